Background: an optimization exercise with open tools, aiming at small area, a short achievable clock period and few clock cycles. Do not read the settings as production practice.
The RTL was checked by simulation tests, not by an equivalence proof against the original design.
Order is by start time. A run may have started before the one above it ended, and the first run may already hold edits.
Not every run is shown, and edits may drop behaviour that the tests do not exercise.
Power and IR drop assume default switching activity.

[config.mk]
export PLATFORM = sky130hd
export DESIGN_NAME = FBCPU
export DESIGN_NICKNAME = FBCPU
export VERILOG_FILES = /design/flow/design.v
export SDC_FILE = /design/flow/constraint.sdc
export NUM_CORES = 4
export LEC_CHECK = 0
export CAP_MARGIN = 20
export CORE_MARGIN = 2
export CORE_UTILIZATION = 40
export SLEW_MARGIN = 20
[constraint.sdc]
create_clock -name core_clock -period 20.0 [get_ports {clk}]
set_input_delay 4.0000 -clock core_clock [delete_from_list [all_inputs] [get_ports {clk}]]
set_output_delay 4.0000 -clock core_clock [all_outputs]
set_load 0.01 [all_outputs]
[design.v]
`timescale 1ns / 1ps
module FBCPU #(
    parameter ADDRESS_WIDTH = 6,
    parameter DATA_WIDTH = 10
)(
    input clk, 
    input rst, 
    output reg [DATA_WIDTH-1:0] MDRIn, 
    output reg RAMWr, 
    output reg [ADDRESS_WIDTH-1:0] MAR, 
    input [DATA_WIDTH-1:0] MDROut, 
    output reg [5:0] PC,
    output HLT
);
reg [DATA_WIDTH - 1:0] IR, IRNext;
reg [5:0] PCNext;
reg [9:0] ACC, ACCNext;
reg [2:0] durum, durumNext;
assign HLT = (durum == 4);
always@(posedge clk) begin
    durum       <= durumNext;
    PC          <= PCNext;
    IR          <= IRNext;
    ACC         <= ACCNext;
end
always@(*) begin
    durumNext   = durum;
    PCNext      = PC;
    IRNext      = IR;
    ACCNext     = ACC;
    MAR         = 0;
    RAMWr       = 0;
    MDRIn       = 0;
    if(rst) begin
        durumNext   = 0;
        PCNext      = 0;
        MAR         = 0;
        RAMWr       = 0;
        IRNext      = 0;
        ACCNext     = 0;
        MDRIn       = 0;
    end else begin
        case(durum)
            0: begin
                MAR = PC;
                RAMWr = 0;
                durumNext = durum + 1;
            end
            1: begin
                IRNext = MDROut;
                PCNext = PC + 1;
                durumNext = durum + 1;
            end
            2: begin
				if(IR[9:6] < 6) begin
                    MAR = IR[5:0];
                    durumNext = 3;
                end else if(IR[9:6] ==  6) begin
                    PCNext = IR[5:0];
                    durumNext = 0;
                end else if(IR[9:6] == 7) begin
                    if(ACC == 0) begin
                        PCNext = IR[5:0];
                    end
                    durumNext = 0;
                end else if(IR[9:6] == 8) begin
                    durumNext = 0;
                end else begin
                    durumNext = 4;
                end
            end
            3: begin
				durumNext = 0;
                RAMWr = 0;
                MAR = 0;
                if(IR[9:6]==0) begin
                    ACCNext = MDROut;
                end else if(IR[9:6] ==  1) begin
                    MAR = IR[5:0];
                    RAMWr = 1;
                    MDRIn = ACC;
                end else if(IR[9:6] ==  2) begin
                    ACCNext = ACC + MDROut;
                end else if(IR[9:6] ==  3) begin
                    ACCNext = ACC - MDROut;
                end else if(IR[9:6] ==  4) begin
                    ACCNext = ACC * MDROut;
                end else if(IR[9:6] ==  5) begin
                    ACCNext = (MDROut == 0) ? 10'h3FF : ACC / MDROut;
                end
            end
            4: begin
                durumNext = durum;
				PCNext = PC;
				IRNext = IR;
				ACCNext = ACC;
				MAR = 0;
				MDRIn = 0;
				RAMWr = 0;
            end
        endcase
    end
end
endmodule
[run.sh]
#!/bin/bash
# synth_recipe.tcl (not shown) runs the flow's synth.tcl, then flattens the netlist and writes it again
# the make line also repeats each setting of config.mk as NAME=value (left out here)
make -C /OpenROAD-flow-scripts/flow DESIGN_CONFIG=/design/flow/config.mk WORK_HOME=/design/flow/orfs CLKGATE_MAP_FILE= SYNTH_SCRIPT=/design/flow/synth_recipe.tcl finish
==> Flow_metrics.wiki, run 1 <==
{| class="wikitable"
! Metric !! Value
|-
| Fraction of final layout cells sized beyond drive strength 1 || 7.75%
|-
| Placed Instances || between 1000 and 1500
|-
| Port bufs || 35
|-
| Net switching component of the power || 253 µW
|-
| Combinational share of power || roughly two thirds
|-
| Antenna viol nets, final || 0
|-
| Post-place instance area || 7140 µm²
|-
| Max clock buf depth || 2
|-
| Initial core utilization || 41.0%
|-
| Critical path required time || 20170 ps
|-
| Post-synthesis instance total || 867
|-
| Sequential-to-total area share from yosys stat || 8.89%
|-
| Most Frequent Cell on Critical Path || sky130_fd_sc_hd__ha_1
|-
| Clock network fraction of design power || 17.1%
|-
| Internal Dissipation || ~270 µW
|-
| Setup Skew || 7.46 ps
|-
| Number of antenna violations at the first check in global routing || 0
|-
| Post-layout utilization of the core || 45.9%
|-
| Worst path buffer plus inverter count || 7
|-
| Layer with the highest usage after global routing || met2
|-
| # DRC || 0
|-
| Core region area || 15900 µm²
|-
| Finished Cell Area || 7320 µm²
|-
| Number of global-route vias before repair || approximately 6000
|-
| P per Cell Area || 71.8 nW/µm²
|-
| Start-to-end type of the worst setup path || input port to register
|-
| Met3 usage || 3.11%
|-
| Total wire length after detailed routing || 20300 µm
|-
| Total grt overflow || 0
|-
| Switching share of power || roughly 48%
|-
| Clock buffer count from CTS || 5
|-
| CTS tree || built
|-
| Fin Hold WS || between 400 and 500 ps
|-
| Nature of the critical path endpoint || register
|-
| Number of max-slew violations in the final report || 0
|-
| Data arrival, critical path || 19060 ps
|-
| Routed WL per cell || 18.4 µm
|-
| Die area || 17400 µm²
|-
| Mean instance size in the synthesized netlist || 7.53 µm²
|-
| Net count after synthesis || 1009
|-
| Layout-stage area growth over the synthesis result || 12.1%
|-
| Number of register bits inferred by synthesis || 29
|-
| Commonest cells after routing, fill and taps aside || sky130_fd_sc_hd__ha_1 (106), sky130_fd_sc_hd__nand2_1 (89), sky130_fd_sc_hd__nor2_1 (82)
|-
| Clock slew at the register clock pins of the worst setup and hold paths || 50 ps
|-
| Most instantiated flip-flop cell in the synthesis netlist || sky130_fd_sc_hd__dfxtp_1
|-
| Total setup violations reported at the end of the flow || 0
|-
| Final Cycle Share || between 90 and 100%
|-
| Final Non-Filler Cells || 1106
|-
| Initial drt markers || between 400 and 500
|-
| Final hold violations || 0
|-
| HPWL after DPL || 15700 µm
|-
| Slowest-stage cell, CP || sky130_fd_sc_hd__or4_1
|-
| Result of the run || finished clean
|-
| Width of the die || 132 µm
|-
| Number of top-level pins || 36
|-
| Pleak || 0.00337 µW
|-
| Height of the die || 132 µm
|-
| Headroom to the max-slew limit || 46.5%
|-
| Timing-limited maximum frequency || 0.0529 GHz
|-
| Depth of the CTS H-tree || 2
|-
| Fin nets || between 1000 and 1500
|-
| Std-Cell Rows || 46
|-
| GR Util All Layers || 23.4%
|-
| Slew at the pin with the worst max-slew slack || 800 ps
|-
| Clock root cell || sky130_fd_sc_hd__clkbuf_16
|-
| Sort of element at the start of the critical path || input port
|-
| Setup total negative slack || 0 ps
|-
| VDD IR max || between 0.03 and 0.04 mV
|-
| Final critical delay including setup and external delays || roughly 19000 ps
|-
| Max FO, Critical Path || 13
|-
| Top Family by Delay on Critical Path || compound AO/OA/AOI/OAI gates
|-
| CTS Sinks || 29
|-
| Count of unique library cells instantiated by Yosys || just under 80
|-
| Post-CTS setup buffers || 0
|-
| Path type of the worst min-delay path || register to register
|-
| Part of the power in registers || 16.8%
|-
| Total standard cell area after synthesis || 6530 µm²
|-
| Final RePlAce weighted congestion || 0.908
|-
| Yosys warns || 1
|-
| Largest stage delay, worst path || 470 ps
|-
| Wire length of the first global-routing pass || 32700 µm
|-
| Number of search-and-repair iterations in the first detailed-routing pass || 5
|-
| Number of enable flip-flop cells after synthesis || 0
|-
| Antenna diode count || 0
|-
| Met2 global-route usage || 36.7%
|-
| Later-pin clock latency in the skew report || 280 ps
|-
| Grt met1 use || 33.7%
|-
| Fraction of registers with async set or reset after synthesis || 0%
|-
| Pin count of the biggest net entering global routing || 35
|-
| Vias/cell || 5.78
|-
| Most common cell after layout, fill and taps aside || sky130_fd_sc_hd__ha_1
|-
| Setup repair after global routing missed its margin || false
|-
| Max-cap check violation count || 0
|-
| Via count || roughly 6400
|}
-- worst paths after layout --
kind                                          start                  end  slack [ps]  cells after the start
worst min-delay path             IR[5]$_SDFFE_PP0P_   IR[5]$_SDFFE_PP0P_         490                      2
worst max register to register  ACC[9]$_SDFFE_PP0P_  ACC[0]$_SDFFE_PP0P_        5300                     62
worst max-delay path                      MDROut[7]  ACC[0]$_SDFFE_PP0P_        1110                     65
worst min register to register   IR[5]$_SDFFE_PP0P_   IR[5]$_SDFFE_PP0P_         490                      2
-- tightest hold or removal path, cell delays in order, from the launching register on --
cell                      delay, ps
sky130_fd_sc_hd__dfxtp_1        330
sky130_fd_sc_hd__nand2_1         60
sky130_fd_sc_hd__a21oi_1         50
-- sequential cells by signal, indices dropped and copies added (netlist names) --
register  cells
durum         3
PC            6
ACC          10
IR           10
-- metal layers --
| metal | part of all wire (%) | vias up |
|---|---|---|
| met5 | 0 | - |
| met4 | 2.9 | 0 |
| met3 | 6.8 | 41 |
| met2 | 43 | 226 |
| met1 | 47 | 3005 |
| li1 | - | 3118 |
-- stage by stage --
stage / total power [µW] / worst slack [ps]
detailed placement: 430 / 882
global route: 572 / 0.473
global placement: 431 / 1250
finish: 526 / 1110
CTS: 522 / 1130
floorplan: 338 / 2510
-- logic make-up (layout without fill, tap and decap cells) --
family / Yosys count / count (layout) / synth area share, %
flip-flops: 29 / 29 / 8.89
AND/OR/NAND/NOR: 303 / 303 / 22.6
multiplexers: 27 / 27 / 4.68
AO/OA/AOI/OAI: 214 / 214 / 22.1
XOR/XNOR: 51 / 51 / 7.05
adder cells (fa/ha/maj): 130 / 130 / 27.7
buffers and inverters: 113 / 136 / 6.96
-- layout make-up --
cell class	count	area [µm²]
fill	1650	8620
multi-input combinational	725	5510
sequential	29	581
timing repair buffer	59	531
tap	216	270
inverter	69	259
clock buffer	7	143
clock inverter	1	30.0
-- synthesized netlist by cell type (6+ instances only) --
cell type / number / area share, %
sky130_fd_sc_hd__a211oi_1: 13 / 1.5
sky130_fd_sc_hd__a21o_1: 12 / 1.4
sky130_fd_sc_hd__a21oi_1: 54 / 4.1
sky130_fd_sc_hd__a221oi_1: 6 / 0.80
sky130_fd_sc_hd__a22oi_1: 12 / 1.4
sky130_fd_sc_hd__a31oi_1: 10 / 0.96
sky130_fd_sc_hd__and2_1: 22 / 2.1
sky130_fd_sc_hd__and3_1: 11 / 1.1
sky130_fd_sc_hd__buf_2: 6 / 0.46
sky130_fd_sc_hd__clkbuf_1: 32 / 1.8
sky130_fd_sc_hd__dfxtp_1: 29 / 8.9
sky130_fd_sc_hd__fa_1: 24 / 7.4
sky130_fd_sc_hd__ha_1: 106 / 20
sky130_fd_sc_hd__inv_1: 68 / 3.9
sky130_fd_sc_hd__mux2_2: 12 / 2.1
sky130_fd_sc_hd__mux2i_1: 11 / 1.7
sky130_fd_sc_hd__nand2_1: 89 / 5.1
sky130_fd_sc_hd__nand2b_1: 8 / 0.77
sky130_fd_sc_hd__nand3_1: 16 / 1.2
sky130_fd_sc_hd__nor2_1: 82 / 4.7
sky130_fd_sc_hd__nor2b_1: 11 / 1.1
sky130_fd_sc_hd__nor3_1: 23 / 1.8
sky130_fd_sc_hd__nor4_1: 7 / 0.67
sky130_fd_sc_hd__o211ai_1: 9 / 1.0
sky130_fd_sc_hd__o21a_1: 12 / 1.4
sky130_fd_sc_hd__o21ai_0: 35 / 2.7
sky130_fd_sc_hd__o31ai_1: 8 / 0.92
sky130_fd_sc_hd__or3_1: 9 / 0.86
sky130_fd_sc_hd__xnor2_1: 31 / 4.2
sky130_fd_sc_hd__xor2_1: 19 / 2.5
-- repair_timing --
action	in CTS	in global routing
hold buffers	0	0
setup endpoints to repair	0	1
gates resized for setup	0	1
-- power by group through the flow --
stage          Sequential [µW]  Combinational (µW)  Clock, µW
3_5_place_dp              89.1                 341          0
5_1_grt                   90.2                 389       92.6
6_report                  88.1                 348       89.9
2_1_floorplan             80.0                 258          0
3_3_place_gp              89.1                 342          0
4_1_cts                   87.9                 344       90.8
Testbench counts, summed over its fixed seeds: cycles 180,667.
==> inputs of run 2 (changes only) <==
==> design.v (replaced) <==
`timescale 1ns / 1ps
module FBCPU #(
    parameter ADDRESS_WIDTH = 6,
    parameter DATA_WIDTH = 10
)(
    input clk,
    input rst,
    output reg [DATA_WIDTH-1:0] MDRIn,
    output reg RAMWr,
    output reg [ADDRESS_WIDTH-1:0] MAR,
    input [DATA_WIDTH-1:0] MDROut,
    output reg [5:0] PC,
    output HLT
);
reg        dec;         
reg        hlt;         
reg        xv;          
reg  [2:0] xop;         
reg  [9:0] ACC;
reg        busy;
reg        mmul;        
reg        ph2;         
reg  [9:0] P;           
reg [10:0] A;           
reg  [3:0] k;           
assign HLT = hlt;
wire [3:0] op    = MDROut[9:6];
wire [5:0] a     = MDROut[5:0];
wire memop = ~op[3] & ~(op[2] & op[1]);
wire isSTO = (op == 4'd1);
wire isJMP = (op == 4'd6);
wire isJZ  = (op == 4'd7);
wire isHLT = op[3] & (op[2] | op[1] | op[0]);
wire accz  = (ACC == 10'd0);
wire md_last = busy & (mmul ? (ACC[9:1] == 9'd0) : (ph2 & (k == 4'd1)));
wire stall = (isSTO | isJZ) ? busy : (memop & busy & ~md_last);
wire taken = isJMP | (isJZ & accz);
wire go    = dec & ~stall;
always @(*) begin
    MDRIn = ACC;
    RAMWr = go & isSTO & ~rst;
    if (go & (memop | taken))
        MAR = a;
    else if (go)
        MAR = PC + 6'd1;
    else
        MAR = PC;
end
wire [10:0] ysel  = mmul ? (ACC[0] ? {1'b0, A[9:0]} : 11'd0)
                         : ~(ph2 ? {1'b0, A[10:1]} : A);
wire [11:0] msum  = {2'b0, P} + {1'b0, ysel} + {11'd0, ~mmul};
wire        ge    = msum[11];       
wire [10:0] adiff = {1'b0, ACC} - {1'b0, MDROut};
wire        mdz   = (MDROut == 10'd0);
always @(posedge clk) begin
    if (rst) begin
        dec  <= 1'b0;
        hlt  <= 1'b0;
        xv   <= 1'b0;
        busy <= 1'b0;
        PC   <= 6'd0;
        ACC  <= 10'd0;
    end else begin
        if (busy) begin
            if (mmul) begin
                if (ACC[9:1] == 9'd0) begin
                    ACC  <= msum[9:0];
                    busy <= 1'b0;
                end else begin
                    P   <= msum[9:0];
                    A   <= {A[9:0], 1'b0};
                    ACC <= {1'b0, ACC[9:1]};
                end
            end else if (!ph2) begin
                if (ge) begin
                    A <= {A[9:0], 1'b0};
                    k <= k + 4'd1;
                end else begin
                    ph2 <= 1'b1;
                end
            end else begin
                if (ge) P <= msum[9:0];
                ACC <= {ACC[8:0], ge};
                A   <= {1'b0, A[10:1]};
                k   <= k - 4'd1;
                if (k == 4'd1) busy <= 1'b0;
            end
        end
        if (hlt) begin
        end else if (!dec) begin
            dec <= 1'b1;
            if (xv) begin
                case (xop)
                    3'd0: ACC <= MDROut;
                    3'd2: ACC <= ACC + MDROut;
                    3'd3: ACC <= adiff[9:0];
                    3'd4: begin
                        if (ACC[9:1] == 9'd0) begin
                            ACC <= ACC[0] ? MDROut : 10'd0;
                        end else begin
                            P    <= ACC[0] ? MDROut : 10'd0;
                            A    <= {MDROut, 1'b0};
                            ACC  <= {1'b0, ACC[9:1]};
                            mmul <= 1'b1;
                            busy <= 1'b1;
                        end
                    end
                    3'd5: begin
                        if (mdz) begin
                            ACC <= 10'h3FF;
                        end else if (adiff[10]) begin
                            ACC <= 10'd0;           
                        end else begin
                            P    <= ACC;
                            A    <= {MDROut, 1'b0};
                            k    <= 4'd1;
                            ACC  <= 10'd0;
                            mmul <= 1'b0;
                            ph2  <= 1'b0;
                            busy <= 1'b1;
                        end
                    end
                    default: ;
                endcase
            end
        end else if (!stall) begin
            if (memop) begin
                PC  <= PC + 6'd1;
                dec <= 1'b0;
                xv  <= ~isSTO;
                xop <= op[2:0];
            end else if (taken) begin
                PC  <= a;
                xv  <= 1'b0;
            end else if (isHLT) begin
                PC  <= PC + 6'd1;
                hlt <= 1'b1;
                dec <= 1'b0;
            end else begin
                PC  <= PC + 6'd1;
                xv  <= 1'b0;
            end
        end
    end
end
endmodule
==> run 2 against run 1 <==
  * Synthesized cell count down 24%
  * Final area down 21%
  * Still clean on timing, DRC and antenna
  * Total power down 38%
  * Global-route usage up 0.59 points
  * Largest power group is now sequential cells
  * Via count down 16%
  * Maximum frequency up 78%
  * Critical endpoint is now MAR[3]
  * First-iteration DRC count up 59%
==> Flow_metrics.wiki, run 2 <==
{| class="wikitable"
! Metric !! Value
|-
| Result of the run || finished clean
|-
| Number of top-level pins || 36 (unchanged)
|-
| Wire length of the first global-routing pass || 27100 µm (-17%)
|-
| Post-synthesis instance total || 657 (-24%)
|-
| Pin count of the biggest net entering global routing || 31 (-11%)
|-
| Final hold violations || 0 (unchanged)
|-
| Post-synthesis share of cell area spent on full adders, half adders and majority gates || 9.25% (-18 points)
|-
| Sequential cell area || 1300 µm² (+120%)
|-
| Length of routed met2 wiring || 7790 µm (-12%)
|-
| Later-pin clock latency in the skew report || 300 ps (+20 ps)
|-
| Final RePlAce weighted congestion || 0.892 (-1.8%)
|-
| Part of the power in registers || 39.3% (+22 points)
|-
| Clock root cell || sky130_fd_sc_hd__clkbuf_16
|-
| Data arrival, critical path || 6640 ps (-12420 ps)
|-
| Fraction of registers with async set or reset after synthesis || 0% (unchanged)
|-
| Number of antenna violations at the first check in global routing || 1 (+1)
|-
| Port bufs || 35 (unchanged)
|-
| Largest registers || A (11), ACC (10), P (10)
|-
| Headroom to the max-slew limit || 31.6% (-15 points)
|-
| Height of the die || 118 µm (-10%)
|-
| Initial drt markers || 761 (+59%)
|-
| # DRC || 0 (unchanged)
|-
| Depth of the CTS H-tree || 2 (unchanged)
|-
| Most common cell after layout, fill and taps aside || sky130_fd_sc_hd__nor2_1
|-
| Clock buffer count from CTS || 5 (unchanged)
|-
| Combinational share of power || 31.3% (-35 points)
|-
| Yosys top cell by area || sky130_fd_sc_hd__edfxtp_1
|-
| Most instantiated flip-flop cell in the synthesis netlist || sky130_fd_sc_hd__edfxtp_1
|-
| Post-synthesis xor/xnor area fraction || 3.04% (-4.0 points)
|-
| Die area || 13900 µm² (-20%)
|-
| Internal Dissipation || 214 µW (-22%)
|-
| Fin nets || 704 (-32%)
|-
| P per Cell Area || 56.7 nW/µm² (-21%)
|-
| Finished Cell Area || 5780 µm² (-21%)
|-
| Net count after synthesis || 705 (-30%)
|-
| Std-Cell Rows || 41 (-11%)
|-
| Initial core utilization || 41.0% (about the same)
|-
| Count of unique library cells instantiated by Yosys || 69 (-12%)
|-
| Post-place instance area || 5600 µm² (-22%)
|-
| Critical path required time || 16000 ps (-4170 ps)
|-
| Path type of the worst min-delay path || register to register
|-
| Final-layout fill cell count || 1282 (-22%)
|-
| Total standard cell area after synthesis || 5190 µm² (-20%)
|-
| Vias/cell || 6.47 (+12%)
|-
| Slew at the pin with the worst max-slew slack || 1030 ps (+226 ps)
|-
| Number of global-route vias before repair || 5000 (-17%)
|-
| Sequential-to-total area share from yosys stat || 25.1% (+16 points)
|-
| Via count || 5374 (-16%)
|-
| Area of combinational cells with multiple inputs || 3560 µm² (-35%)
|-
| Layout-stage area growth over the synthesis result || 11.3%
|-
| Number of flip-flops under the largest register name || 11
|-
| Clock network fraction of design power || 29.4% (+12 points)
|-
| Register name with the most flops || A
|-
| Max FO, Critical Path || 14 (+1)
|-
| Fraction of final layout cells sized beyond drive strength 1 || 4.87% (-2.9 points)
|-
| CTS tree || built
|-
| Number of enable flip-flop cells after synthesis || 30 (+30)
|-
| Wire length on met3 || 1430 µm (+3.2%)
|-
| VDD IR max || 0.0311 mV (-9.3%)
|-
| Width of the die || 118 µm (-10%)
|-
| Setup repair after global routing missed its margin || false
|-
| Setup total negative slack || 0 ps (unchanged)
|-
| Max-cap check violation count || 0 (unchanged)
|-
| Core region area || 12700 µm² (-21%)
|-
| Total setup violations reported at the end of the flow || 0 (unchanged)
|-
| CTS Sinks || 50 (+72%)
|-
| Area contributors post-synth || sky130_fd_sc_hd__edfxtp_1 (17%), sky130_fd_sc_hd__dfxtp_1 (7.7%), sky130_fd_sc_hd__ha_1 (7.7%)
|-
| Total grt overflow || 0 (unchanged)
|-
| Synth top area share || 17.3% (-3.0 points)
|-
| Timing-limited maximum frequency || 0.0940 GHz (+78%)
|-
| Highest signal layer in the routed design || met4
|-
| Simple-gate share of the synthesized area || 18.6% (-4.1 points)
|-
| Start-to-end type of the worst setup path || input port to primary output
|-
| Hold buffer count at CTS || 0 (unchanged)
|-
| Area fraction in compound gates after synthesis || 31.4% (+9.3 points)
|-
| Routed WL per cell || 20.7 µm (+13%)
|-
| Clock slew at the register clock pins of the worst setup and hold paths || 70 ps (+20 ps)
|-
| Setup Skew || 2.77 ps (-4.69 ps)
|-
| Final Cycle Share || 53.2% (-41 points)
|-
| Number of register bits inferred by synthesis || 50 (+72%)
|-
| Max clock buf depth || 2 (unchanged)
|-
| Pleak || 0.00207 µW (-39%)
|-
| Yosys warns || 1 (unchanged)
|-
| Nature of the critical path endpoint || primary output
|-
| Most frequent cell after synthesis || sky130_fd_sc_hd__nor2_1
|-
| Mean instance size in the synthesized netlist || 7.91 µm² (+5.0%)
|-
| Post-CTS setup buffers || 0 (unchanged)
|-
| Total wire length after detailed routing || 17200 µm (-15%)
|-
| Share of synthesized area spent on multiplexers || 6.07% (+1.4 points)
|-
| Top cell types by occurrence after synthesis || sky130_fd_sc_hd__nor2_1 (58), sky130_fd_sc_hd__nand2_1 (53), sky130_fd_sc_hd__a21oi_1 (46)
|-
| Commonest cells after routing, fill and taps aside || sky130_fd_sc_hd__nor2_1 (58), sky130_fd_sc_hd__nand2_1 (53), sky130_fd_sc_hd__a21oi_1 (46)
|-
| Net switching component of the power || 114 µW (-55%)
|-
| Final critical delay including setup and external delays || 10640 ps (-8250 ps)
|-
| Switching share of power || 34.7% (-13 points)
|-
| Number of instances resized during post-cts repair || 0 (unchanged)
|-
| Number of max-slew violations in the final report || 0 (unchanged)
|-
| GR Util All Layers || 24.0% (+0.59 points)
|-
| Antenna viol nets, final || 0 (unchanged)
|-
| Dominant combinational cell family by area after synthesis || compound AO/OA/AOI/OAI gates
|-
| M1 WL || 7480 µm (-22%)
|-
| Sort of element at the start of the critical path || input port
|-
| HPWL after DPL || 12600 µm (-20%)
|-
| Number of search-and-repair iterations in the first detailed-routing pass || 6 (+1)
|}
-- run 2: cell count changes after synthesis, sizes merged, moves of 16 or more --
| cell | delta |
|---|---|
| ha | -74 |
| nand2 | -36 |
| o22ai | +22 |
| edfxtp | +30 |
| inv | -38 |
| and2 | -16 |
| xnor2 | -22 |
| fa | -20 |
| nor2 | -24 |
| mux2i | +16 |
-- run 2: metal layers --
| layer | global-route usage [%] | vias to the layer above |
|---|---|---|
| li1 | - | 2498 |
| met1 | 33.5 | 2545 |
| met2 | 38.5 | 290 |
| met3 | 3.00 | 41 |
| met4 | 7.61 | 0 |
| met5 | 0 | - |
-- run 2: through the flow --
stage / util, % / setup slack, ps / hold slack, ps / total power (µW) / cells
6_report: 45.6 / 9360 / 514 / 328 / 830
2_1_floorplan: - / 10600 / 452 / 199 / 657
5_1_grt: 45.6 / 9170 / 551 / 343 / 829
3_3_place_gp: 44.2 / 9520 / 489 / 230 / 820
3_5_place_dp: 44.2 / 9450 / 502 / 231 / 820
4_1_cts: 45.5 / 9440 / 512 / 328 / 828
-- run 2: power by group through the flow --
stage	registers [µW]	logic (µW)	clock network (µW)
final	129	103	96.3
after floorplan	124	75.3	0
after global placement	130	99.2	0
after global routing	130	113	100
after CTS	128	101	98.0
after detailed placement	131	100	0
-- run 2: worst paths after layout --
path / start / endpoint / slack [ps] / depth (start not counted)
min reg2reg: PC[5]$_SDFFE_PP0P_ / PC[5]$_SDFFE_PP0P_ / 510 / 2
max: MDROut[7] / MAR[3] / 9360 / 7
max reg2reg: mmul$_DFFE_PP_ / P[9]$_DFFE_PN_ / 15180 / 11
min: PC[5]$_SDFFE_PP0P_ / PC[5]$_SDFFE_PP0P_ / 510 / 2
-- run 2: worst max-delay path, cell delays in order --
cell,delay [ps]
sky130_fd_sc_hd__clkdlybuf4s50_1,760
sky130_fd_sc_hd__nand2_1,190
sky130_fd_sc_hd__o21ai_1,720
sky130_fd_sc_hd__nor2_1,90
sky130_fd_sc_hd__a31oi_1,180
sky130_fd_sc_hd__o22a_1,150
sky130_fd_sc_hd__clkdlybuf4s50_1,530
-- run 2: logic make-up after synthesis --
family          after synthesis
fa+ha+maj                    36
simple gates                203
buf+inv                      83
xor+xnor                     18
flops                        50
compound gates              236
mux                          31
-- run 2: area by class of cell --
cell class              count  area share, %
repair buffers             44           7.23
flip-flops and latches     50           22.5
inverters                  31           2.01
diodes                      1         0.0433
well taps                 172           3.72
clock inverters             2          0.303
multi-input cells         524           61.6
clock buffers               6           2.60
Testbench counts for the RTL of run 2, summed over its fixed seeds: cycles 108,927.
==> inputs of run 3 (changes only) <==
==> design.v (replaced) <==
`timescale 1ns / 1ps
module FBCPU #(
    parameter ADDRESS_WIDTH = 6,
    parameter DATA_WIDTH = 10
)(
    input clk,
    input rst,
    output reg [DATA_WIDTH-1:0] MDRIn,
    output reg RAMWr,
    output reg [ADDRESS_WIDTH-1:0] MAR,
    input [DATA_WIDTH-1:0] MDROut,
    output reg [5:0] PC,
    output HLT
);
reg        dec;         
reg        hlt;         
reg  [2:0] xop;         
reg  [9:0] ACC;
reg        busy;
reg        mmul;        
reg        ph2;         
reg  [9:0] P;           
reg [10:0] A;           
reg  [3:0] k;           
assign HLT = hlt;
wire [3:0] op    = MDROut[9:6];
wire [5:0] a     = MDROut[5:0];
wire memop = ~op[3] & ~(op[2] & op[1]);
wire isSTO = (op == 4'd1);
wire isJZ  = (op == 4'd7);
wire isHLT = op[3] & (op[2] | op[1] | op[0]);
wire accz  = (ACC == 10'd0);
wire md_last = mmul ? (P[9:1] == 9'd0) : (ph2 & (k == 4'd1));
wire wait_rd = busy & ~md_last;       
wire wait_ac = busy;                  
wire stall = ~op[3] & (op[2] & op[1] ? (op[0] & wait_ac)
                                     : (isSTO ? wait_ac : wait_rd));
wire use_a = ~op[3] & ~stall & ~(op[2] & op[1] & op[0] & ~accz);
always @(*) begin
    MDRIn = ACC;
    RAMWr = dec & isSTO & ~wait_ac & ~rst;
    if (dec & use_a)
        MAR = a;
    else if (dec & ~stall)
        MAR = PC + 6'd1;
    else
        MAR = PC;
end
wire [10:0] yb  = busy ? ((~mmul & ph2) ? {1'b0, A[10:1]} : A) : {1'b0, MDROut};
wire        inv = busy ? ~mmul : xop[0];
wire        ym  = ~busy | ~mmul | P[0];
wire [10:0] y   = inv ? ~yb : (ym ? yb : 11'd0);
reg  [11:0] c;
reg  [10:0] s;
integer i;
always @(*) begin
    c[0] = inv;
    for (i = 0; i < 11; i = i + 1) begin
        s[i]   = (i < 10 ? ACC[i] : 1'b0) ^ y[i] ^ c[i];
        c[i+1] = ((i < 10 ? ACC[i] : 1'b0) & y[i]) | (c[i] & ((i < 10 ? ACC[i] : 1'b0) ^ y[i]));
    end
end
wire ge  = c[11];                     
wire mdz = (MDROut == 10'd0);
always @(posedge clk) begin
    if (rst) begin
        dec  <= 1'b0;
        hlt  <= 1'b0;
        xop  <= 3'd1;
        busy <= 1'b0;
        PC   <= 6'd0;
        ACC  <= 10'd0;
    end else begin
        if (busy) begin
            if (mmul) begin
                ACC <= s[9:0];
                P   <= {1'b0, P[9:1]};
                A   <= {A[9:0], 1'b0};
                if (P[9:1] == 9'd0) busy <= 1'b0;
            end else if (!ph2) begin
                if (ge) begin
                    A <= {A[9:0], 1'b0};
                    k <= k + 4'd1;
                end else begin
                    ph2 <= 1'b1;
                end
            end else begin
                if (k == 4'd1) begin
                    ACC  <= {P[8:0], ge};
                    busy <= 1'b0;
                end else if (ge) begin
                    ACC <= s[9:0];
                end
                P <= {P[8:0], ge};
                A <= {1'b0, A[10:1]};
                k <= k - 4'd1;
            end
        end
        if (hlt) begin
        end else if (!dec) begin
            dec <= 1'b1;
            case (xop)
                3'd0: ACC <= MDROut;
                3'd2, 3'd3: ACC <= s[9:0];
                3'd4: begin
                    ACC <= ACC[0] ? MDROut : 10'd0;
                    if (ACC[9:1] != 9'd0) begin
                        P    <= {1'b0, ACC[9:1]};
                        A    <= {MDROut, 1'b0};
                        mmul <= 1'b1;
                        busy <= 1'b1;
                    end
                end
                3'd5: begin
                    if (mdz) begin
                        ACC <= 10'h3FF;
                    end else if (!ge) begin
                        ACC <= 10'd0;           
                    end else begin
                        P    <= 10'd0;
                        A    <= {MDROut, 1'b0};
                        k    <= 4'd1;
                        mmul <= 1'b0;
                        ph2  <= 1'b0;
                        busy <= 1'b1;
                    end
                end
                default: ;
            endcase
        end else if (!stall) begin
            if (memop) begin
                PC  <= PC + 6'd1;
                dec <= 1'b0;
                xop <= op[2:0];
            end else if (use_a) begin
                PC  <= a;
            end else if (isHLT) begin
                PC  <= PC + 6'd1;
                hlt <= 1'b1;
                dec <= 1'b0;
            end else begin
                PC  <= PC + 6'd1;
            end
        end
    end
end
endmodule
==> run 3 against run 2 <==
  * First-iteration DRC count is 28% lower
  * Critical path depth increased by 12
  * Final cell count is 14% lower
  * Total power decreased by 1.7%
  * Critical path type is now input port to register
  * Non-clock buffer count is 2 higher
  * Die area down 12%
  * Synthesized cell count shrank 14%
  * Clock skew increased by 6.4 ps
  * Largest power group unchanged
  * Utilization grew 1.2 points
==> Flow_metrics.wiki, run 3 <==
{| class="wikitable"
! Metric !! Value
|-
| Mean instance size in the synthesized netlist || 8.08 µm² (+2.2%)
|-
| Setup Skew || 9.12 ps (+6.35 ps)
|-
| Commonest cells after routing, fill and taps aside || sky130_fd_sc_hd__a21oi_1 (58), sky130_fd_sc_hd__nand2_1 (48), sky130_fd_sc_hd__nor2_1 (35), sky130_fd_sc_hd__clkdlybuf4s50_1 (35), sky130_fd_sc_hd__o21ai_0 (32)
|-
| Core region area || 11000 µm² (-13%)
|-
| Setup total negative slack || 0 ps (unchanged)
|-
| Pin count of the biggest net entering global routing || 54 (+74%)
|-
| Critical path required time || 20050 ps (+4050 ps)
|-
| Area contributors post-synth || sky130_fd_sc_hd__edfxtp_1 (18%), sky130_fd_sc_hd__dfxtp_1 (9.7%), sky130_fd_sc_hd__a21oi_1 (6.4%)
|-
| Antenna diode count || 0 (-1)
|-
| Number of cells on the worst reg-to-reg path || 19 (+8)
|-
| P per Cell Area || 62.7 nW/µm² (+11%)
|-
| Most common cell after layout, fill and taps aside || sky130_fd_sc_hd__a21oi_1
|-
| Max FO, Critical Path || 21 (+7)
|-
| Data arrival, critical path || 10960 ps (+4320 ps)
|-
| Final critical delay including setup and external delays || 10910 ps (+274 ps)
|-
| Timing-limited maximum frequency || 0.0916 GHz (-2.5%)
|-
| Largest registers || A (11), ACC (10), P (10)
|-
| Total wire length after detailed routing || 15900 µm (-7.4%)
|-
| Yosys warns || 1 (unchanged)
|-
| Sort of element at the start of the critical path || input port
|-
| Headroom to the max-slew limit || 24.4% (-7.2 points)
|-
| Depth of the CTS H-tree || 2 (unchanged)
|-
| Finished Cell Area || 5140 µm² (-11%)
|-
| Total grt overflow || 0 (unchanged)
|-
| Sequential-to-total area share from yosys stat || 27.5% (+2.4 points)
|-
| Count of unique library cells instantiated by Yosys || 72 (+4.3%)
|-
| Clock buffer count from CTS || 5 (unchanged)
|-
| Number of max-slew violations in the final report || 0 (unchanged)
|-
| Path type of the worst min-delay path || register to register
|-
| GR Util All Layers || 25.3% (+1.3 points)
|-
| Start-to-end type of the worst setup path || input port to register
|-
| Register name with the most flops || A
|-
| Fraction of final layout cells sized beyond drive strength 1 || 7.72% (+2.8 points)
|-
| VDD IR max || 0.0359 mV (+16%)
|-
| Capture point of the critical path || A[7]$_DFFE_PN_
|-
| Number of antenna violations at the first check in global routing || 0 (-1)
|-
| Height of the die || 111 µm (-6.1%)
|-
| Number of global-route vias before repair || 4382 (-12%)
|-
| Post-place instance area || 4970 µm² (-11%)
|-
| Total standard cell area after synthesis || 4560 µm² (-12%)
|-
| Initial drt markers || 550 (-28%)
|-
| Worst setup startpoint || MDROut[0]
|-
| Routed WL per cell || 22.4 µm (+8.3%)
|-
| Total setup violations reported at the end of the flow || 0 (unchanged)
|-
| Vias/cell || 6.73 (+3.9%)
|-
| Critical register-to-register path startpoint || busy$_SDFF_PP0_
|-
| Pleak || 0.00171 µW (-17%)
|-
| Number of register bits inferred by synthesis || 49 (-2.0%)
|-
| Clock slew at the register clock pins of the worst setup and hold paths || 70 ps (about the same)
|-
| Result of the run || finished clean
|-
| Final hold violations || 0 (unchanged)
|-
| Wire length of the first global-routing pass || 25100 µm (-7.4%)
|-
| Hold buffer count at CTS || 0 (unchanged)
|-
| Reg2Reg Setup Slack || 12200 ps (-2980 ps)
|-
| Top cell types by occurrence after synthesis || sky130_fd_sc_hd__a21oi_1 (58), sky130_fd_sc_hd__nand2_1 (48), sky130_fd_sc_hd__clkbuf_1 (41)
|-
| Number of enable flip-flop cells after synthesis || 27 (-10%)
|-
| Via count || 4775 (-11%)
|-
| Fraction of registers with async set or reset after synthesis || 0% (unchanged)
|-
| Number of search-and-repair iterations in the first detailed-routing pass || 5 (-1)
|-
| Nature of the critical path endpoint || register
|-
| Post-synthesis instance total || 564 (-14%)
|-
| Width of the die || 111 µm (-6.1%)
|-
| Slew at the pin with the worst max-slew slack || 1130 ps (+105 ps)
|-
| Std-Cell Rows || 38 (-7.3%)
|-
| Layout-stage area growth over the synthesis result || 12.7%
|-
| Yosys top cell by area || sky130_fd_sc_hd__edfxtp_1
|-
| Port bufs || 35 (unchanged)
|-
| Net count after synthesis || 590 (-16%)
|-
| Most frequent cell after synthesis || sky130_fd_sc_hd__a21oi_1
|-
| # DRC || 0 (unchanged)
|-
| Fin nets || 595 (-15%)
|-
| Antenna viol nets, final || 0 (unchanged)
|-
| Number of flip-flops under the largest register name || 11 (unchanged)
|-
| Setup repair after global routing missed its margin || false
|-
| Final Cycle Share || 54.6% (+1.4 points)
|-
| Number of top-level pins || 36 (unchanged)
|-
| Number of instances resized during post-cts repair || 0 (unchanged)
|-
| Later-pin clock latency in the skew report || 290 ps (about the same)
|-
| Worst flop-to-flop path endpoint || A[7]$_DFFE_PN_
|-
| Initial core utilization || 41.5% (+0.50 points)
|-
| Max clock buf depth || 2 (unchanged)
|-
| Max-cap check violation count || 0 (unchanged)
|-
| Post-CTS setup buffers || 0 (unchanged)
|-
| Synth top area share || 17.8% (+0.45 points)
|-
| Most instantiated flip-flop cell in the synthesis netlist || sky130_fd_sc_hd__edfxtp_1
|-
| Clock root cell || sky130_fd_sc_hd__clkbuf_16
|-
| CTS tree || built
|-
| Die area || 12300 µm² (-12%)
|-
| Number of stages on the worst hold path || 2 (unchanged)
|-
| Final RePlAce weighted congestion || 0.930 (+4.3%)
|-
| HPWL after DPL || 10800 µm (-14%)
|-
| CTS Sinks || 49 (-2.0%)
|}
run 3: final cells by class:
type | count | area, µm²
timing repair buffer | 46 | 430
fill | 1108 | 5850
tap | 140 | 175
clock inverter | 1 | 3.75
clock buffer | 7 | 154
sequential | 49 | 1250
inverter | 18 | 67.6
multi-input combinational | 449 | 3050
run 3: worst min-delay path by stage:
stage                       startpoint            endpoint
floorplan             dec$_SDFFE_PP0N_    dec$_SDFFE_PP0N_
global placement    PC[4]$_SDFFE_PP0P_  PC[4]$_SDFFE_PP0P_
detailed placement  PC[4]$_SDFFE_PP0P_  PC[4]$_SDFFE_PP0P_
CTS                 PC[4]$_SDFFE_PP0P_  PC[4]$_SDFFE_PP0P_
global route        PC[4]$_SDFFE_PP0P_  PC[4]$_SDFFE_PP0P_
finish              PC[4]$_SDFFE_PP0P_  PC[4]$_SDFFE_PP0P_
run 3: stage by stage:
step                hold WS (ps)  utilization [%]  total power [µW]  cells  worst slack [ps]
floorplan                    523                -               192    564             10320
global placement             521             45.2               227    700              8830
detailed placement           527             45.3               228    701              8820
CTS                          540             46.7               321    709              9110
global route                 565             46.8               337    710              8720
finish                       540             46.8               322    710              9090
run 3: power breakdown:
group | leakage, µW | switching, µW | internal [µW] | total (µW)
logic | 0.00120 | 58.0 | 43.2 | 101
clock network | 0.0000767 | 39.6 | 53.8 | 93.4
registers | 0.000441 | 13.3 | 114 | 127
total | 0.00171 | 111 | 211 | 322
run 3: routing by layer:
metal / share of wire [%] / GRT usage [%]
met3: 7.1 / 3.44
met4: 2.8 / 8.25
met2: 47 / 40.9
met5: 0 / 0
met1: 43 / 35.0
run 3: critical path: stages:
cell	delay [ps]
sky130_fd_sc_hd__clkdlybuf4s50_1	550
sky130_fd_sc_hd__xor2_1	200
sky130_fd_sc_hd__nand2_1	90
sky130_fd_sc_hd__o21ai_0	120
sky130_fd_sc_hd__fa_1	450
sky130_fd_sc_hd__fa_1	430
sky130_fd_sc_hd__fa_1	440
sky130_fd_sc_hd__fa_1	440
sky130_fd_sc_hd__fa_1	440
sky130_fd_sc_hd__fa_1	430
sky130_fd_sc_hd__fa_1	430
sky130_fd_sc_hd__fa_1	430
sky130_fd_sc_hd__fa_1	390
sky130_fd_sc_hd__inv_1	80
sky130_fd_sc_hd__fa_1	250
sky130_fd_sc_hd__o21ba_2	230
sky130_fd_sc_hd__o211a_1	430
sky130_fd_sc_hd__a31oi_2	690
sky130_fd_sc_hd__mux2_2	410
run 3: cell families (layout without fill, tap and decap cells):
logic type                 after synthesis  after routing  share of synthesized area [%]
and+or+nand+nor                        163            163                           18.4
DFF                                     49             49                           27.5
muxes                                    7              7                           1.73
AOI/OAI and AO/OA                      251            251                           38.7
xor gates and xnor gates                14             14                           2.69
adders and majority gates               14             14                           5.49
buffers and inverters                   66             72                           5.55
Testbench counts for the RTL of run 3, summed over its fixed seeds: cycles 108,927.
==> inputs of run 4 (changes only) <==
--- a/config.mk
+++ b/config.mk
@@ -7,2 +7,3 @@
 export LEC_CHECK = 0
+export ABC_AREA = 1
 export CAP_MARGIN = 20
==> run 4 against run 3 <==
  * Non-clock buffer count down 8
  * Clock skew up 4.0 ps
  * Flip-flop and latch count unchanged
  * Sequential share of layout area up 1.2 points
  * Register-to-register slack better by 70 ps
  * Still clean on timing, DRC and antenna
  * Largest cell class unchanged
  * Routed wire length down 8.2%
  * Area after synthesis down 4.7%
  * Via count down 2.3%
  * Clock-buffer cell count up 1
  * Final cell count up 15%
  * First-iteration DRC count down 13%
==> Flow_metrics.wiki, run 4 <==
{| class="wikitable"
! Metric !! Value
|-
| VDD IR max || 0.0391 mV (+8.8%)
|-
| Yosys warns || 1 (unchanged)
|-
| Synth top area share || 18.7% (+0.88 points)
|-
| # DRC || 0 (unchanged)
|-
| Clock slew at the register clock pins of the worst setup and hold paths || 100 ps (+30 ps)
|-
| CTS Sinks || 49 (unchanged)
|-
| CTS tree || built
|-
| Overall power after layout || 331 µW (+2.7%)
|-
| Layout-stage area growth over the synthesis result || 12.7% (about the same)
|-
| Antenna diode count || 0 (unchanged)
|-
| Hold buffer count at CTS || 0 (unchanged)
|-
| Max clock buf depth || 2 (unchanged)
|-
| Final Non-Filler Cells || 815 (+15%)
|-
| Clock root cell || sky130_fd_sc_hd__clkbuf_8
|-
| Setup total negative slack || 0 ps (unchanged)
|-
| Pleak || 0.00220 µW (+28%)
|-
| Sequential-to-total area share from yosys stat || 28.8% (+1.4 points)
|-
| Result of the run || finished clean
|-
| Post-synthesis instance total || 653 (+16%)
|-
| Net switching component of the power || 129 µW (+17%)
|-
| Most common cell after layout, fill and taps aside || sky130_fd_sc_hd__nand2_1
|-
| Worst hold start || xop[2]$_SDFFE_PP0P_
|-
| Number of global-route vias before repair || 4237 (-3.3%)
|-
| Data arrival, critical path || 6730 ps (-4230 ps)
|-
| Mean instance size in the synthesized netlist || 6.65 µm² (-18%)
|-
| Max FO, Critical Path || 12 (-43%)
|-
| Final RePlAce weighted congestion || 0.993 (+6.7%)
|-
| Path type of the worst min-delay path || register to register
|-
| Number of instances resized during post-cts repair || 0 (unchanged)
|-
| Headroom to the max-slew limit || 51.2% (+27 points)
|-
| Register name with the most flops || A
|-
| Largest registers || A (11), ACC (10), P (10)
|-
| Area contributors post-synth || sky130_fd_sc_hd__edfxtp_1 (19%), sky130_fd_sc_hd__nand2_1 (15%), sky130_fd_sc_hd__dfxtp_1 (10%)
|-
| Number of search-and-repair iterations in the first detailed-routing pass || 5 (unchanged)
|-
| Critical register-to-register path startpoint || mmul$_DFFE_PP_
|-
| Top cell types by occurrence after synthesis || sky130_fd_sc_hd__nand2_1 (169), sky130_fd_sc_hd__inv_1 (98), sky130_fd_sc_hd__o21ai_0 (55)
|-
| Net count after synthesis || 679 (+15%)
|-
| Die area || 11700 µm² (-4.6%)
|-
| Slew at the pin with the worst max-slew slack || 727 ps (-404 ps)
|-
| P per Cell Area || 67.6 nW/µm² (+7.8%)
|-
| Number of stages on the worst hold path || 2 (unchanged)
|-
| Total standard cell area after synthesis || 4340 µm² (-4.7%)
|-
| Core region area || 10700 µm² (-2.6%)
|-
| Total setup violations reported at the end of the flow || 0 (unchanged)
|-
| Initial core utilization || 40.6% (-0.91 points)
|-
| Clock network fraction of design power || 21.9% (-7.1 points)
|-
| Placed Instances || 807 (+15%)
|-
| Total wire length after detailed routing || 14600 µm (-8.2%)
|-
| Number of flip-flops under the largest register name || 11 (unchanged)
|-
| HPWL after DPL || 10900 µm (+1.3%)
|-
| Height of the die || 108 µm (-2.3%)
|-
| Sort of element at the start of the critical path || input port
|-
| Later-pin clock latency in the skew report || 320 ps (+30 ps)
|-
| Routed WL per cell || 17.9 µm (-20%)
|-
| Part of the power in registers || 39.2% (-0.3 points)
|-
| Number of top-level pins || 36 (unchanged)
|-
| Timing-limited maximum frequency || 0.0932 GHz (+1.7%)
|-
| Port bufs || 35 (unchanged)
|-
| Post-CTS setup buffers || 0 (unchanged)
|-
| Final critical delay including setup and external delays || 10730 ps (-186 ps)
|-
| Fin Hold WS || 504 ps (-36.2 ps)
|-
| Via count || 4667 (-2.3%)
|-
| Endpoint with the worst hold slack || xop[2]$_SDFFE_PP0P_
|-
| Setup Skew || 13.1 ps (+4.01 ps)
|-
| Yosys top cell by area || sky130_fd_sc_hd__edfxtp_1
|-
| Final hold violations || 0 (unchanged)
|-
| Fraction of registers with async set or reset after synthesis || 0% (unchanged)
|-
| Internal Dissipation || 201 µW (-4.6%)
|-
| Initial drt markers || 477 (-13%)
|-
| Setup repair after global routing missed its margin || false
|-
| Post-layout utilization of the core || 45.7% (-1.0 points)
|-
| Worst flop-to-flop path endpoint || A[9]$_DFFE_PN_
|-
| Reg2Reg Setup Slack || 12270 ps (+70 ps)
|-
| Vias/cell || 5.73 (-15%)
|-
| Number of max-slew violations in the final report || 0 (unchanged)
|-
| Total grt overflow || 0 (unchanged)
|-
| Fraction of final layout cells sized beyond drive strength 1 || 5.04% (-2.7 points)
|-
| Number of cells on the worst reg-to-reg path || 26 (+7)
|-
| Commonest cells after routing, fill and taps aside || sky130_fd_sc_hd__nand2_1 (169), sky130_fd_sc_hd__inv_1 (98), sky130_fd_sc_hd__o21ai_0 (55)
|-
| Most frequent cell after synthesis || sky130_fd_sc_hd__nand2_1
|-
| Most instantiated flip-flop cell in the synthesis netlist || sky130_fd_sc_hd__edfxtp_1
|-
| Std-Cell Rows || 38 (unchanged)
|-
| Switching share of power || 39.2% (+4.7 points)
|-
| GR Util All Layers || 25.5% (+0.19 points)
|-
| Pin count of the biggest net entering global routing || 39 (-28%)
|-
| Max-cap check violation count || 0 (unchanged)
|-
| Number of antenna violations at the first check in global routing || 0 (unchanged)
|-
| Start-to-end type of the worst setup path || input port to primary output
|-
| Nature of the critical path endpoint || primary output
|-
| Critical path required time || 16000 ps (-4050 ps)
|-
| Antenna viol nets, final || 0 (unchanged)
|-
| Combinational share of power || 38.9% (+7.5 points)
|-
| Count of unique library cells instantiated by Yosys || 37 (-49%)
|-
| Width of the die || 108 µm (-2.3%)
|-
| Wire length of the first global-routing pass || 23200 µm (-7.7%)
|-
| Clock buffer count from CTS || 5 (unchanged)
|-
| Depth of the CTS H-tree || 2 (unchanged)
|-
| Number of enable flip-flop cells after synthesis || 27 (unchanged)
|-
| Fin nets || 700 (+18%)
|-
| Number of register bits inferred by synthesis || 49 (unchanged)
|-
| Final Cycle Share || 53.6% (-0.93 points)
|-
| Final-layout fill cell count || 1132 (+2.2%)
|}
run 4: cell types whose count changed after synthesis, sizes merged, moves of 10 or more:
cell    before  now
o311ai      10    0
o221ai       1   15
inv         17  107
a21oi       58   43
o22ai       10   27
nor2        35   46
o21ai       34   58
a211oi      19    3
a31oi       11    0
nand3        9   50
clkbuf      42   16
a22oi       17    2
nand2       48  175
run 4: worst max-delay path by stage:
stage	slack, ps	cells past startpoint	from	endpoint
floorplan	10540	27	MDROut[0]	A[10]$_DFFE_PN_
global placement	9260	25	MDROut[0]	A[9]$_DFFE_PN_
detailed placement	9080	25	MDROut[0]	A[9]$_DFFE_PN_
CTS	9330	10	MDROut[8]	MAR[0]
global route	8970	25	MDROut[0]	A[9]$_DFFE_PN_
finish	9270	10	MDROut[8]	MAR[0]
run 4: stage by stage:
| step | instance area, µm² | setup slack, ps |
|---|---|---|
| final | 4890 | 9270 |
| after global routing | 4890 | 8970 |
| after CTS | 4890 | 9330 |
| after detailed placement | 4780 | 9080 |
| after global placement | 4780 | 9260 |
| after floorplan | 4340 | 10540 |
run 4: worst max-delay path, cell delays in order:
cell and delay, ps:
sky130_fd_sc_hd__clkdlybuf4s50_1 680, sky130_fd_sc_hd__nor2_1 110, sky130_fd_sc_hd__inv_1 90, sky130_fd_sc_hd__nor3_1 60, sky130_fd_sc_hd__o21ai_0 150, sky130_fd_sc_hd__nand2_1 90, sky130_fd_sc_hd__nor2_1 360, sky130_fd_sc_hd__nand2_1 340
sky130_fd_sc_hd__o22ai_1 270, sky130_fd_sc_hd__clkdlybuf4s50_1 570
run 4: cell type report:
cell class              instances  area, µm²  share of cell area [%]
well taps                     140        175                    3.58
multi-input cells             472       2570                    52.6
clock buffers                   8        111                    2.28
repair buffers                 38        373                    7.62
flip-flops and latches         49       1250                    25.6
inverters                     108        405                    8.29
run 4: power groups by stage:
stage,clock [µW],sequential (µW),combinational (µW)
after CTS,72.8,129,126
after floorplan,0,129,81.6
final,72.5,129,129
after detailed placement,0,132,126
after global routing,77.3,131,142
after global placement,0,131,126
run 4: kinds of logic after synthesis:
kind of cell	after synthesis	synth area share, %
xor+xnor	6	1.21
fa+ha+maj	14	5.76
flops	49	28.8
compound gates	170	24.7
buf+inv	132	11.9
simple gates	282	27.6
run 4: layer usage:
metal / vias up / wire (µm) / GRT usage (%)
met5: - / 0 / 0
met4: 0 / 157 / 5.13
met3: 17 / 1110 / 5.06
met2: 223 / 6440 / 38.4
met1: 2173 / 6900 / 37.8
li1: 2254 / - / -
==> inputs of run 5 (changes only) <==
==> design.v (replaced) <==
`timescale 1ns / 1ps
module FBCPU #(
    parameter ADDRESS_WIDTH = 6,
    parameter DATA_WIDTH = 10
)(
    input clk,
    input rst,
    output reg [DATA_WIDTH-1:0] MDRIn,
    output reg RAMWr,
    output reg [ADDRESS_WIDTH-1:0] MAR,
    input [DATA_WIDTH-1:0] MDROut,
    output reg [5:0] PC,
    output HLT
);
reg        dec;         
reg        hlt;         
reg  [2:0] xop;         
reg  [9:0] ACC;
reg        busy;
reg        mmul;        
reg        ph2;         
reg  [9:0] P;           
reg [10:0] A;           
reg  [3:0] k;           
assign HLT = hlt;
wire [3:0] op   = MDROut[9:6];
wire [5:0] a    = MDROut[5:0];
wire       accz = (ACC == 10'd0);
always @(*) begin
    MDRIn = ACC;
    RAMWr = dec & (op == 4'd1) & ~rst;
    MAR   = dec ? a : PC;
end
wire [10:0] yb  = busy ? ((~mmul & ph2) ? {1'b0, A[10:1]} : A) : {1'b0, MDROut};
wire        inv = busy ? ~mmul : xop[0];
wire        ym  = ~busy | ~mmul | P[0];
wire [10:0] y   = inv ? ~yb : (ym ? yb : 11'd0);
wire [10:0] x = {1'b0, ACC};
reg  [10:0] s0, s1;        
reg  [11:0] c0, c1;        
reg         k4r, k8r0, k8r1;
integer i;
always @(*) begin
    k4r = 1'b0; k8r0 = 1'b0; k8r1 = 1'b0;
    c0 = 12'd0;
    c1 = 12'd0;
    c0[0] = inv;
    c1[0] = inv;
    for (i = 0; i < 11; i = i + 1) begin
        if (i == 4) k4r = c0[4];
        if (i == 8) begin k8r0 = c0[8]; k8r1 = c1[8]; end
        if (i == 4 || i == 8) begin
            c0[i] = 1'b0;
            c1[i] = 1'b1;
        end
        s0[i]   = x[i] ^ y[i] ^ c0[i];
        c0[i+1] = (x[i] & y[i]) | (c0[i] & (x[i] ^ y[i]));
        s1[i]   = x[i] ^ y[i] ^ c1[i];
        c1[i+1] = (x[i] & y[i]) | (c1[i] & (x[i] ^ y[i]));
    end
end
wire        k4 = k4r;
wire        k8 = k4 ? k8r1 : k8r0;
wire [10:0] s  = {k8 ? s1[10:8] : s0[10:8], k4 ? s1[7:4] : s0[7:4], s0[3:0]};
wire        c11 = k8 ? c1[11] : c0[11];
wire ge  = c11;                     
wire md_last = mmul ? (P[9:1] == 9'd0) : (ph2 & (k == 4'd1));
always @(posedge clk) begin
    if (rst) begin
        dec  <= 1'b0;
        hlt  <= 1'b0;
        xop  <= 3'd1;
        busy <= 1'b0;
        PC   <= 6'd0;
        ACC  <= 10'd0;
    end else begin
        if (busy) begin
            if (mmul) begin
                ACC <= s[9:0];
                P   <= {1'b0, P[9:1]};
                A   <= {A[9:0], 1'b0};
                if (P[9:1] == 9'd0) begin
                    busy <= 1'b0;
                    dec  <= 1'b1;
                end
            end else if (!ph2) begin
                if (A == 11'd0) begin
                    ACC  <= 10'h3FF;            
                    busy <= 1'b0;
                    dec  <= 1'b1;
                end else if (k == 4'd0) begin
                    ACC  <= 10'd0;              
                    busy <= 1'b0;
                    dec  <= 1'b1;
                end else if (ge) begin
                    A <= {A[9:0], 1'b0};
                    k <= k + 4'd1;
                end else begin
                    ph2 <= 1'b1;
                end
            end else begin
                if (k == 4'd1) begin
                    ACC  <= {P[8:0], ge};
                    busy <= 1'b0;
                    dec  <= 1'b1;
                end else if (ge) begin
                    ACC <= s[9:0];
                end
                P <= {P[8:0], ge};
                A <= {1'b0, A[10:1]};
                k <= k - 4'd1;
            end
        end
        if (hlt) begin
        end else if (!dec) begin
            xop <= 3'd1;
            if (!busy) dec <= 1'b1;
            case (xop)
                3'd0: ACC <= MDROut;
                3'd2, 3'd3: ACC <= s[9:0];
                3'd4: begin
                    ACC <= ACC[0] ? MDROut : 10'd0;
                    if (ACC[9:1] != 9'd0) begin
                        P    <= {1'b0, ACC[9:1]};
                        A    <= {MDROut, 1'b0};
                        mmul <= 1'b1;
                        busy <= 1'b1;
                        dec  <= 1'b0;
                    end
                end
                3'd5: begin
                    P    <= 10'd0;
                    A    <= {MDROut, 1'b0};
                    k    <= {3'd0, ge};
                    mmul <= 1'b0;
                    ph2  <= 1'b0;
                    busy <= 1'b1;
                    dec  <= 1'b0;
                end
                default: ;
            endcase
        end else begin
            if (op[3]) begin
                PC  <= PC + 6'd1;
                dec <= 1'b0;
                hlt <= op[2] | op[1] | op[0];
            end else if (op[2] & op[1] & (~op[0] | accz)) begin
                PC  <= a;                       
            end else begin
                PC  <= PC + 6'd1;
                dec <= 1'b0;
                xop <= op[2:0];                 
            end
        end
    end
end
endmodule
==> flow/run.sh (new file) <==
#!/bin/bash
# Standard ORFS layout (standard.sh, unchanged synthesis) with two
# changes to how the layout is optimised, not to the constraints:
#  - port buffers are buf_2 instead of the resizer's default pick
#  - repair_timing aims for a larger setup margin, so it shortens the
#    critical paths although the 20 ns clock is met with room to spare
set -euo pipefail
bash standard.sh \
  "BUFFER_PORTS_ARGS=-buffer_cell sky130_fd_sc_hd__buf_2" \
  "SETUP_SLACK_MARGIN=${MARGIN:-11}" \
  finish > layout.log 2>&1
==> standard.sh (new file) <==
#!/bin/bash
# synth_recipe.tcl (not shown) runs the flow's synth.tcl, then flattens the netlist and writes it again
# the make line also repeats each setting of config.mk as NAME=value (left out here)
make -C /OpenROAD-flow-scripts/flow DESIGN_CONFIG=/design/flow/config.mk WORK_HOME=/design/flow/orfs CLKGATE_MAP_FILE= SYNTH_SCRIPT=/design/flow/synth_recipe.tcl "${@:-finish}"
removed: run.sh
==> run 5 against run 4 <==
  * Still clean on timing, DRC and antenna
  * Largest power group is now combinational cells
  * Total power up 35%
  * Largest cell class unchanged
  * Register-to-register slack gained 1100 ps
  * Highest routed layer unchanged
  * Non-clock buffer count grew 8
  * Die area down 0.40%
==> Flow_metrics.wiki, run 5 <==
{| class="wikitable"
! Metric !! Value
|-
| Total grt overflow || 0 (unchanged)
|-
| Clock slew at the register clock pins of the worst setup and hold paths || 100 ps (about the same)
|-
| Clock buffer count from CTS || 5 (unchanged)
|-
| Initial drt markers || 330 (-31%)
|-
| Sort of element at the start of the critical path || input port
|-
| Timing-limited maximum frequency || 0.115 GHz (+23%)
|-
| Synth top area share || 18.8% (+0.076 points)
|-
| Number of global-route vias before repair || 4237 (unchanged)
|-
| Std-Cell Rows || 37 (-2.6%)
|-
| Hold buffer count at CTS || 0 (unchanged)
|-
| Start-to-end type of the worst setup path || input port to primary output
|-
| Number of antenna violations at the first check in global routing || 0 (unchanged)
|-
| Setup Skew || 10.4 ps (-2.74 ps)
|-
| Setup repair after global routing missed its margin || false
|-
| Commonest cells after routing, fill and taps aside || sky130_fd_sc_hd__nand2_1 (159), sky130_fd_sc_hd__inv_1 (91), sky130_fd_sc_hd__o21ai_0 (56)
|-
| Worst setup startpoint || MDROut[8]
|-
| Number of search-and-repair iterations in the first detailed-routing pass || 5 (unchanged)
|-
| Core region area || 10400 µm² (-2.6%)
|-
| Routed WL per cell || 17.5 µm (-2.5%)
|-
| Largest registers || A (11), ACC (10), P (10)
|-
| Total standard cell area after synthesis || 4320 µm² (-0.40%)
|-
| Max-cap check violation count || 0 (unchanged)
|-
| CTS tree || built
|-
| Max clock buf depth || 2 (unchanged)
|-
| Post-synthesis instance total || 647 (-0.92%)
|-
| # DRC || 0 (unchanged)
|-
| Yosys warns || 1 (unchanged)
|-
| Number of max-slew violations in the final report || 0 (unchanged)
|-
| Worst slack after detailed placement || 10690 ps (+1610 ps)
|-
| Most common cell after layout, fill and taps aside || sky130_fd_sc_hd__nand2_1
|-
| P per Cell Area || 94.4 nW/µm² (+40%)
|-
| Area contributors post-synth || sky130_fd_sc_hd__edfxtp_1 (19%), sky130_fd_sc_hd__nand2_1 (14%), sky130_fd_sc_hd__dfxtp_1 (10%)
|-
| Sequential-to-total area share from yosys stat || 28.9% (+0.12 points)
|-
| Final RePlAce weighted congestion || 0.888 (-11%)
|-
| Number of stages on the worst hold path || 2 (unchanged)
|-
| Result of the run || finished clean
|-
| Via count || 4592 (-1.6%)
|-
| Final critical delay including setup and external delays || 8730 ps (-2000 ps)
|-
| Headroom to the max-slew limit || 36.9% (-14 points)
|-
| Fraction of final layout cells sized beyond drive strength 1 || 11.1% (+6.1 points)
|-
| Layout-stage area growth over the synthesis result || 9.66%
|-
| Total wire length after detailed routing || 14200 µm (-3.1%)
|-
| Initial core utilization || 41.5% (+0.93 points)
|-
| Vias/cell || 5.67 (-1.0%)
|-
| Pleak || 0.00216 µW (-1.8%)
|-
| Pin count of the biggest net entering global routing || 53 (+36%)
|-
| Setup total negative slack || 0 ps (unchanged)
|-
| Clock root cell || sky130_fd_sc_hd__clkbuf_8
|-
| Fin nets || 702 (+0.29%)
|-
| Width of the die || 108 µm (-0.20%)
|-
| Depth of the CTS H-tree || 2 (unchanged)
|-
| Most frequent cell after synthesis || sky130_fd_sc_hd__nand2_1
|-
| Number of top-level pins || 36 (unchanged)
|-
| Antenna diode count || 0 (unchanged)
|-
| Most instantiated flip-flop cell in the synthesis netlist || sky130_fd_sc_hd__edfxtp_1
|-
| Final hold violations || 0 (unchanged)
|-
| Port bufs || 35 (unchanged)
|-
| Path type of the worst min-delay path || register to register
|-
| VDD IR max || 0.0392 mV (+0.23%)
|-
| Later-pin clock latency in the skew report || 320 ps (about the same)
|-
| Number of cells on the worst reg-to-reg path || 29 (+12%)
|-
| Slew at the pin with the worst max-slew slack || 946 ps (+219 ps)
|-
| Yosys top cell by area || sky130_fd_sc_hd__edfxtp_1
|-
| Height of the die || 108 µm (-0.20%)
|-
| Count of unique library cells instantiated by Yosys || 38 (+2.7%)
|-
| Net count after synthesis || 676 (-0.44%)
|-
| CTS Sinks || 49 (unchanged)
|-
| Die area || 11700 µm² (-0.40%)
|-
| Nature of the critical path endpoint || primary output
|-
| Number of flip-flops under the largest register name || 11 (unchanged)
|-
| Antenna viol nets, final || 0 (unchanged)
|-
| Total setup violations reported at the end of the flow || 0 (unchanged)
|-
| Critical register-to-register path startpoint || mmul$_DFFE_PP_
|-
| Top cell types by occurrence after synthesis || sky130_fd_sc_hd__nand2_1 (159), sky130_fd_sc_hd__inv_1 (92), sky130_fd_sc_hd__o21ai_0 (56)
|-
| Max FO, Critical Path || 7 (-5)
|-
| Data arrival, critical path || 4730 ps (-2000 ps)
|-
| Mean instance size in the synthesized netlist || 6.68 µm² (+0.52%)
|-
| GR Util All Layers || 24.9% (-0.58 points)
|-
| Worst hold start || xop[2]$_SDFFE_PP0P_
|-
| Final Cycle Share || 43.6% (-10 points)
|-
| Final critical-path setup slack || 11270 ps (+2000 ps)
|-
| Fraction of registers with async set or reset after synthesis || 0% (unchanged)
|-
| Critical path required time || 16000 ps (about the same)
|-
| Number of enable flip-flop cells after synthesis || 27 (unchanged)
|-
| Register name with the most flops || A
|-
| Wire length of the first global-routing pass || 22600 µm (-2.4%)
|-
| HPWL after DPL || 10100 µm (-7.6%)
|-
| Number of register bits inferred by synthesis || 49 (unchanged)
|}
run 5: cell types whose count changed in the layout (fill, tap and decap cells not counted), sizes merged, moves of 4 or more:
cell / previous run / this run
buf: 3 / 46
clkdlybuf4s50: 35 / 0
nand3: 50 / 28
a221oi: 19 / 1
o211ai: 0 / 12
inv: 107 / 97
nand2: 175 / 166
nor2: 46 / 55
mux2i: 0 / 7
nand4: 4 / 11
o21ai: 58 / 64
ha: 4 / 9
a21oi: 43 / 47
o221ai: 15 / 19
run 5: report_power, final:
group	total, µW	switching (µW)	internal, µW
clock network	73.4	36.3	37.0
registers	146	21.4	125
logic	228	145	83.5
run 5: final timing paths:
kind | to | slack (ps)
worst max-delay path | RAMWr | 11270
worst min-delay path | xop[2]$_SDFFE_PP0P_ | 500
worst max register to register | A[3]$_DFFE_PN_ | 13410
worst min register to register | xop[2]$_SDFFE_PP0P_ | 500
run 5: critical path, stage by stage:
cell	delay, ps
sky130_fd_sc_hd__buf_2	170
sky130_fd_sc_hd__nor2_1	160
sky130_fd_sc_hd__nand3_1	80
sky130_fd_sc_hd__nor3_1	150
sky130_fd_sc_hd__buf_2	160
run 5: area by class of cell:
| cell class | instances | area, µm² |
|---|---|---|
| fill | 1112 | 5670 |
| multi-input combinational | 474 | 2590 |
| sequential | 49 | 1250 |
| inverter | 97 | 364 |
| timing repair buffer | 46 | 258 |
| tap | 136 | 170 |
| clock buffer | 6 | 72.6 |
| clock inverter | 2 | 33.8 |
run 5: cell families (layout without fill, tap and decap cells):
logic type	count (synthesis)	after routing	synth area share, %
DFF	49	49	28.9
buffers and inverters	124	151	11.3
muxes	7	7	1.62
AOI/OAI and AO/OA	176	176	24.2
xor gates and xnor gates	7	7	1.42
and+or+nand+nor	267	267	26.2
adders and majority gates	17	17	6.31
run 5: what timing repair did:
item	4_1_cts	5_1_grt
resized for setup	0	3
setup buffers	0	7
endpoints found under the setup margin	0	20
run 5: through the flow:
step           total power [µW]  util (%)  instance area (µm²)  hold slack (ps)  instances
2_1_floorplan               304         -                 4320              458        647
3_3_place_gp                362      43.9                 4570              478        795
3_5_place_dp                364      43.9                 4570              482        795
4_1_cts                     439      44.9                 4680              495        803
5_1_grt                     483      45.5                 4740              544        810
6_report                    448      45.5                 4740              501        810
run 5: routing by layer:
metal / routed length, µm / GRT usage (%) / vias up
met3: 724 / 2.53 / 18
met2: 6620 / 40.3 / 165
met5: 0 / 0 / -
met1: 6550 / 35.0 / 2169
met4: 257 / 7.78 / 0
li1: - / - / 2240
Testbench counts for the RTL of run 5, summed over its fixed seeds: cycles 118,611.
==> inputs of run 6 (changes only) <==
--- a/design.v
+++ b/design.v
@@ -22,4 +22,5 @@
 reg  [9:0] P;           
-reg [10:0] A;           
+reg  [9:0] A;           
 reg  [3:0] k;           
+reg        pb;          
 assign HLT = hlt;
@@ -33,5 +34,8 @@
 end
-wire [10:0] yb  = busy ? ((~mmul & ph2) ? {1'b0, A[10:1]} : A) : {1'b0, MDROut};
-wire        inv = busy ? ~mmul : xop[0];
-wire        ym  = ~busy | ~mmul | P[0];
+wire        bone  = P[0] ^ pb;
+wire        btwo  = ~bone & (P[1] ^ P[0]);
+wire        bzero = ~bone & ~btwo;
+wire [10:0] yb  = busy ? ((mmul ? btwo : ~ph2) ? {A, 1'b0} : {1'b0, A}) : {1'b0, MDROut};
+wire        inv = busy ? (~mmul | (P[1] & ~bzero)) : xop[0];
+wire        ym  = ~busy | ~mmul | ~bzero;
 wire [10:0] y   = inv ? ~yb : (ym ? yb : 11'd0);
@@ -66,3 +70,3 @@
 wire ge  = c11;                     
-wire md_last = mmul ? (P[9:1] == 9'd0) : (ph2 & (k == 4'd1));
+wire mul_end = (P[9:1] == 9'd0) | (A[7:0] == 8'd0);
 always @(posedge clk) begin
@@ -79,5 +83,6 @@
                 ACC <= s[9:0];
-                P   <= {1'b0, P[9:1]};
-                A   <= {A[9:0], 1'b0};
-                if (P[9:1] == 9'd0) begin
+                P   <= {2'b0, P[9:2]};
+                pb  <= P[1];
+                A   <= {A[7:0], 2'b0};
+                if (mul_end) begin
                     busy <= 1'b0;
@@ -86,3 +91,3 @@
             end else if (!ph2) begin
-                if (A == 11'd0) begin
+                if (A == 10'd0) begin
                     ACC  <= 10'h3FF;            
@@ -95,3 +100,3 @@
                 end else if (ge) begin
-                    A <= {A[9:0], 1'b0};
+                    A <= {A[8:0], 1'b0};
                     k <= k + 4'd1;
@@ -109,3 +114,3 @@
                 P <= {P[8:0], ge};
-                A <= {1'b0, A[10:1]};
+                A <= {1'b0, A[9:1]};
                 k <= k - 4'd1;
@@ -124,3 +129,4 @@
                         P    <= {1'b0, ACC[9:1]};
-                        A    <= {MDROut, 1'b0};
+                        pb   <= 1'b0;
+                        A    <= {MDROut[8:0], 1'b0};
                         mmul <= 1'b1;
@@ -132,3 +138,3 @@
                     P    <= 10'd0;
-                    A    <= {MDROut, 1'b0};
+                    A    <= MDROut;
                     k    <= {3'd0, ge};
==> run 6 against run 5 <==
  * Still clean
  * Combinational power rose by 4%
  * Die area grew 4.2%
  * Sequential share of layout area fell by 1.4 points
  * Synthesized cell count is 7.6% higher
  * Setup slack better by 96 ps
  * Critical endpoint is now A[8]$_DFFE_PN_
  * Largest cell class unchanged
  * Highest routed layer unchanged
==> Flow_metrics.wiki, run 6 <==
{| class="wikitable"
! Metric !! Value
|-
| Later-pin clock latency in the skew report || 310 ps (about the same)
|-
| Final-layout fill cell count || 1190 (+7.0%)
|-
| Max FO, Critical Path || 7 (unchanged)
|-
| Antenna viol nets, final || 0 (unchanged)
|-
| Fraction of final layout cells sized beyond drive strength 1 || 10.2% (-0.93 points)
|-
| Yosys top cell by area || sky130_fd_sc_hd__edfxtp_1
|-
| Area contributors post-synth || sky130_fd_sc_hd__edfxtp_1 (18%), sky130_fd_sc_hd__nand2_1 (15%), sky130_fd_sc_hd__dfxtp_1 (9.8%)
|-
| Nature of the critical path endpoint || register
|-
| Wire length of the first global-routing pass || 25600 µm (+13%)
|-
| Max-cap check violation count || 0 (unchanged)
|-
| Post-synthesis share of cell area spent on full adders, half adders and majority gates || 6.05% (-0.26 points)
|-
| Worst path buffer plus inverter count || 6 (+4)
|-
| Number of top-level pins || 36 (unchanged)
|-
| Post-synthesis instance total || 696 (+7.6%)
|-
| Routed WL per cell || 19.0 µm (+8.6%)
|-
| Number of antenna violations at the first check in global routing || 0 (unchanged)
|-
| Worst slack after detailed placement || 10660 ps (-27.7 ps)
|-
| VDD IR max || 0.0463 mV (+18%)
|-
| Mean instance size in the synthesized netlist || 6.48 µm² (-3.0%)
|-
| Most common cell after layout, fill and taps aside || sky130_fd_sc_hd__nand2_1
|-
| P per Cell Area || 95.5 nW/µm² (+1.2%)
|-
| Die area || 12100 µm² (+4.2%)
|-
| CTS Sinks || 49 (unchanged)
|-
| Number of register bits inferred by synthesis || 49 (unchanged)
|-
| Slowest-stage cell, CP || sky130_fd_sc_hd__fa_2
|-
| Width of the die || 110 µm (+2.1%)
|-
| Port bufs || 35 (unchanged)
|-
| Max clock buf depth || 2 (unchanged)
|-
| Initial drt markers || 646 (+96%)
|-
| Placed Instances || 848 (+6.7%)
|-
| Top Family by Delay on Critical Path || adder cells
|-
| Final critical delay including setup and external delays || 8630 ps (-96.4 ps)
|-
| Fraction of registers with async set or reset after synthesis || 0% (unchanged)
|-
| Dominant combinational cell family by area after synthesis || simple AND/OR/NAND/NOR gates
|-
| Core region area || 10900 µm² (+5.0%)
|-
| Fin nets || 754 (+7.4%)
|-
| Number of global-route vias before repair || 4518 (+6.6%)
|-
| Std-Cell Rows || 38 (+2.7%)
|-
| Path type of the worst min-delay path || register to register
|-
| Total grt overflow || 0 (unchanged)
|-
| Most instantiated flip-flop cell in the synthesis netlist || sky130_fd_sc_hd__edfxtp_1
|-
| Simple-gate share of the synthesized area || 27.8% (+1.6 points)
|-
| Sequential cell area || 1250 µm² (unchanged)
|-
| Initial core utilization || 41.3% (-0.25 points)
|-
| Final Cycle Share || 43.2% (-0.48 points)
|-
| Final Non-Filler Cells || 866 (+6.9%)
|-
| Post-synthesis xor/xnor area fraction || 1.55% (+0.14 points)
|-
| Start-to-end type of the worst setup path || input port to register
|-
| Setup Skew || 6.07 ps (-4.32 ps)
|-
| Setup repair after global routing missed its margin || false
|-
| Count of unique library cells instantiated by Yosys || 36 (-5.3%)
|-
| Layout-stage area growth over the synthesis result || 11.2%
|-
| Headroom to the max-slew limit || 32.5% (-4.4 points)
|-
| Hold buffer count at CTS || 0 (unchanged)
|-
| Top cell types by occurrence after synthesis || sky130_fd_sc_hd__nand2_1 (186), sky130_fd_sc_hd__inv_1 (90), sky130_fd_sc_hd__o21ai_0 (61)
|-
| Clock root cell || sky130_fd_sc_hd__clkbuf_16
|-
| Data arrival, critical path || 8700 ps (+3970 ps)
|-
| Number of max-slew violations in the final report || 0 (unchanged)
|-
| Number of enable flip-flop cells after synthesis || 27 (unchanged)
|-
| # DRC || 0 (unchanged)
|-
| Area of combinational cells with multiple inputs || 2790 µm² (+7.4%)
|-
| Net count after synthesis || 725 (+7.2%)
|-
| Pin count of the biggest net entering global routing || 36 (-32%)
|-
| Total standard cell area after synthesis || 4510 µm² (+4.3%)
|-
| Final RePlAce weighted congestion || 0.962 (+8.3%)
|-
| Share of synthesized area spent on multiplexers || 0.222% (-1.4 points)
|-
| CTS tree || built
|-
| Area fraction in compound gates after synthesis || 25.3% (+1.2 points)
|-
| Slew at the pin with the worst max-slew slack || 1010 ps (+66.5 ps)
|-
| Total wire length after detailed routing || 16400 µm (+16%)
|-
| Total setup violations reported at the end of the flow || 0 (unchanged)
|-
| Largest stage delay, worst path || 470 ps (+300 ps)
|-
| Number of search-and-repair iterations in the first detailed-routing pass || 5 (unchanged)
|-
| Yosys warns || 1 (unchanged)
|-
| Pleak || 0.00225 µW (+4.0%)
|-
| HPWL after DPL || 12000 µm (+19%)
|-
| Commonest cells after routing, fill and taps aside || sky130_fd_sc_hd__nand2_1 (185), sky130_fd_sc_hd__inv_1 (90), sky130_fd_sc_hd__o21ai_0 (59)
|-
| GR Util All Layers || 28.1% (+3.2 points)
|-
| Sequential-to-total area share from yosys stat || 27.7% (-1.2 points)
|-
| Depth of the CTS H-tree || 2 (unchanged)
|-
| Clock slew at the register clock pins of the worst setup and hold paths || 70 ps (-30 ps)
|-
| Via count || 5105 (+11%)
|-
| Vias/cell || 5.89 (+4.0%)
|-
| Result of the run || finished clean
|-
| Timing-limited maximum frequency || 0.116 GHz (+1.1%)
|-
| Largest registers || ACC (10), A (10), P (10)
|-
| Antenna diode count || 0 (unchanged)
|-
| Final critical-path setup slack || 11370 ps (+96.4 ps)
|-
| Most frequent cell after synthesis || sky130_fd_sc_hd__nand2_1
|-
| Height of the die || 110 µm (+2.1%)
|-
| Clock buffer count from CTS || 5 (unchanged)
|-
| Synth top area share || 18.0% (-0.78 points)
|-
| Sort of element at the start of the critical path || input port
|-
| Final hold violations || 0 (unchanged)
|-
| Setup total negative slack || 0 ps (unchanged)
|-
| Critical path required time || 20070 ps (+4070 ps)
|}
-- run 6: changes by cell type after synthesis, moves of 6 or more --
| cell | change |
|---|---|
| sky130_fd_sc_hd__o221ai_1 | -7 |
| sky130_fd_sc_hd__mux2i_1 | -6 |
| sky130_fd_sc_hd__a221oi_1 | +14 |
| sky130_fd_sc_hd__clkinv_1 | +7 |
| sky130_fd_sc_hd__nand4_1 | -8 |
| sky130_fd_sc_hd__nand2_1 | +27 |
| sky130_fd_sc_hd__nand3_1 | +20 |
-- run 6: path summary, 6_finish.rpt --
path | start | end | slack [ps] | cells after the start
worst max register to register | mmul$_DFFE_PP_ | A[8]$_DFFE_PN_ | 13470 | 27
worst min register to register | xop[1]$_SDFFE_PP0P_ | xop[1]$_SDFFE_PP0P_ | 500 | 2
worst max-delay path | MDROut[0] | A[8]$_DFFE_PN_ | 11370 | 25
worst min-delay path | xop[1]$_SDFFE_PP0P_ | xop[1]$_SDFFE_PP0P_ | 500 | 2
-- run 6: kinds of logic after synthesis --
family          Yosys count
simple gates            301
compound gates          192
buf+inv                 128
flops                    49
fa+ha+maj                17
xor+xnor                  8
mux                       1
-- run 6: per-stage QoR --
step           utilization [%]  hold slack (ps)  total power [µW]  area [µm²]
3_3_place_gp              43.6              489               368        4770
3_5_place_dp              43.6              493               369        4770
4_1_cts                   45.0              503               460        4920
5_1_grt                   45.9              533               513        5020
2_1_floorplan                -              459               301        4510
6_report                  45.9              497               479        5020
-- run 6: metal layers --
layer	part of all wire, %	vias to the layer above	track usage [%]
met5	0	-	0
met4	3.2	0	10.6
met3	10	41	5.76
met2	45	306	43.7
met1	42	2337	38.5
li1	-	2421	-
-- run 6: cell type report --
class                           count  share of cell area, %
Timing Repair Buffer               49                   5.84
Inverter                          100                   7.48
Clock buffer                        8                   2.74
Sequential cell                    49                   24.9
Tap cell                          140                   3.49
Multi-Input combinational cell    520                   55.5
-- run 6: power breakdown --
group	total (µW)	leakage (µW)	internal [µW]	switching, µW
Clock	90.1	0.0000681	47.3	42.8
Sequential	151	0.000444	125	26.0
Combinational	238	0.00174	85.1	153
Total	479	0.00225	257	222
-- run 6: repair_timing --
| item | CTS | global route |
|---|---|---|
| cloned | 1 | 0 |
| pin swaps | 1 | 3 |
| setup endpoints to repair | 9 | 26 |
| setup buffers | 0 | 9 |
| gates resized for setup | 0 | 9 |
-- run 6: worst min-delay path, stage by stage (launching register included) --
cell and delay, ps:
sky130_fd_sc_hd__dfxtp_1 330, sky130_fd_sc_hd__inv_1 70, sky130_fd_sc_hd__a21oi_1 60
Testbench counts for the RTL of run 6, summed over its fixed seeds: cycles 111,508.
==> inputs of run 7 (changes only) <==
--- a/design.v
+++ b/design.v
@@ -69,3 +69,4 @@
 wire        c11 = k8 ? c1[11] : c0[11];
-wire ge  = c11;                     
+wire ge  = c11;
+wire mdz = (MDROut == 10'd0);                     
 wire mul_end = (P[9:1] == 9'd0) | (A[7:0] == 8'd0);
@@ -91,11 +92,3 @@
             end else if (!ph2) begin
-                if (A == 10'd0) begin
-                    ACC  <= 10'h3FF;            
-                    busy <= 1'b0;
-                    dec  <= 1'b1;
-                end else if (k == 4'd0) begin
-                    ACC  <= 10'd0;              
-                    busy <= 1'b0;
-                    dec  <= 1'b1;
-                end else if (ge) begin
+                if (ge) begin
                     A <= {A[8:0], 1'b0};
@@ -139,7 +132,13 @@
                     A    <= MDROut;
-                    k    <= {3'd0, ge};
+                    k    <= 4'd1;
                     mmul <= 1'b0;
                     ph2  <= 1'b0;
-                    busy <= 1'b1;
-                    dec  <= 1'b0;
+                    if (mdz) begin
+                        ACC  <= 10'h3FF;        
+                    end else if (!ge) begin
+                        ACC  <= 10'd0;          
+                    end else begin
+                        busy <= 1'b1;
+                        dec  <= 1'b0;
+                    end
                 end
--- a/flow/run.sh
+++ b/flow/run.sh
@@ -9,3 +9,3 @@
   "BUFFER_PORTS_ARGS=-buffer_cell sky130_fd_sc_hd__buf_2" \
-  "SETUP_SLACK_MARGIN=${MARGIN:-11}" \
+  "SETUP_SLACK_MARGIN=${MARGIN:-11.5}" \
   finish > layout.log 2>&1
==> run 7 against run 6 <==
  * Critical endpoint is now RAMWr
  * Clock skew grew 2.2 ps
  * Via count shrank 1.6%
  * Die area shrank 1.9%
  * Largest power group unchanged
  * Combinational power grew 17%
  * Flip-flop and latch count is the same
  * First-iteration DRC count shrank 12%
  * Clock-buffer cell count shrank 2
  * Utilization grew 1.0 points
  * Non-clock buffer count grew 10
==> Flow_metrics.wiki, run 7 <==
{| class="wikitable"
! Metric !! Value
|-
| # DRC || 0 (unchanged)
|-
| CTS Sinks || 49 (unchanged)
|-
| Routed WL per cell || 19.3 µm (+1.9%)
|-
| Critical path, cell by cell || buf_12 -> nor2_4 -> nand3_2 -> nor3_2 -> buf_2
|-
| Endpoint with the worst hold slack || xop[1]$_SDFFE_PP0P_
|-
| Worst path buffer plus inverter count || 2 (-4)
|-
| Max-cap check violation count || 0 (unchanged)
|-
| Number of top-level pins || 36 (unchanged)
|-
| Fraction of registers with async set or reset after synthesis || 0% (unchanged)
|-
| Setup repair after global routing missed its margin || true
|-
| Via count || 5022 (-1.6%)
|-
| Fin Hold WS || 530 ps (+33.9 ps)
|-
| CTS tree || built
|-
| Later-pin clock latency in the skew report || 320 ps (about the same)
|-
| Data arrival, critical path || 4570 ps (-4130 ps)
|-
| Timing-limited maximum frequency || 0.117 GHz (+0.74%)
|-
| Start-to-end type of the worst setup path || input port to primary output
|-
| Slew at the pin with the worst max-slew slack || 1130 ps (+121 ps)
|-
| Sequential-to-total area share from yosys stat || 28.3% (+0.57 points)
|-
| Pin count of the biggest net entering global routing || 40 (+11%)
|-
| Headroom to the max-slew limit || 24.2% (-8.3 points)
|-
| Most instantiated flip-flop cell in the synthesis netlist || sky130_fd_sc_hd__edfxtp_1
|-
| Clock slew at the register clock pins of the worst setup and hold paths || 100 ps (+30 ps)
|-
| Setup Skew || 8.28 ps (+2.21 ps)
|-
| Depth of the CTS H-tree || 2 (unchanged)
|-
| Total setup violations reported at the end of the flow || 0 (unchanged)
|-
| Largest registers || ACC (10), A (10), P (10)
|-
| Antenna viol nets, final || 0 (unchanged)
|-
| Slowest-stage cell, CP || sky130_fd_sc_hd__buf_2
|-
| Number of max-slew violations in the final report || 0 (unchanged)
|-
| Nature of the critical path endpoint || primary output
|-
| Worst setup startpoint || MDROut[8]
|-
| Worst flop-to-flop path endpoint || ACC[1]$_SDFF_PP0_
|-
| Core region area || 10800 µm² (-1.3%)
|-
| Clock buffer count from CTS || 5 (unchanged)
|-
| Post-synthesis instance total || 658 (-5.5%)
|-
| Mean instance size in the synthesized netlist || 6.72 µm² (+3.6%)
|-
| Clock root cell || sky130_fd_sc_hd__clkbuf_8
|-
| Layout-stage area growth over the synthesis result || 14.5%
|-
| Fin nets || 725 (-3.8%)
|-
| Final RePlAce weighted congestion || 0.938 (-2.4%)
|-
| Post-place instance area || 4680 µm² (-1.8%)
|-
| Most frequent cell after synthesis || sky130_fd_sc_hd__nand2_1
|-
| Reg2Reg Setup Slack || 13730 ps (+260 ps)
|-
| Number of global-route vias before repair || 4575 (+1.3%)
|-
| Die area || 11900 µm² (-1.9%)
|-
| Top cell types by occurrence after synthesis || sky130_fd_sc_hd__nand2_1 (141), sky130_fd_sc_hd__inv_1 (80), sky130_fd_sc_hd__o21ai_0 (59)
|-
| Std-Cell Rows || 38 (unchanged)
|-
| Initial drt markers || 569 (-12%)
|-
| Port bufs || 35 (unchanged)
|-
| Pleak || 0.00213 µW (-5.2%)
|-
| Finished Cell Area || 5060 µm² (+0.92%)
|-
| Max clock buf depth || 2 (unchanged)
|-
| Vias/cell || 5.99 (+1.7%)
|-
| Height of the die || 109 µm (-0.98%)
|-
| GR Util All Layers || 28.1% (-0.072 points)
|-
| Commonest cells after routing, fill and taps aside || sky130_fd_sc_hd__nand2_1 (140), sky130_fd_sc_hd__inv_1 (77), sky130_fd_sc_hd__a21oi_1 (57)
|-
| Number of antenna violations at the first check in global routing || 0 (unchanged)
|-
| Wire length of the first global-routing pass || 25200 µm (-1.2%)
|-
| Combinational share of power || 56.0% (+6.3 points)
|-
| Fraction of final layout cells sized beyond drive strength 1 || 15.9% (+5.7 points)
|-
| Switching share of power || 47.9% (+1.6 points)
|-
| P per Cell Area || 98.3 nW/µm² (+2.9%)
|-
| Synth top area share || 18.3% (+0.37 points)
|-
| Total grt overflow || 0 (unchanged)
|-
| VDD IR max || 0.0433 mV (-6.5%)
|-
| Largest stage delay, worst path || 150 ps (-320 ps)
|-
| Area contributors post-synth || sky130_fd_sc_hd__edfxtp_1 (18%), sky130_fd_sc_hd__nand2_1 (12%), sky130_fd_sc_hd__dfxtp_1 (10%)
|-
| Total wire length after detailed routing || 16200 µm (-1.4%)
|-
| Number of search-and-repair iterations in the first detailed-routing pass || 7 (+2)
|-
| Top Family by Delay on Critical Path || simple AND/OR/NAND/NOR gates
|-
| Initial core utilization || 41.0% (-0.30 points)
|-
| Setup total negative slack || 0 ps (unchanged)
|-
| Most common cell after layout, fill and taps aside || sky130_fd_sc_hd__nand2_1
|-
| Critical register-to-register path startpoint || mmul$_DFFE_PP_
|-
| Number of enable flip-flop cells after synthesis || 27 (unchanged)
|-
| Critical path required time || 16000 ps (-4070 ps)
|-
| Number of register bits inferred by synthesis || 49 (unchanged)
|-
| Antenna diode count || 0 (unchanged)
|-
| Yosys warns || 1 (unchanged)
|-
| Result of the run || finished clean
|-
| Width of the die || 109 µm (-0.98%)
|-
| Final Cycle Share || 42.8% (-0.32 points)
|-
| HPWL after DPL || 11400 µm (-5.3%)
|-
| Net switching component of the power || 238 µW (+7.3%)
|-
| Number of cells on the worst reg-to-reg path || 29 (+7.4%)
|-
| Count of unique library cells instantiated by Yosys || 46 (+28%)
|-
| Number of stages on the worst hold path || 2 (unchanged)
|-
| Part of the power in registers || 31.4% (about the same)
|-
| Max FO, Critical Path || 3 (-4)
|-
| Overall power after layout || 498 µW (+3.8%)
|-
| Final critical delay including setup and external delays || 8570 ps (-63.5 ps)
|-
| Clock network fraction of design power || 12.6% (-6.2 points)
|-
| Worst hold start || xop[1]$_SDFFE_PP0P_
|-
| Yosys top cell by area || sky130_fd_sc_hd__edfxtp_1
|-
| Net count after synthesis || 686 (-5.4%)
|-
| Path type of the worst min-delay path || register to register
|-
| Internal Dissipation || 259 µW (+0.80%)
|-
| Total standard cell area after synthesis || 4420 µm² (-2.0%)
|-
| Final hold violations || 0 (unchanged)
|-
| Sort of element at the start of the critical path || input port
|}
[run 7: cell count changes in the layout (fill, tap and decap cells not counted), sizes merged, moves of 6 or more]
cell,change
o221ai,-11
buf,+9
nand2,-47
nor2,-6
nand3,+10
a21oi,+9
inv,-9
o22ai,+13
[run 7: worst max path at each step]
stage               cells past startpoint        endpoint
floorplan                               3           RAMWr
global route                            5           RAMWr
CTS                                     5           RAMWr
global placement                       24  A[5]$_DFFE_PN_
detailed placement                     24  A[6]$_DFFE_PN_
finish                                  5           RAMWr
[run 7: power by group through the flow]
stage               clock [µW]  combinational, µW  sequential, µW
finish                    62.6                279             156
global route              67.4                307             159
CTS                       62.8                262             155
detailed placement           0                242             158
global placement             0                240             158
floorplan                    0                176             151
[run 7: cell type report]
cell class / instances / area (µm²)
Clock buffer: 6 / 72.6
Clock inverter: 2 / 10.0
Fill cell: 1094 / 5730
Inverter: 90 / 353
Multi-Input combinational cell: 492 / 2780
Sequential cell: 49 / 1250
Tap cell: 140 / 175
Timing Repair Buffer: 59 / 427
[run 7: worst register-to-register path: cells and delay by family (launching register included)]
kind / cells / cell delay, ps
AND/OR/NAND/NOR: 10 / 1400
flip-flops: 1 / 580
AO/OA/AOI/OAI: 6 / 730
buffers and inverters: 5 / 810
adder cells (fa/ha/maj): 8 / 2700
[run 7: cells by family after synthesis]
group / count (synthesis) / synth area share, %
simple gates: 263 / 26.0
compound gates: 204 / 27.4
buf+inv: 119 / 11.0
flops: 49 / 28.3
fa+ha+maj: 16 / 5.89
xor+xnor: 7 / 1.39
[run 7: repair_timing]
item,4_1_cts,5_1_grt
endpoints found under the setup margin,31,31
hold buffers,0,0
buffers inserted,10,9
resized for setup,24,13
cloned,2,0
pin swaps,3,8
[run 7: through the flow]
step | utilization [%] | instances | worst slack, ps
floorplan | - | 658 | 11510
global placement | 43.4 | 809 | 10540
detailed placement | 43.4 | 809 | 10460
CTS | 45.9 | 829 | 11420
global route | 46.9 | 838 | 11410
finish | 46.9 | 838 | 11430
[run 7: per-layer routing]
layer,up-vias,track usage [%],routed length (µm)
met4,0,9.52,443
met2,322,42.7,7150
met1,2309,39.7,6880
li1,2361,-,-
met5,-,0,0
met3,30,5.32,1730
Testbench counts for the RTL of run 7, summed over its fixed seeds: cycles 109,453.
==> inputs of run 8 (changes only) <==
--- a/design.v
+++ b/design.v
@@ -23,3 +23,2 @@
 reg  [9:0] A;           
-reg  [3:0] k;           
 reg        pb;          
@@ -69,4 +68,4 @@
 wire        c11 = k8 ? c1[11] : c0[11];
-wire ge  = c11;
-wire mdz = (MDROut == 10'd0);                     
+wire ge  = c11;                     
+wire mdz = (MDROut == 10'd0);
 wire mul_end = (P[9:1] == 9'd0) | (A[7:0] == 8'd0);
@@ -85,3 +84,2 @@
                 P   <= {2'b0, P[9:2]};
-                pb  <= P[1];
                 A   <= {A[7:0], 2'b0};
@@ -94,8 +92,6 @@
                     A <= {A[8:0], 1'b0};
-                    k <= k + 4'd1;
-                end else begin
-                    ph2 <= 1'b1;
+                    P <= {1'b0, P[9:1]};
                 end
             end else begin
-                if (k == 4'd1) begin
+                if (P[9]) begin
                     ACC  <= {P[8:0], ge};
@@ -108,9 +104,15 @@
                 A <= {1'b0, A[9:1]};
-                k <= k - 4'd1;
             end
+        end else begin
+            A    <= xop[0] ? MDROut : {MDROut[8:0], 1'b0};
+            P    <= xop[0] ? 10'h200 : {1'b0, ACC[9:1]};
+            mmul <= ~xop[0];
         end
+        pb  <= busy & P[1];             
+        ph2 <= busy & (ph2 | ~ge);      
+        xop <= op[2:0] | {2'b0, op[3]};
         if (hlt) begin
         end else if (!dec) begin
-            xop <= 3'd1;
-            if (!busy) dec <= 1'b1;
+            if (!busy) begin
+            dec <= 1'b1;
             case (xop)
@@ -121,6 +123,2 @@
                     if (ACC[9:1] != 9'd0) begin
-                        P    <= {1'b0, ACC[9:1]};
-                        pb   <= 1'b0;
-                        A    <= {MDROut[8:0], 1'b0};
-                        mmul <= 1'b1;
                         busy <= 1'b1;
@@ -130,7 +128,2 @@
                 3'd5: begin
-                    P    <= 10'd0;
-                    A    <= MDROut;
-                    k    <= 4'd1;
-                    mmul <= 1'b0;
-                    ph2  <= 1'b0;
                     if (mdz) begin
@@ -146,2 +139,3 @@
             endcase
+            end
         end else begin
@@ -154,5 +148,4 @@
             end else begin
-                PC  <= PC + 6'd1;
+                PC  <= PC + 6'd1;               
                 dec <= 1'b0;
-                xop <= op[2:0];                 
             end
==> run 8 against run 7 <==
  * First-iteration DRC count shrank 16%
  * Utilization grew 1.1 points
  * Critical path type unchanged
  * Final cell count shrank 14%
  * Global-route usage is 2.1 points lower
  * Area after synthesis down 14%
  * Final area decreased by 12%
  * Synthesized cell count fell by 15%
  * Highest routed layer unchanged
  * Sequential share of layout area grew 0.79 points
  * Die area is 13% lower
  * Clock-buffer cell count fell by 1
==> Flow_metrics.wiki, run 8 <==
{| class="wikitable"
! Metric !! Value
|-
| Number of register bits inferred by synthesis || 45 (-8.2%)
|-
| Fin nets || 618 (-15%)
|-
| Number of antenna violations at the first check in global routing || 0 (unchanged)
|-
| Path type of the worst min-delay path || register to register
|-
| GR Util All Layers || 25.9% (-2.1 points)
|-
| Synth top area share || 18.1% (-0.23 points)
|-
| Data arrival, critical path || 4520 ps (-50 ps)
|-
| Timing-limited maximum frequency || 0.117 GHz (+0.52%)
|-
| Final-layout fill cell count || 965 (-12%)
|-
| Post-layout utilization of the core || 48.0% (+1.1 points)
|-
| Sort of element at the start of the critical path || input port
|-
| Net switching component of the power || 149 µW (-38%)
|-
| Critical path required time || 16000 ps (about the same)
|-
| Internal Dissipation || 190 µW (-27%)
|-
| Vias/cell || 5.90 (-1.5%)
|-
| Initial drt markers || 478 (-16%)
|-
| Depth of the CTS H-tree || 2 (unchanged)
|-
| CTS tree || built
|-
| Via count || 4266 (-15%)
|-
| Most common cell after layout, fill and taps aside || sky130_fd_sc_hd__nand2_1
|-
| Worst hold start || PC[1]$_SDFFE_PP0P_
|-
| Post-synthesis instance total || 561 (-15%)
|-
| Number of stages on the worst hold path || 2 (unchanged)
|-
| Number of cells on the worst reg-to-reg path || 27 (-6.9%)
|-
| HPWL after DPL || 9370 µm (-18%)
|-
| Finished Cell Area || 4440 µm² (-12%)
|-
| Number of max-slew violations in the final report || 0 (unchanged)
|-
| Antenna diode count || 0 (unchanged)
|-
| Number of search-and-repair iterations in the first detailed-routing pass || 5 (-2)
|-
| CTS Sinks || 45 (-8.2%)
|-
| Hold buffer count at CTS || 0 (unchanged)
|-
| P per Cell Area || 76.4 nW/µm² (-22%)
|-
| Overall power after layout || 339 µW (-32%)
|-
| Port bufs || 35 (unchanged)
|-
| Count of unique library cells instantiated by Yosys || 41 (-11%)
|-
| Wire length of the first global-routing pass || 20700 µm (-18%)
|-
| Setup repair after global routing missed its margin || true
|-
| # DRC || 0 (unchanged)
|-
| Final critical delay including setup and external delays || 8520 ps (-44.6 ps)
|-
| Top cell types by occurrence after synthesis || sky130_fd_sc_hd__nand2_1 (130), sky130_fd_sc_hd__inv_1 (68), sky130_fd_sc_hd__a21oi_1 (63)
|-
| Layout-stage area growth over the synthesis result || 16.3%
|-
| Pin count of the biggest net entering global routing || 30 (-25%)
|-
| Max FO, Critical Path || 2 (-1)
|-
| Most instantiated flip-flop cell in the synthesis netlist || sky130_fd_sc_hd__edfxtp_1
|-
| Max clock buf depth || 2 (unchanged)
|-
| Mean instance size in the synthesized netlist || 6.80 µm² (+1.2%)
|-
| Total grt overflow || 0 (unchanged)
|-
| Max-cap check violation count || 0 (unchanged)
|-
| Final hold violations || 0 (unchanged)
|-
| Number of top-level pins || 36 (unchanged)
|-
| Fraction of registers with async set or reset after synthesis || 0% (unchanged)
|-
| Most frequent cell after synthesis || sky130_fd_sc_hd__nand2_1
|-
| Width of the die || 102 µm (-6.9%)
|-
| VDD IR max || 0.0347 mV (-20%)
|-
| Reg2Reg Setup Slack || 13590 ps (-140 ps)
|-
| Part of the power in registers || 35.8% (+4.4 points)
|-
| Sequential-to-total area share from yosys stat || 29.7% (+1.4 points)
|-
| Area contributors post-synth || sky130_fd_sc_hd__edfxtp_1 (18%), sky130_fd_sc_hd__nand2_1 (13%), sky130_fd_sc_hd__dfxtp_1 (12%)
|-
| Routed WL per cell || 18.4 µm (-5.0%)
|-
| Clock network fraction of design power || 17.4% (+4.8 points)
|-
| Yosys top cell by area || sky130_fd_sc_hd__edfxtp_1
|-
| Nature of the critical path endpoint || primary output
|-
| Clock root cell || sky130_fd_sc_hd__clkbuf_8
|-
| Net count after synthesis || 586 (-15%)
|-
| Post-place instance area || 4080 µm² (-13%)
|-
| Std-Cell Rows || 35 (-7.9%)
|-
| Setup Skew || 10.5 ps (+2.22 ps)
|-
| Final Cycle Share || 42.6% (-0.22 points)
|-
| Die area || 10300 µm² (-13%)
|-
| Critical register-to-register path startpoint || mmul$_DFFE_PP_
|-
| Height of the die || 102 µm (-6.9%)
|-
| Yosys warns || 1 (unchanged)
|-
| Clock buffer count from CTS || 5 (unchanged)
|-
| Commonest cells after routing, fill and taps aside || sky130_fd_sc_hd__nand2_1 (130), sky130_fd_sc_hd__inv_1 (64), sky130_fd_sc_hd__a21oi_1 (58)
|-
| Total standard cell area after synthesis || 3810 µm² (-14%)
|-
| Worst flop-to-flop path endpoint || ACC[9]$_SDFF_PP0_
|-
| Headroom to the max-slew limit || 24.1% (-0.13 points)
|-
| Setup total negative slack || 0 ps (unchanged)
|-
| Number of enable flip-flop cells after synthesis || 23 (-15%)
|-
| Switching share of power || 43.9% (-4.0 points)
|-
| Later-pin clock latency in the skew report || 310 ps (about the same)
|-
| Endpoint with the worst hold slack || PC[1]$_SDFFE_PP0P_
|-
| Total wire length after detailed routing || 13300 µm (-18%)
|-
| Slew at the pin with the worst max-slew slack || 1130 ps (+1.99 ps)
|-
| Start-to-end type of the worst setup path || input port to primary output
|-
| Antenna viol nets, final || 0 (unchanged)
|-
| Core region area || 9240 µm² (-14%)
|-
| Initial core utilization || 41.3% (+0.32 points)
|-
| Worst setup startpoint || MDROut[8]
|-
| Clock slew at the register clock pins of the worst setup and hold paths || 100 ps (about the same)
|-
| Largest registers || ACC (10), A (10), P (10)
|-
| Fraction of final layout cells sized beyond drive strength 1 || 17.0% (+1.1 points)
|-
| Pleak || 0.00187 µW (-12%)
|-
| Final RePlAce weighted congestion || 0.914 (-2.6%)
|-
| Combinational share of power || 46.9% (-9.1 points)
|-
| Result of the run || finished clean
|-
| Total setup violations reported at the end of the flow || 0 (unchanged)
|-
| Number of global-route vias before repair || 3850 (-16%)
|}
## run 8: changes by cell type after synthesis, moves of 5 or more
cell and change:
sky130_fd_sc_hd__nand2_1 -11, sky130_fd_sc_hd__inv_1 -12, sky130_fd_sc_hd__o21ai_0 -9, sky130_fd_sc_hd__nand3_1 -29, sky130_fd_sc_hd__nor2_1 -11, sky130_fd_sc_hd__a21oi_1 +5, sky130_fd_sc_hd__o221ai_1 +8, sky130_fd_sc_hd__nand4_1 +9
sky130_fd_sc_hd__o22ai_1 -23
## run 8: stage by stage
stage,worst slack (ps),hold slack (ps),instances
after CTS,11460,522,716
after detailed placement,10670,506,700
after floorplan,11500,515,561
after global placement,10740,501,700
after global routing,11420,564,723
final,11480,516,723
## run 8: per-layer routing
metal	GRT usage, %	up-vias	routed length (µm)
met4	8.63	0	263
met3	3.31	21	1220
met1	38.3	1993	5890
met2	39.1	232	5910
li1	-	2020	-
met5	0	-	0
## run 8: logic make-up after synthesis
kind of cell / count (synthesis) / share of synthesized area (%)
AO/OA/AOI/OAI: 179 / 27.4
AND/OR/NAND/NOR: 211 / 24.7
flip-flops: 45 / 29.7
buffers and inverters: 108 / 11.3
XOR/XNOR: 5 / 1.15
adder cells (fa/ha/maj): 13 / 5.84
## run 8: repair_timing
item / CTS / global route
endpoints found under the setup margin: 36 / 39
gates resized for setup: 19 / 23
buffers inserted: 6 / 6
cloned: 2 / 1
pin swaps: 4 / 7
## run 8: critical path: stages
cell and delay (ps):
sky130_fd_sc_hd__buf_8 100, sky130_fd_sc_hd__nor2_4 120, sky130_fd_sc_hd__nand3_2 70, sky130_fd_sc_hd__nor3_2 100, sky130_fd_sc_hd__buf_2 140
## run 8: power by group through the flow
stage	clock network, µW	logic, µW	registers (µW)
2_1_floorplan	0	98.1	120
3_3_place_gp	0	137	123
3_5_place_dp	0	137	123
4_1_cts	59.3	142	121
5_1_grt	62.2	175	123
6_report	58.9	159	121
## run 8: worst max-delay path by stage
stage | to | slack [ps]
2_1_floorplan | RAMWr | 11500
3_3_place_gp | P[7]$_DFFE_PP_ | 10740
3_5_place_dp | P[5]$_DFFE_PP_ | 10670
4_1_cts | A[0]$_DFFE_PP_ | 11460
5_1_grt | RAMWr | 11420
6_report | RAMWr | 11480
## run 8: area by class of cell
class                           count  area (µm²)  area share (%)
Multi-Input combinational cell    411        2400            54.0
Sequential cell                    45        1130            25.5
Timing Repair Buffer               50         348            7.84
Inverter                           80         313            7.05
Tap cell                          129         161            3.64
Clock buffer                        5        68.8            1.55
Clock inverter                      3        17.5           0.395
Testbench counts for the RTL of run 8, summed over its fixed seeds: cycles 109,453.
==> inputs of run 9 (changes only) <==
--- a/design.v
+++ b/design.v
@@ -69,3 +69,2 @@
 wire ge  = c11;                     
-wire mdz = (MDROut == 10'd0);
 wire mul_end = (P[9:1] == 9'd0) | (A[7:0] == 8'd0);
@@ -90,3 +89,3 @@
             end else if (!ph2) begin
-                if (ge) begin
+                if (ge & ~P[0]) begin
                     A <= {A[8:0], 1'b0};
@@ -111,3 +110,3 @@
         pb  <= busy & P[1];             
-        ph2 <= busy & (ph2 | ~ge);      
+        ph2 <= busy & (ph2 | ~ge | P[0]);   
         xop <= op[2:0] | {2'b0, op[3]};
@@ -128,5 +127,3 @@
                 3'd5: begin
-                    if (mdz) begin
-                        ACC  <= 10'h3FF;        
-                    end else if (!ge) begin
+                    if (!ge) begin
                         ACC  <= 10'd0;          
==> run 9 against run 8 <==
  * Maximum frequency decreased by 0.21%
  * Non-clock buffer count decreased by 6
  * Register-to-register slack lost 570 ps
  * Global-route usage is 0.71 points higher
  * Still clean on timing, DRC and antenna
  * Final area down 4.5%
  * Utilization down 1.5 points
  * Largest cell class unchanged
  * Flip-flop and latch count stayed put
  * Clock-buffer cell count rose by 2
  * First-iteration DRC count shrank 2.7%
  * Sequential power about the same
  * Via count decreased by 5.4%
==> Flow_metrics.wiki, run 9 <==
{| class="wikitable"
! Metric !! Value
|-
| Most frequent cell after synthesis || sky130_fd_sc_hd__nand2_1
|-
| Total grt overflow || 0 (unchanged)
|-
| Routed WL per cell || 19.3 µm (+4.9%)
|-
| Most common cell after layout, fill and taps aside || sky130_fd_sc_hd__nand2_1
|-
| Pleak || 0.00175 µW (-6.8%)
|-
| Critical path, cell by cell || buf_8 -> nor2_4 -> nand3_2 -> nor3_4 -> buf_2
|-
| Fraction of registers with async set or reset after synthesis || 0% (unchanged)
|-
| Final hold violations || 0 (unchanged)
|-
| Start-to-end type of the worst setup path || input port to primary output
|-
| Core region area || 9110 µm² (-1.4%)
|-
| Antenna viol nets, final || 0 (unchanged)
|-
| Number of max-slew violations in the final report || 0 (unchanged)
|-
| # DRC || 0 (unchanged)
|-
| Slew at the pin with the worst max-slew slack || 941 ps (-193 ps)
|-
| Setup total negative slack || 0 ps (unchanged)
|-
| Die area || 10000 µm² (-3.0%)
|-
| Total wire length after detailed routing || 12900 µm (-3.0%)
|-
| Total standard cell area after synthesis || 3690 µm² (-3.1%)
|-
| Area contributors post-synth || sky130_fd_sc_hd__edfxtp_1 (19%), sky130_fd_sc_hd__dfxtp_1 (12%), sky130_fd_sc_hd__nand2_1 (10%)
|-
| Number of register bits inferred by synthesis || 45 (unchanged)
|-
| Most instantiated flip-flop cell in the synthesis netlist || sky130_fd_sc_hd__edfxtp_1
|-
| Width of the die || 100 µm (-1.5%)
|-
| Sort of element at the start of the critical path || input port
|-
| Max clock buf depth || 2 (unchanged)
|-
| Layout-stage area growth over the synthesis result || 14.7%
|-
| Pin count of the biggest net entering global routing || 32 (+6.7%)
|-
| Clock root cell || sky130_fd_sc_hd__clkbuf_8
|-
| Path type of the worst min-delay path || register to register
|-
| GR Util All Layers || 26.6% (+0.71 points)
|-
| Yosys warns || 1 (unchanged)
|-
| Hold buffer count at CTS || 0 (unchanged)
|-
| Post-synthesis instance total || 526 (-6.2%)
|-
| CTS Sinks || 45 (unchanged)
|-
| Depth of the CTS H-tree || 2 (unchanged)
|-
| Max-cap check violation count || 0 (unchanged)
|-
| Net count after synthesis || 551 (-6.0%)
|-
| Mean instance size in the synthesized netlist || 7.02 µm² (+3.3%)
|-
| Port bufs || 35 (unchanged)
|-
| Final RePlAce weighted congestion || 0.984 (+7.7%)
|-
| Worst slack after detailed placement || 10940 ps (+270 ps)
|-
| Std-Cell Rows || 35 (unchanged)
|-
| Setup Skew || 13.7 ps (+3.18 ps)
|-
| Sequential-to-total area share from yosys stat || 30.6% (+0.96 points)
|-
| CTS tree || built
|-
| Final-layout fill cell count || 944 (-2.2%)
|-
| P per Cell Area || 71.3 nW/µm² (-6.7%)
|-
| Height of the die || 100 µm (-1.5%)
|-
| Initial drt markers || 465 (-2.7%)
|-
| Top Family by Delay on Critical Path || simple AND/OR/NAND/NOR gates
|-
| Initial core utilization || 40.5% (-0.72 points)
|-
| Number of global-route vias before repair || 3836 (-0.36%)
|-
| Grt met1 use || 37.5% (-0.79 points)
|-
| Later-pin clock latency in the skew report || 320 ps (about the same)
|-
| Result of the run || finished clean
|-
| HPWL after DPL || 9420 µm (+0.51%)
|-
| Vias/cell || 6.04 (+2.4%)
|-
| Yosys top cell by area || sky130_fd_sc_hd__edfxtp_1
|-
| Fraction of final layout cells sized beyond drive strength 1 || 16.0% (-1.0 points)
|-
| Max FO, Critical Path || 2 (unchanged)
|-
| Number of search-and-repair iterations in the first detailed-routing pass || 5 (unchanged)
|-
| Number of enable flip-flop cells after synthesis || 23 (unchanged)
|-
| Antenna diode count || 0 (unchanged)
|-
| Nature of the critical path endpoint || primary output
|-
| Layer with the highest usage after global routing || met2
|-
| Fin nets || 581 (-6.0%)
|-
| Slowest-stage cell, CP || sky130_fd_sc_hd__buf_2
|-
| Number of top-level pins || 36 (unchanged)
|-
| Met2 global-route usage || 39.9% (+0.80 points)
|-
| Synth top area share || 18.7% (+0.59 points)
|-
| Count of unique library cells instantiated by Yosys || 46 (+12%)
|-
| Total setup violations reported at the end of the flow || 0 (unchanged)
|-
| Headroom to the max-slew limit || 37.2% (+13 points)
|-
| Commonest cells after routing, fill and taps aside || sky130_fd_sc_hd__nand2_1 (99), sky130_fd_sc_hd__inv_1 (68), sky130_fd_sc_hd__a21oi_1 (62)
|-
| Largest stage delay, worst path || 140 ps (about the same)
|-
| Timing-limited maximum frequency || 0.117 GHz (-0.21%)
|-
| Number of antenna violations at the first check in global routing || 0 (unchanged)
|-
| Worst path buffer plus inverter count || 2 (unchanged)
|-
| Via count || 4035 (-5.4%)
|-
| Data arrival, critical path || 4540 ps (+20 ps)
|-
| Wire length of the first global-routing pass || 20600 µm (-0.73%)
|-
| Top cell types by occurrence after synthesis || sky130_fd_sc_hd__nand2_1 (99), sky130_fd_sc_hd__inv_1 (74), sky130_fd_sc_hd__a21oi_1 (64)
|-
| Final critical delay including setup and external delays || 8540 ps (+17.7 ps)
|-
| Final critical-path setup slack || 11460 ps (-17.7 ps)
|-
| Setup repair after global routing missed its margin || true
|-
| VDD IR max || 0.0330 mV (-5.1%)
|-
| Clock slew at the register clock pins of the worst setup and hold paths || 100 ps (about the same)
|-
| Clock buffer count from CTS || 5 (unchanged)
|-
| Critical path required time || 16000 ps (about the same)
|-
| Met3 usage || 5.50% (+2.2 points)
|-
| Largest registers || ACC (10), A (10), P (10)
|-
| Final Cycle Share || 42.7% (+0.088 points)
|}
[run 9: cell types whose count changed after synthesis, sizes merged, moves of 3 or more]
cell / delta
clkbuf: -6
o21ai: -5
inv: +3
o22ai: +8
nand2: -32
nor4: -3
nand3: +4
a221oi: -7
a31oi: -3
[run 9: worst min-delay path, delay by kind of cell (launching register included)]
| kind | cells | cell delay [ps] |
|---|---|---|
| DFF | 1 | 360 |
| and+or+nand+nor | 1 | 80 |
| AOI/OAI and AO/OA | 1 | 60 |
[run 9: cells by family (layout without fill, tap and decap cells)]
| group | Yosys count | after routing | share of synthesized area [%] |
|---|---|---|---|
| AOI/OAI and AO/OA | 174 | 177 | 27.1 |
| xor gates and xnor gates | 6 | 6 | 1.42 |
| adders and majority gates | 13 | 13 | 6.03 |
| buffers and inverters | 105 | 133 | 11.8 |
| DFF | 45 | 45 | 30.6 |
| and+or+nand+nor | 183 | 183 | 23.0 |
[run 9: worst paths after layout]
kind                                         start                 end  slack, ps  cells past startpoint
worst max-delay path                     MDROut[9]               RAMWr      11460                      5
worst min-delay path            PC[5]$_SDFFE_PP0P_  PC[5]$_SDFFE_PP0P_        540                      2
worst max register to register     busy$_SDFF_PP0_      P[0]$_DFFE_PP_      13020                     24
worst min register to register  PC[5]$_SDFFE_PP0P_  PC[5]$_SDFFE_PP0P_        540                      2
[run 9: metrics by stage]
stage / area (µm²) / std cells / power [µW] / hold slack [ps] / util (%)
detailed placement: 3930 / 649 / 223 / 521 / 43.2
finish: 4240 / 668 / 302 / 537 / 46.5
floorplan: 3760 / 526 / 192 / 521 / -
global route: 4240 / 668 / 319 / 561 / 46.5
global placement: 3930 / 649 / 223 / 504 / 43.2
CTS: 4220 / 668 / 299 / 535 / 46.3
[run 9: area by class of cell]
cell class	count	area (µm²)	area share [%]
clock inverters	1	6.26	0.148
well taps	111	139	3.28
clock buffers	7	108	2.54
multi-input cells	379	2240	52.8
flip-flops and latches	45	1130	26.7
inverters	81	314	7.41
repair buffers	44	303	7.15
[run 9: what timing repair did]
item	in CTS	in global routing
gates cloned	4	0
setup buffers	7	0
endpoints found under the setup margin	25	37
pin swaps	7	2
resized for setup	19	9
[run 9: power by group]
part / internal, µW / total (µW) / leakage (µW) / switching, µW
combinational: 39.6 / 112 / 0.00128 / 72.1
sequential: 106 / 119 / 0.000410 / 12.8
clock: 35.8 / 71.1 / 0.0000599 / 35.3
[run 9: per-layer routing]
layer,wire length (µm),share of wire [%]
met1,5540,43
met2,5550,43
met3,1310,10
met4,486,3.8
met5,0,0
Testbench counts for the RTL of run 9, summed over its fixed seeds: cycles 111,993.
==> inputs of run 10 (changes only) <==
--- a/design.v
+++ b/design.v
@@ -105,4 +105,4 @@
         end else begin
-            A    <= xop[0] ? MDROut : {MDROut[8:0], 1'b0};
-            P    <= xop[0] ? 10'h200 : {1'b0, ACC[9:1]};
+            A    <= MDROut;
+            P    <= xop[0] ? 10'h200 : ACC;
             mmul <= ~xop[0];
@@ -120,4 +120,4 @@
                 3'd4: begin
-                    ACC <= ACC[0] ? MDROut : 10'd0;
-                    if (ACC[9:1] != 9'd0) begin
+                    ACC <= 10'd0;
+                    if (!accz) begin
                         busy <= 1'b1;
==> run 10 against run 9 <==
  * Non-clock buffer count up 7
  * Largest cell class unchanged
  * Utilization up 1.9 points
  * Setup slack better by 7.2 ps
  * Total power down 1.5%
  * Register-to-register slack better by 950 ps
  * First-iteration DRC count up 3.9%
  * Clock power up 2.8%
  * Area after synthesis down 4.1%
  * Still clean on timing, DRC and antenna
  * Flip-flop and latch count unchanged
  * Final cell count down 0.45%
==> Flow_metrics.wiki, run 10 <==
{| class="wikitable"
! Metric !! Value
|-
| Core region area || 8640 µm² (-5.2%)
|-
| CTS tree || built
|-
| CTS Sinks || 45 (unchanged)
|-
| Std-Cell Rows || 34 (-2.9%)
|-
| Pleak || 0.00177 µW (+1.5%)
|-
| Port bufs || 35 (unchanged)
|-
| Layout-stage area growth over the synthesis result || 18.1%
|-
| Die area || 9620 µm² (-3.9%)
|-
| Area contributors post-synth || sky130_fd_sc_hd__edfxtp_1 (19%), sky130_fd_sc_hd__dfxtp_1 (12%), sky130_fd_sc_hd__nand2_1 (11%)
|-
| Antenna viol nets, final || 0 (unchanged)
|-
| Total standard cell area after synthesis || 3540 µm² (-4.1%)
|-
| Sort of element at the start of the critical path || input port
|-
| Final RePlAce weighted congestion || 0.927 (-5.9%)
|-
| Post-layout utilization of the core || 48.4% (+1.9 points)
|-
| Final Cycle Share || 42.7% (about the same)
|-
| HPWL after DPL || 8430 µm (-11%)
|-
| Setup repair after global routing missed its margin || true
|-
| Largest stage delay, worst path || 140 ps (about the same)
|-
| Via count || 3919 (-2.9%)
|-
| Fin nets || 581 (unchanged)
|-
| Number of max-slew violations in the final report || 0 (unchanged)
|-
| Fin Hold WS || 509 ps (-28.6 ps)
|-
| Antenna diode count || 0 (unchanged)
|-
| Top cell types by occurrence after synthesis || sky130_fd_sc_hd__nand2_1 (100), sky130_fd_sc_hd__inv_1 (76), sky130_fd_sc_hd__o21ai_0 (70)
|-
| Height of the die || 98.1 µm (-2.0%)
|-
| Number of top-level pins || 36 (unchanged)
|-
| Sequential-to-total area share from yosys stat || 31.9% (+1.3 points)
|-
| Total setup violations reported at the end of the flow || 0 (unchanged)
|-
| Clock slew at the register clock pins of the worst setup and hold paths || 90 ps (about the same)
|-
| Top Family by Delay on Critical Path || simple AND/OR/NAND/NOR gates
|-
| Final critical delay including setup and external delays || 8530 ps (-7.20 ps)
|-
| Width of the die || 98.1 µm (-2.0%)
|-
| Yosys warns || 1 (unchanged)
|-
| Setup Skew || 13.2 ps (-0.493 ps)
|-
| Overall power after layout || 297 µW (-1.5%)
|-
| GR Util All Layers || 24.3% (-2.3 points)
|-
| Most common cell after layout, fill and taps aside || sky130_fd_sc_hd__nand2_1
|-
| Pin count of the biggest net entering global routing || 31 (-3.1%)
|-
| Post-synthesis instance total || 514 (-2.3%)
|-
| Number of search-and-repair iterations in the first detailed-routing pass || 5 (unchanged)
|-
| Start-to-end type of the worst setup path || input port to primary output
|-
| Clock root cell || sky130_fd_sc_hd__clkbuf_8
|-
| P per Cell Area || 71.1 nW/µm² (-0.20%)
|-
| Vias/cell || 5.89 (-2.4%)
|-
| Number of antenna violations at the first check in global routing || 0 (unchanged)
|-
| Number of enable flip-flop cells after synthesis || 23 (unchanged)
|-
| Max FO, Critical Path || 4 (+2)
|-
| Most frequent cell after synthesis || sky130_fd_sc_hd__nand2_1
|-
| Critical register-to-register path startpoint || P[0]$_DFFE_PP_
|-
| Later-pin clock latency in the skew report || 310 ps (about the same)
|-
| Commonest cells after routing, fill and taps aside || sky130_fd_sc_hd__nand2_1 (100), sky130_fd_sc_hd__inv_1 (76), sky130_fd_sc_hd__o21ai_0 (67)
|-
| Depth of the CTS H-tree || 2 (unchanged)
|-
| Critical path, cell by cell || buf_8 -> nor2_4 -> nand3_2 -> nor3_2 -> buf_2
|-
| Data arrival, critical path || 4530 ps (about the same)
|-
| VDD IR max || 0.0308 mV (-6.4%)
|-
| Headroom to the max-slew limit || 58.4% (+21 points)
|-
| Slew at the pin with the worst max-slew slack || 622 ps (-319 ps)
|-
| Mean instance size in the synthesized netlist || 6.89 µm² (-1.9%)
|-
| Max-cap check violation count || 0 (unchanged)
|-
| Largest registers || ACC (10), A (10), P (10)
|-
| Routed WL per cell || 18.2 µm (-5.7%)
|-
| Timing-limited maximum frequency || 0.117 GHz (about the same)
|-
| Initial core utilization || 41.0% (+0.47 points)
|-
| Total wire length after detailed routing || 12100 µm (-6.1%)
|-
| Net count after synthesis || 539 (-2.2%)
|-
| Worst hold start || PC[1]$_SDFFE_PP0P_
|-
| Number of register bits inferred by synthesis || 45 (unchanged)
|-
| Yosys top cell by area || sky130_fd_sc_hd__edfxtp_1
|-
| Result of the run || finished clean
|-
| # DRC || 0 (unchanged)
|-
| Nature of the critical path endpoint || primary output
|-
| Path type of the worst min-delay path || register to register
|-
| Fraction of final layout cells sized beyond drive strength 1 || 16.0% (unchanged)
|-
| Final hold violations || 0 (unchanged)
|-
| Setup total negative slack || 0 ps (unchanged)
|-
| Fraction of registers with async set or reset after synthesis || 0% (unchanged)
|-
| Max clock buf depth || 2 (unchanged)
|-
| Worst setup startpoint || MDROut[9]
|-
| Worst path buffer plus inverter count || 2 (unchanged)
|-
| Critical path required time || 16000 ps (about the same)
|-
| Clock buffer count from CTS || 5 (unchanged)
|-
| Slowest-stage cell, CP || sky130_fd_sc_hd__buf_2
|-
| Wire length of the first global-routing pass || 18600 µm (-9.8%)
|-
| Number of global-route vias before repair || 3507 (-8.6%)
|-
| Initial drt markers || 483 (+3.9%)
|-
| Synth top area share || 19.5% (+0.80 points)
|-
| Count of unique library cells instantiated by Yosys || 34 (-26%)
|-
| Total grt overflow || 0 (unchanged)
|-
| Most instantiated flip-flop cell in the synthesis netlist || sky130_fd_sc_hd__edfxtp_1
|}
[run 10: cell count changes after synthesis, moves of 4 or more]
cell | before | now
sky130_fd_sc_hd__a21oi_1 | 64 | 34
sky130_fd_sc_hd__buf_2 | 6 | 2
sky130_fd_sc_hd__nand3_1 | 26 | 22
sky130_fd_sc_hd__nor2_1 | 30 | 40
sky130_fd_sc_hd__nor3_1 | 2 | 10
sky130_fd_sc_hd__o21ai_0 | 51 | 70
sky130_fd_sc_hd__o221ai_1 | 8 | 14
sky130_fd_sc_hd__o22ai_1 | 26 | 19
[run 10: worst paths after layout]
kind | to | cells past startpoint | slack (ps)
max reg2reg | P[1]$_DFFE_PP_ | 26 | 13970
max | RAMWr | 5 | 11470
min reg2reg | PC[1]$_SDFFE_PP0P_ | 2 | 510
min | PC[1]$_SDFFE_PP0P_ | 2 | 510
[run 10: kinds of logic (layout without fill, tap and decap cells)]
group / count (synthesis) / in the layout / synth area share [%]
adders and majority gates: 13 / 13 / 6.29
xor gates and xnor gates: 6 / 6 / 1.48
buffers and inverters: 100 / 138 / 11.1
AOI/OAI and AO/OA: 157 / 160 / 25.9
DFF: 45 / 45 / 31.9
and+or+nand+nor: 193 / 195 / 23.3
[run 10: power by group]
group | leakage, µW | internal (µW) | switching [µW]
clock | 0.0000543 | 37.5 | 35.6
sequential | 0.000410 | 106 | 11.3
combinational | 0.00131 | 39.4 | 67.5
total | 0.00177 | 183 | 114
[run 10: routing by layer]
metal / track usage, % / vias up / share of wire, %
met4: 7.69 / 0 / 2.2
met1: 35.3 / 1820 / 43
met3: 4.15 / 26 / 9.7
met2: 37.0 / 219 / 45
li1: - / 1854 / -
met5: 0 / - / 0
[run 10: tightest hold or removal path, cell delays in order, from the launching register on]
cell                      delay [ps]
sky130_fd_sc_hd__dfxtp_1         350
sky130_fd_sc_hd__nand2_1          70
sky130_fd_sc_hd__a21oi_1          60
[run 10: final cells by class]
class,count,area [µm²]
fillers,861,4450
multi-input cells,374,2150
flip-flops and latches,45,1130
repair buffers,51,353
inverters,79,297
well taps,108,135
clock buffers,5,68.8
clock inverters,3,46.3
[run 10: metrics by stage]
step | instance area (µm²) | cells | setup WS (ps)
6_report | 4180 | 665 | 11470
2_1_floorplan | 3550 | 514 | 11540
3_5_place_dp | 3800 | 640 | 10890
3_3_place_gp | 3800 | 640 | 11020
4_1_cts | 4050 | 655 | 11420
5_1_grt | 4180 | 665 | 11450
[run 10: what timing repair did]
item                                    in CTS  in global routing
resized for setup                           14                 14
pin swaps                                    3                  7
endpoints found under the setup margin      23                 35
setup buffers                                5                  6
hold buffers                                 0                  0
gates cloned                                 2                  4
Testbench counts for the RTL of run 10, summed over its fixed seeds: cycles 113,290.
==> inputs of run 11 (changes only) <==
--- a/flow/run.sh
+++ b/flow/run.sh
@@ -9,3 +9,3 @@
   "BUFFER_PORTS_ARGS=-buffer_cell sky130_fd_sc_hd__buf_2" \
-  "SETUP_SLACK_MARGIN=${MARGIN:-11.5}" \
+  "SETUP_SLACK_MARGIN=${MARGIN:-11.3}" \
   finish > layout.log 2>&1
==> run 11 against run 10 <==
  * Final cell count is 1.5% lower
  * First-iteration DRC count is 22% higher
  * Sequential share of layout area is 1.3 points higher
  * Die area stayed put
  * Register-to-register slack worse by 200 ps
  * Via count is 1.4% lower
  * Still clean on timing, DRC and antenna
  * Final area is 4.5% lower
==> Flow_metrics.wiki, run 11 <==
{| class="wikitable"
! Metric !! Value
|-
| Final RePlAce weighted congestion || 0.953 (+2.8%)
|-
| Yosys top cell by area || sky130_fd_sc_hd__edfxtp_1
|-
| Routed WL per cell || 17.6 µm (-3.5%)
|-
| Final Cycle Share || 43.0% (+0.36 points)
|-
| Post-synthesis share of cell area spent on full adders, half adders and majority gates || 6.29% (unchanged)
|-
| Fraction of final layout cells sized beyond drive strength 1 || 13.3% (-2.6 points)
|-
| CTS Sinks || 45 (unchanged)
|-
| Data arrival, critical path || 4610 ps (+80 ps)
|-
| Width of the die || 98.1 µm (unchanged)
|-
| Setup total negative slack || 0 ps (unchanged)
|-
| Setup repair after global routing missed its margin || true
|-
| Clock slew at the register clock pins of the worst setup and hold paths || 90 ps (about the same)
|-
| Net switching component of the power || 112 µW (-2.0%)
|-
| # DRC || 0 (unchanged)
|-
| Number of global-route vias before repair || 3480 (-0.77%)
|-
| Hold buffer count at CTS || 0 (unchanged)
|-
| Total standard cell area after synthesis || 3540 µm² (unchanged)
|-
| Switching share of power || 40.1% (+1.6 points)
|-
| GR Util All Layers || 23.8% (-0.58 points)
|-
| Simple-gate share of the synthesized area || 23.3% (unchanged)
|-
| Die area || 9620 µm² (unchanged)
|-
| Largest stage delay, worst path || 160 ps (+20 ps)
|-
| Max FO, Critical Path || 22 (+18)
|-
| Post-place instance area || 3790 µm² (-0.30%)
|-
| Layout-stage area growth over the synthesis result || 12.7%
|-
| Fin nets || 571 (-1.7%)
|-
| Initial core utilization || 41.0% (unchanged)
|-
| Internal Dissipation || 167 µW (-8.6%)
|-
| Nature of the critical path endpoint || primary output
|-
| Post-synthesis instance total || 514 (unchanged)
|-
| Pin count of the biggest net entering global routing || 31 (unchanged)
|-
| Clock root cell || sky130_fd_sc_hd__clkbuf_8
|-
| Combinational share of power || 36.5% (+0.6 points)
|-
| Part of the power in registers || 42.1% (+2.6 points)
|-
| Start-to-end type of the worst setup path || input port to primary output
|-
| P per Cell Area || 70.0 nW/µm² (-1.6%)
|-
| Antenna viol nets, final || 0 (unchanged)
|-
| Top cell types by occurrence after synthesis || sky130_fd_sc_hd__nand2_1 (100), sky130_fd_sc_hd__inv_1 (76), sky130_fd_sc_hd__o21ai_0 (70)
|-
| Max clock buf depth || 2 (unchanged)
|-
| Count of unique library cells instantiated by Yosys || 34 (unchanged)
|-
| Number of enable flip-flop cells after synthesis || 23 (unchanged)
|-
| Vias/cell || 5.90 (about the same)
|-
| Critical path required time || 16000 ps (about the same)
|-
| Finished Cell Area || 3990 µm² (-4.5%)
|-
| CTS tree || built
|-
| Depth of the CTS H-tree || 2 (unchanged)
|-
| Result of the run || finished clean
|-
| Post-synthesis xor/xnor area fraction || 1.48% (unchanged)
|-
| Most instantiated flip-flop cell in the synthesis netlist || sky130_fd_sc_hd__edfxtp_1
|-
| Clock network fraction of design power || 21.4% (-3.2 points)
|-
| Max-cap check violation count || 0 (unchanged)
|-
| HPWL after DPL || 8330 µm (-1.1%)
|-
| Later-pin clock latency in the skew report || 310 ps (about the same)
|-
| Number of antenna violations at the first check in global routing || 0 (unchanged)
|-
| Sort of element at the start of the critical path || input port
|-
| Initial drt markers || 588 (+22%)
|-
| Number of register bits inferred by synthesis || 45 (unchanged)
|-
| Total wire length after detailed routing || 11500 µm (-5.0%)
|-
| Area contributors post-synth || sky130_fd_sc_hd__edfxtp_1 (19%), sky130_fd_sc_hd__dfxtp_1 (12%), sky130_fd_sc_hd__nand2_1 (11%)
|-
| Timing-limited maximum frequency || 0.116 GHz (-0.84%)
|-
| Port bufs || 35 (unchanged)
|-
| Pleak || 0.00169 µW (-4.8%)
|-
| Fraction of registers with async set or reset after synthesis || 0% (unchanged)
|-
| Setup Skew || 11.0 ps (-2.22 ps)
|-
| Dominant combinational cell family by area after synthesis || compound AO/OA/AOI/OAI gates
|-
| Std-Cell Rows || 34 (unchanged)
|-
| Slew at the pin with the worst max-slew slack || 612 ps (-10.1 ps)
|-
| Mean instance size in the synthesized netlist || 6.89 µm² (unchanged)
|-
| Via count || 3863 (-1.4%)
|-
| Number of search-and-repair iterations in the first detailed-routing pass || 5 (unchanged)
|-
| Sequential-to-total area share from yosys stat || 31.9% (unchanged)
|-
| Commonest cells after routing, fill and taps aside || sky130_fd_sc_hd__nand2_1 (100), sky130_fd_sc_hd__inv_1 (76), sky130_fd_sc_hd__o21ai_0 (68)
|-
| Slowest-stage cell, CP || sky130_fd_sc_hd__buf_6
|-
| Largest registers || ACC (10), A (10), P (10)
|-
| Headroom to the max-slew limit || 59.1% (+0.68 points)
|-
| VDD IR max || 0.0316 mV (+2.6%)
|-
| Most common cell after layout, fill and taps aside || sky130_fd_sc_hd__nand2_1
|-
| Final hold violations || 0 (unchanged)
|-
| Path type of the worst min-delay path || register to register
|-
| Final critical delay including setup and external delays || 8610 ps (+72.1 ps)
|-
| Core region area || 8640 µm² (unchanged)
|-
| Total setup violations reported at the end of the flow || 0 (unchanged)
|-
| Antenna diode count || 0 (unchanged)
|-
| Number of max-slew violations in the final report || 0 (unchanged)
|-
| Most frequent cell after synthesis || sky130_fd_sc_hd__nand2_1
|-
| Post-layout utilization of the core || 46.2% (-2.2 points)
|-
| Height of the die || 98.1 µm (unchanged)
|-
| Clock buffer count from CTS || 5 (unchanged)
|-
| Final-layout fill cell count || 896 (+4.1%)
|-
| Share of synthesized area spent on multiplexers || 0% (unchanged)
|-
| Area fraction in compound gates after synthesis || 25.9% (unchanged)
|-
| Total grt overflow || 0 (unchanged)
|-
| Yosys warns || 1 (unchanged)
|-
| Critical path, cell by cell || buf_6 -> nor2_4 -> nand3_1 -> nor3_1 -> buf_2
|-
| Wire length of the first global-routing pass || 18400 µm (-1.0%)
|-
| Net count after synthesis || 539 (unchanged)
|-
| Number of top-level pins || 36 (unchanged)
|-
| Synth top area share || 19.5% (unchanged)
|}
[run 11: cell counts after synthesis]
Identical to the previous run, type by type.
[run 11: path summary, 6_finish.rpt]
check,cells after the start,startpoint,slack (ps),to
hold / removal,2,PC[1]$_SDFFE_PP0P_,510,PC[1]$_SDFFE_PP0P_
hold reg to reg,2,PC[1]$_SDFFE_PP0P_,510,PC[1]$_SDFFE_PP0P_
setup reg to reg,26,P[0]$_DFFE_PP_,13770,A[9]$_DFFE_PP_
setup / recovery,5,rst,11390,RAMWr
[run 11: area by class of cell]
| class | count | area [µm²] | share of cell area (%) |
|---|---|---|---|
| well taps | 108 | 135 | 3.38 |
| clock buffers | 5 | 68.8 | 1.72 |
| clock inverters | 3 | 21.3 | 0.533 |
| repair buffers | 42 | 234 | 5.86 |
| inverters | 79 | 297 | 7.43 |
| flip-flops and latches | 45 | 1130 | 28.3 |
| multi-input cells | 373 | 2110 | 52.7 |
[run 11: power by group through the flow]
stage	registers [µW]	clock network (µW)	logic (µW)
floorplan	117	0	66.6
finish	118	59.8	102
global route	119	65.1	113
global placement	119	0	94.3
CTS	117	61.1	96.4
detailed placement	119	0	94.6
[run 11: metal layers]
| metal | vias to the layer above | routed length [µm] | GRT usage [%] |
|---|---|---|---|
| met5 | - | 0 | 0 |
| met4 | 0 | 175 | 5.77 |
| met3 | 15 | 1190 | 3.65 |
| met2 | 217 | 5230 | 37.1 |
| met1 | 1794 | 4910 | 34.6 |
| li1 | 1837 | - | - |
[run 11: stage by stage]
| step | setup WS [ps] | cells | power [µW] | hold WS, ps |
|---|---|---|---|---|
| floorplan | 11390 | 514 | 184 | 492 |
| global route | 11290 | 655 | 297 | 536 |
| finish | 11390 | 655 | 279 | 507 |
| global placement | 10830 | 640 | 214 | 490 |
| detailed placement | 10610 | 640 | 214 | 494 |
| CTS | 11310 | 649 | 275 | 508 |
[run 11: timing repair]
item,in CTS,in global routing
setup endpoints to repair,21,35
gates cloned,1,3
buffers inserted,0,3
gates resized for setup,6,10
pin swaps,0,4
[run 11: worst max-delay path, delay by kind of cell]
family | cells | cell delay (ps)
buf+inv | 2 | 310
simple gates | 3 | 290
[run 11: logic make-up (layout without fill, tap and decap cells)]
logic type / Yosys count / count (layout)
compound gates: 157 / 159
xor+xnor: 6 / 6
buf+inv: 100 / 129
flops: 45 / 45
simple gates: 193 / 195
fa+ha+maj: 13 / 13

[afterwards: timing with drivers on the ports]
In the flow no input, the clock included, has a driving cell. The finished layouts below were timed again as built, in two steps. Step 1 (the two cells are an assumption about what drives the block):
set clk [get_ports {clk}]
set_driving_cell -lib_cell sky130_fd_sc_hd__clkbuf_16 $clk
set_driving_cell -lib_cell sky130_fd_sc_hd__buf_2 [delete_from_list [all_inputs] $clk]
Step 2 times the ports against the registers' clock, not the clock port: input delays grow and output delays shrink by t, the midpoint of the rising clock arrivals with the driver on. a / b / c = ideal / step 1 / step 2; a / b = the first two.
run | t, ns | setup WS [ns] | worst setup path after step 2 | slew at the worst register clock pin (ns) | worst slew at a driven data input, ns
run 1 | 0.309 | 1.110 / 1.119 / 0.810 | input to register | 0.06 / 0.06 | 0.03
run 2 | 0.332 | 9.362 / 9.339 / 9.339 | input to output | 0.07 / 0.07 | 0.04
run 3 | 0.330 | 9.088 / 9.107 / 8.777 | input to register | 0.07 / 0.07 | 0.04
run 4 | 0.349 | 9.274 / 9.250 / 9.028 | input to register | 0.10 / 0.10 | 0.03
run 5 | 0.353 | 11.273 / 11.246 / 11.034 | input to register | 0.10 / 0.10 | 0.03
run 6 | 0.344 | 11.369 / 11.354 / 11.045 | input to register | 0.07 / 0.07 | 0.03
run 7 | 0.349 | 11.433 / 11.388 / 11.388 | input to output | 0.10 / 0.10 | 0.06
run 8 | 0.336 | 11.477 / 11.439 / 11.384 | input to register | 0.10 / 0.10 | 0.06
run 9 | 0.341 | 11.459 / 11.369 / 11.369 | input to output | 0.10 / 0.10 | 0.15
run 10 | 0.339 | 11.467 / 11.414 / 11.414 | input to output | 0.10 / 0.10 | 0.11
run 11 | 0.337 | 11.395 / 11.362 / 11.185 | input to register | 0.10 / 0.10 | 0.04
After both steps setup and hold are still met in every run listed. For run 6, which loses most, drivers alone change the setup slack by -0.015 ns; drivers and shift together by -0.324 ns.
